This design comes from an exercise in tuning for small area on the open sky130 flow, not from production work.
Only simulation tests tie the RTL to the original design; equivalence was not proved.
Order is by start time. A run may have started before the one above it ended, and the first run may already hold edits.
Not every run is shown, and edits may drop behaviour that the tests do not exercise.

==> design/flow/design.v <==
module fir_filter #(
    parameter ORDER            = 50,
    parameter DATA_IN_WIDTH   = 16,
    parameter DATA_OUT_WIDTH  = 32,
    parameter TAP_DATA_WIDTH  = 16,
    parameter TAP_ADDR_WIDTH  = 6
)(
    input  wire signed [DATA_IN_WIDTH-1:0]   i_fir_data_in,
    input  wire                              i_fir_en,
    input  wire                              i_tap_wr_en,
    input  wire       [TAP_ADDR_WIDTH-1:0]   i_tap_wr_addr,
    input  wire       [TAP_DATA_WIDTH-1:0]   i_tap_wr_data,
    input  wire                              i_clk,
    input  wire                              i_rst_n,
    output reg  signed [DATA_OUT_WIDTH-1:0]  o_fir_data_out
);
reg signed [TAP_DATA_WIDTH-1:0]  tap[0:ORDER];
reg signed [DATA_IN_WIDTH-1:0]   buffer[0:ORDER];
reg signed [DATA_OUT_WIDTH-1:0]  accumulator[0:ORDER];
integer i;
always @(posedge i_clk or negedge i_rst_n) begin
    if (!i_rst_n) begin
        tap[ 0] <= 16'sb1111111111111101;
        tap[ 1] <= 16'sb1111111111101011;
        tap[ 2] <= 16'sb1111111111011010;
        tap[ 3] <= 16'sb1111111111001011;
        tap[ 4] <= 16'sb1111111111000101;
        tap[ 5] <= 16'sb1111111111010010;
        tap[ 6] <= 16'sb1111111111111010;
        tap[ 7] <= 16'sb0000000000111110;
        tap[ 8] <= 16'sb0000000010010011;
        tap[ 9] <= 16'sb0000000011011111;
        tap[10] <= 16'sb0000000100000010;
        tap[11] <= 16'sb0000000011011010;
        tap[12] <= 16'sb0000000001010001;
        tap[13] <= 16'sb1111111101101110;
        tap[14] <= 16'sb1111111001010110;
        tap[15] <= 16'sb1111110101010001;
        tap[16] <= 16'sb1111110010111110;
        tap[17] <= 16'sb1111110011111101;
        tap[18] <= 16'sb1111111001010110;
        tap[19] <= 16'sb0000000011100011;
        tap[20] <= 16'sb0000010010000000;
        tap[21] <= 16'sb0000100011000111;
        tap[22] <= 16'sb0000110100100100;
        tap[23] <= 16'sb0001000011101001;
        tap[24] <= 16'sb0001001101110111;
        tap[25] <= 16'sb0001010001011111;
        tap[26] <= 16'sb0001001101110111;
        tap[27] <= 16'sb0001000011101001;
        tap[28] <= 16'sb0000110100100100;
        tap[29] <= 16'sb0000100011000111;
        tap[30] <= 16'sb0000010010000000;
        tap[31] <= 16'sb0000000011100011;
        tap[32] <= 16'sb1111111001010110;
        tap[33] <= 16'sb1111110011111101;
        tap[34] <= 16'sb1111110010111110;
        tap[35] <= 16'sb1111110101010001;
        tap[36] <= 16'sb1111111001010110;
        tap[37] <= 16'sb1111111101101110;
        tap[38] <= 16'sb0000000001010001;
        tap[39] <= 16'sb0000000011011010;
        tap[40] <= 16'sb0000000100000010;
        tap[41] <= 16'sb0000000011011111;
        tap[42] <= 16'sb0000000010010011;
        tap[43] <= 16'sb0000000000111110;
        tap[44] <= 16'sb1111111111111010;
        tap[45] <= 16'sb1111111111010010;
        tap[46] <= 16'sb1111111111000101;
        tap[47] <= 16'sb1111111111001011;
        tap[48] <= 16'sb1111111111011010;
        tap[49] <= 16'sb1111111111101011;
        tap[50] <= 16'sb1111111111111101;
    end else if (i_tap_wr_en && !i_fir_en) begin
        tap[i_tap_wr_addr] <= i_tap_wr_data;  
    end
end
always @(posedge i_clk or negedge i_rst_n) begin
    if (!i_rst_n) begin
        for (i = 0; i <= ORDER; i = i + 1)
            buffer[i] <= '0;
    end else if (i_fir_en) begin
        buffer[0] <= i_fir_data_in;
        for (i = 1; i <= ORDER; i = i + 1)
            buffer[i] <= buffer[i - 1];
    end
end
always @(posedge i_clk or negedge i_rst_n) begin
    if (!i_rst_n) begin
        for (i = 0; i <= ORDER; i = i + 1)
            accumulator[i] <= '0;
    end else if (i_fir_en) begin
        for (i = 0; i <= ORDER; i = i + 1)
            accumulator[i] <= buffer[i] * tap[i];
    end
end
reg signed [DATA_OUT_WIDTH-1:0] acc_sum;
integer j;
always @(*) begin
    acc_sum = '0;
    for (j = 0; j <= ORDER; j = j + 1)
        acc_sum = acc_sum + accumulator[j];
end
always @(posedge i_clk or negedge i_rst_n) begin
    if (!i_rst_n)
        o_fir_data_out <= '0;
    else if (i_fir_en)
        o_fir_data_out <= acc_sum;
end
endmodule
==> design/flow/run.sh <==
#!/bin/bash
# synth_recipe.tcl (not shown) runs the flow's synth.tcl, then flattens the netlist and writes it again
# the make line also repeats each setting of config.mk as NAME=value (left out here)
make -C /OpenROAD-flow-scripts/flow DESIGN_CONFIG=/design/flow/config.mk WORK_HOME=/design/flow/orfs CLKGATE_MAP_FILE= SYNTH_SCRIPT=/design/flow/synth_recipe.tcl finish
==> design/flow/config.mk <==
export PLATFORM = sky130hd
export DESIGN_NAME = fir_filter
export DESIGN_NICKNAME = fir_filter
export VERILOG_FILES = /design/flow/design.v
export SDC_FILE = /design/flow/constraint.sdc
export NUM_CORES = 8
export LEC_CHECK = 0
export CAP_MARGIN = 20
export CORE_MARGIN = 2
export CORE_UTILIZATION = 30
export PLACE_DENSITY = 0.4
export SLEW_MARGIN = 20
==> design/flow/constraint.sdc <==
create_clock -name core_clock -period 12.0 [get_ports {i_clk}]
set_input_delay 2.4000 -clock core_clock [delete_from_list [all_inputs] [get_ports {i_clk}]]
set_output_delay 2.4000 -clock core_clock [all_outputs]
set_load 0.01 [all_outputs]
==> summary.md, run 1 <==
| Metric | Value |
|---|---|
| Register area share after synthesis | `12.68%` |
| Mapped Cells | `66500` |
| Vias in the first global route | `486200` |
| Post-DP HPWL | `2001000 µm` |
| Die Area | `2194000 µm²` |
| Clk slew on worst S/H paths | `0.06 ns` |
| Sum Neg Setup Slack | `0 ns` |
| Number of synthesized flops with an enable pin | `0` |
| Max-cap check violation count | `0` |
| CP top delay family | `adder cells` |
| Setup crit start | `accumulator[21][10]` |
| Cell row count | `542` |
| Crit path to | `o_fir_data_out[24]` |
| FF+latch count, synth | `3296` |
| DRT iter0 DRCs | `26830` |
| Initial Utilization | `30.08%` |
| Setup Fix Bufs, Post-CTS | `0` |
| Final setup viols | `0` |
| Die H | `1481 µm` |
| Pins Over Slew Limit | `0` |
| Boundary Pins | `74` |
| Max stage delay on crit path | `0.84 ns` |
| Initial antenna violation count | `315` |
| RR Endpoint | `o_fir_data_out[24]` |
| Antenna viol nets, final | `0` |
| Cell mode on critical path | `fa_1` |
| Min Tclk post-route | `8.972 ns` |
| Synth Area per Inst | `9.846 µm²` |
| Total track usage | `22.48%` |
| Area fraction of the dominant cell type after synthesis | `45.36%` |
| Max Clock Skew | `0.1362 ns` |
| Number of fill cells | `227100` |
| Reg2reg setup slack | `3.03 ns` |
| CTS Sinks | `3296` |
| RSZ-0062 raised after global routing | `false` |
| Drt total wl | `2429000 µm` |
| Via density | `4.634` |
| Distinct cell type count after synthesis | `88` |
| Synth warn | `4` |
| Final Hold Fails | `0` |
| Critical Path Fanout Max | `5` |
| CTS Root Cell | `clkbuf_16` |
| Status | `finished clean` |
| H-tree levels | `5` |
| Largest net degree at the start of global routing | `142` |
| Final Cycle Share | `74.77%` |
| IO Port Bufs | `73` |
| Least-Margin Pin Slew | `1.382 ns` |
| CTS max path bufs | `6` |
| Layout cells sized above 1 | `7.523%` |
| Core ar. | `2177000 µm²` |
| Die X | `1481 µm` |
| CTS tree | `done` |
| Required time worst endpoint | `13.33 ns` |
| Post-Layout Cell Count | `95240` |
| Nets@finish | `84500` |
| Crit path DAT | `10.31 ns` |
| DP Cell Count | `93710` |
| Synth Cell Area | `654800 µm²` |
| Hold_buf cts | `0` |
| CP max-delay cell | `fa_1` |
| Gr ovfl total | `0` |
| Async SR Flop Fraction | `100.0%` |
| Layout area overhead | `8.446%` |
| WL/cell | `25.51 µm` |
| Worst skew pair latency | `1.53 ns` |
| CP Capture Type | `flip-flop` |
| Post-CTS Resized | `0` |
| Via count | `441300` |
| Reg-to-Reg Start | `accumulator[21][10]` |
| Dominant cell type by area after synthesis | `fa_1` |
| Post-route DRC | `0` |
| TritonCTS buffer count | `500` |
| Prevailing post-synth register cell | `dfrtp_1` |
| 1st-pass router iterations | `6` |
| WS Path Type | `flip-flop to flip-flop` |
| Top cells by count, synth | `inv_1, fa_1, nand2_1` |
| Slew headroom | `7.402%` |
| Worst min-delay path class | `flip-flop to flip-flop` |
| FMAX | `0.1115 GHz` |
| Most common cell in the synthesized netlist | `inv_1` |
| Synth area leaders | `fa_1, dfrtp_1, inv_1, ha_1, and2_1` |
| Buf+Inv Stages, Crit Path | `6` |
| Startpoint Class | `flip-flop` |
| Syn Nets | `85620` |
| Levels on crit path | `26` |
| Placer Congestion | `0.9039` |
| Worst R2R Path Depth | `26` |
| First-pass GRT wire length | `3579000 µm` |
layout make-up:
type	instances	area, µm²	area share (%)
multi-input cells	43960	501100	70.57
flip-flops and latches	3296	83050	11.70
inverters	16600	62300	8.774
well taps	28830	36070	5.081
clock buffers	648	14010	1.974
repair buffers	1025	8377	1.180
clock inverters	271	3618	0.5096
diodes	608	1521	0.2143
cell families (layout without fill, tap and decap cells):
family / Yosys count / in the layout / share of synthesized area [%]
buf+inv: 19240 / 18540 / 11.03
mux: 2378 / 2378 / 4.073
compound gates: 4496 / 4496 / 4.369
simple gates: 16210 / 16210 / 11.97
flops: 3296 / 3296 / 12.68
xor+xnor: 1807 / 1807 / 2.417
other cells: 0 / 608 / 0
fa+ha+maj: 19070 / 19070 / 53.46
per-stage QoR:
stage / hold slack [ns] / instance area (µm²) / setup slack (ns) / util [%]
after global routing: 0.4964 / 709600 / 2.735 / 32.60
final: 0.4774 / 710100 / 3.028 / 32.62
after CTS: 0.4795 / 708500 / 3.050 / 32.55
after global placement: 0.4618 / 690600 / 3.007 / 31.73
after floorplan: 0.4432 / 654800 / 4.330 / -
after detailed placement: 0.4660 / 690900 / 3.062 / 31.74
flip-flops by register name (all words and copies together) (netlist names):
signal,flops
tap,816
accumulator,1632
o_fir_data_out,32
buffer,816
per-layer routing:
metal / up-vias / share of wire, % / GRT usage [%]
met5: - / 0.021 / 0
li1: 194100 / - / -
met3: 1887 / 4.4 / 2.743
met2: 8176 / 47 / 37.21
met4: 78 / 3.8 / 7.285
met1: 237100 / 44 / 30.64
placed cells by master (no fill, tap or decap), types with 54 or more instances in the layout:
cell / count
a211o_1: 62
a211oi_1: 161
a21o_1: 669
a21oi_1: 1146
a31oi_1: 128
and2_1: 5109
and3_1: 110
buf_4: 921
bufinv_16: 69
clkbuf_1: 58
clkbuf_16: 504
clkbuf_8: 86
clkdlybuf4s50_1: 54
clkinv_2: 77
dfrtp_1: 2839
dfstp_2: 452
diode_2: 608
fa_1: 14840
ha_1: 4238
inv_1: 16600
mux2_2: 2288
mux2i_1: 90
nand2_1: 8132
nand2b_1: 870
nand3_1: 274
nand4_1: 87
nor2_1: 835
nor2b_1: 122
nor3_1: 291
o211ai_1: 75
o21a_1: 215
o21ai_0: 1197
o21bai_1: 187
o31ai_1: 107
or3_1: 109
xnor2_1: 1409
xnor2_2: 124
xor2_1: 249
worst min path at each step:
| stage | start | to | slack (ns) | depth (start not counted) |
|---|---|---|---|---|
| after CTS | accumulator[13][28] | accumulator[13][28] | 0.48 | 1 |
| after global routing | accumulator[31][11] | accumulator[31][11] | 0.50 | 1 |
| final | accumulator[13][28] | accumulator[13][28] | 0.48 | 1 |
| after detailed placement | accumulator[13][28] | accumulator[13][28] | 0.47 | 1 |
| after global placement | accumulator[38][9] | accumulator[38][9] | 0.46 | 1 |
| after floorplan | accumulator[41][27] | accumulator[41][27] | 0.44 | 2 |
Power of run 1 is left out: the tool's default activity adds up to more than one toggle a clock period on the data nets, which glitch-free logic cannot reach.
==> run 2: too many edits to list; what changed since run 1 <==
design/flow/design.v: 110 -> 9000 lines; modules unchanged: 0
  fir_filter: edited, 110 -> 8992 lines, shown in part
  FA: new, 4 lines
  HAN: new, 4 lines
==> module fir_filter, changes in run 2, first 44 of 9090 lines <==
@@ -1,110 +1,8992 @@
-module fir_filter #(
-    parameter ORDER            = 50,
-    parameter DATA_IN_WIDTH   = 16,
-    parameter DATA_OUT_WIDTH  = 32,
-    parameter TAP_DATA_WIDTH  = 16,
-    parameter TAP_ADDR_WIDTH  = 6
-)(
-    input  wire signed [DATA_IN_WIDTH-1:0]   i_fir_data_in,
-    input  wire                              i_fir_en,
-    input  wire                              i_tap_wr_en,
-    input  wire       [TAP_ADDR_WIDTH-1:0]   i_tap_wr_addr,
-    input  wire       [TAP_DATA_WIDTH-1:0]   i_tap_wr_data,
-    input  wire                              i_clk,
-    input  wire                              i_rst_n,
-    output reg  signed [DATA_OUT_WIDTH-1:0]  o_fir_data_out
+module fir_filter (
+    input  wire signed [15:0] i_fir_data_in,
+    input  wire               i_fir_en,
+    input  wire               i_tap_wr_en,
+    input  wire        [5:0]  i_tap_wr_addr,
+    input  wire        [15:0] i_tap_wr_data,
+    input  wire               i_clk,
+    input  wire               i_rst_n,
+    output reg  signed [31:0] o_fir_data_out
 );
-reg signed [TAP_DATA_WIDTH-1:0]  tap[0:ORDER];
-reg signed [DATA_IN_WIDTH-1:0]   buffer[0:ORDER];
-reg signed [DATA_OUT_WIDTH-1:0]  accumulator[0:ORDER];
+reg [15:0] tap [0:50];
+reg [16:0] buffer [0:50];
+reg [31:0] acc_a, acc_b;    
+reg [21:0] macc_n;
 integer i;
 always @(posedge i_clk or negedge i_rst_n) begin
     if (!i_rst_n) begin
-        tap[ 0] <= 16'sb1111111111111101;
-        tap[ 1] <= 16'sb1111111111101011;
-        tap[ 2] <= 16'sb1111111111011010;
-        tap[ 3] <= 16'sb1111111111001011;
-        tap[ 4] <= 16'sb1111111111000101;
-        tap[ 5] <= 16'sb1111111111010010;
-        tap[ 6] <= 16'sb1111111111111010;
-        tap[ 7] <= 16'sb0000000000111110;
==> module FA as of run 2 <==
module FA (input wire a, input wire b, input wire c, output wire s, output wire co);
    assign s  = a ^ b ^ c;
    assign co = (a & b) | (a & c) | (b & c);
endmodule
==> module HAN as of run 2 <==
module HAN (input wire a, input wire b, output wire s, output wire co);
    assign s  = ~(a ^ b);
    assign co = a | b;
endmodule
--- a/design/flow/config.mk
+++ b/design/flow/config.mk
@@ -5,8 +5,11 @@
 export SDC_FILE = /design/flow/constraint.sdc
 export NUM_CORES = 8
 export LEC_CHECK = 0
+export ABC_AREA = 1
 export CAP_MARGIN = 20
 export CORE_MARGIN = 2
 export CORE_UTILIZATION = 30
 export PLACE_DENSITY = 0.4
 export SLEW_MARGIN = 20
+export SYNTH_HIERARCHICAL = 1
+export SYNTH_MINIMUM_KEEP_SIZE = 0
==> run 2 against run 1 <==
- clock skew shrank 0.019 ns
- critical endpoint is now acc_a[28]
- worst setup slack lost 1.5 ns
- final cell count shrank 51%
- first-iteration DRC count grew 91%
- clock-buffer cell count shrank 261
- die area shrank 52%
- non-clock buffer count shrank 171
- routed wire length grew 7.1%
- area after synthesis shrank 52%
- synthesized cell count shrank 48%
==> summary.md, run 2 <==
| Metric | Value |
|---|---|
| CTS tree | `done` |
| Status | `finished clean` |
| H-tree levels | `5 (unchanged)` |
| Number of synthesized flops with an enable pin | `0 (unchanged)` |
| Reg2reg setup slack | `1.51 ns (-1.52 ns)` |
| Async SR Flop Fraction | `100.0% (unchanged)` |
| Synth area leaders | `fa_1, o22ai_1, dfrtp_1, a21oi_1, dfstp_2` |
| Distinct cell type count after synthesis | `50 (-43%)` |
| Post-route DRC | `0 (unchanged)` |
| CP Capture Type | `flip-flop` |
| Reg-to-Reg Start | `tap[32][15]` |
| Syn Nets | `41570 (-51%)` |
| Most common cell in the synthesized netlist | `fa_1` |
| Worst R2R Path Depth | `18 (-31%)` |
| FMAX | `0.09535 GHz (-14%)` |
| Die Area | `1050000 µm² (-52%)` |
| Initial Utilization | `30.12% (+0.039 points)` |
| Post-CTS Resized | `0 (unchanged)` |
| First-pass GRT wire length | `3251000 µm (-9.2%)` |
| Most frequent cells in the layout | `fa_1, a21oi_1, o22ai_1` |
| Clk slew on worst S/H paths | `0.06 ns (about the same)` |
| Gr ovfl total | `0 (unchanged)` |
| Total track usage | `48.29% (+26 points)` |
| Largest net degree at the start of global routing | `194 (+37%)` |
| IO Port Bufs | `73 (unchanged)` |
| Area fraction of the dominant cell type after synthesis | `43.81% (-1.5 points)` |
| Crit path DAT | `11.51 ns (+1.20 ns)` |
| Cell row count | `374 (-31%)` |
| Pins Over Slew Limit | `0 (unchanged)` |
| Final Cycle Share | `87.40% (+13 points)` |
| Nets@finish | `39370 (-53%)` |
| Hold_buf cts | `0 (unchanged)` |
| Min Tclk post-route | `10.49 ns (+1.516 ns)` |
| Worst hold stages | `2 (+1)` |
| Max-cap check violation count | `0 (unchanged)` |
| RSZ-0062 raised after global routing | `false` |
| RR Endpoint | `acc_a[28]` |
| Prevailing post-synth register cell | `dfrtp_1` |
| Biggest regs | `buffer: 867 flops, tap: 816 flops` |
| Max stage delay on crit path | `1.07 ns (+0.23 ns)` |
| Placer Congestion | `1.137 (+26%)` |
| Reg with most FFs | `buffer` |
| Die X | `1025 µm (-31%)` |
| FF+latch count, synth | `1801 (-45%)` |
| Drt total wl | `2602000 µm (+7.1%)` |
| Max FFs per register | `867 (-47%)` |
| Final setup viols | `0 (unchanged)` |
| Die H | `1025 µm (-31%)` |
| Startpoint Class | `flip-flop` |
| Synth warn | `9 (+5)` |
| Via count | `307300 (-30%)` |
| Most common cell after layout, fill and taps aside | `fa_1` |
| Worst skew pair latency | `1.20 ns (-0.33 ns)` |
| WL/cell | `55.83 µm (+120%)` |
| CP max-delay cell | `fa_1` |
| Dominant cell type by area after synthesis | `fa_1` |
| Via density | `6.595 (+42%)` |
| Layout cells sized above 1 | `6.042% (-1.5 points)` |
| Post-DP HPWL | `2224000 µm (+11%)` |
| Cell mode on critical path | `fa_1` |
| Worst hold start | `tap[47][8]` |
| Setup Fix Bufs, Post-CTS | `0 (unchanged)` |
| Required time worst endpoint | `13.02 ns (-0.31 ns)` |
| Max Clock Skew | `0.1175 ns (-0.01868 ns)` |
| Vias in the first global route | `284300 (-42%)` |
| Synth Area per Inst | `9.038 µm² (-8.2%)` |
| CTS Sinks | `1801 (-45%)` |
| Sum Neg Setup Slack | `0 ns (unchanged)` |
| Register area share after synthesis | `14.64% (+2.0 points)` |
| Layout area overhead | `7.108%` |
| Hold endpoint | `tap[47][8]` |
| Core ar. | `1037000 µm² (-52%)` |
| WS Path Type | `flip-flop to flip-flop` |
| Slew headroom | `5.916% (-1.5 points)` |
| Least-Margin Pin Slew | `1.407 ns (+0.02494 ns)` |
| Top cells by count, synth | `fa_1, a21oi_1, o22ai_1` |
| 1st-pass router iterations | `9 (+3)` |
| Initial antenna violation count | `265 (-16%)` |
| Number of fill cells | `107800 (-53%)` |
| DRT iter0 DRCs | `51230 (+91%)` |
| Boundary Pins | `74 (unchanged)` |
| Mapped Cells | `34570 (-48%)` |
| Critical Path Fanout Max | `29 (+24)` |
| Synth Cell Area | `312400 µm² (-52%)` |
| TritonCTS buffer count | `292 (-42%)` |
| Antenna viol nets, final | `0 (unchanged)` |
| Worst min-delay path class | `flip-flop to flip-flop` |
| CTS max path bufs | `5 (-1)` |
| CP Cell Sequence | `inv_1 > nor3_1 > a21oi_1 > fa_1 > fa_1 > fa_1 > fa_1 > fa_1 > fa_1 > fa_1 > fa_1 > fa_1 > fa_1 > fa_1 > fa_1 > fa_1 > nand2_1 > o21ai_0` |
| Final Hold Fails | `0 (unchanged)` |
| CTS Root Cell | `clkbuf_16` |
==> run 2: cell types whose count changed in the layout (fill, tap and decap cells not counted), moves of 1387 or more <==
cell	change
a21oi_1	+4671
and2_1	-5109
dfrtp_1	-1574
fa_1	-8021
ha_1	-4125
inv_1	-13530
mux2_2	-2288
nand2_1	-5617
o22ai_1	+5711
xnor2_1	-1387
==> run 2: logic make-up after synthesis <==
kind of cell    after synthesis  share of synthesized area (%)
buf+inv                    6525                          7.920
fa+ha+maj                  6953                          44.27
flops                      1801                          14.64
compound gates            13830                          24.88
xor+xnor                    914                          2.562
simple gates               4546                          5.728
==> run 2: modules after synthesis, one instance, submodules excluded <==
module	area [µm²]	cells inside	flops+latches	copies in the design
fir_filter	174400	27500	1801	1
HAN	27.53	5	0	48
FA	20.02	1	0	6829
==> run 2: worst max-delay path by stage <==
stage                                 from  slack [ns]    endpoint
after CTS                   buffer[50][12]        1.98   acc_b[20]
after global routing           tap[32][15]        1.76   acc_a[28]
after global placement    i_fir_data_in[1]        1.21  macc_n[17]
after floorplan           i_fir_data_in[1]        3.85  macc_n[21]
final                          tap[32][15]        1.51   acc_a[28]
after detailed placement  i_fir_data_in[1]        1.64  macc_n[21]
==> run 2: cell type report <==
type                       instances  area, µm²  share of cell area, %
clock inverter                   139       1853                 0.5537
antenna                          270      675.6                 0.2019
inverter                        3180      11980                  3.581
clock buffer                     387       8124                  2.428
timing repair buffer             854       6885                  2.057
multi-input combinational      26240     242200                  72.38
tap                            13720      17170                  5.131
sequential                      1801      45740                  13.67
==> run 2: through the flow <==
stage	area (µm²)	hold slack [ns]	util [%]	std cells	setup WS (ns)
finish	334700	0.4746	32.26	46600	1.512
global route	334200	0.4885	32.21	46400	1.757
CTS	333900	0.4761	32.18	46330	1.977
detailed placement	323900	0.4624	31.22	45800	1.639
global placement	323700	0.4635	31.20	45790	1.212
floorplan	312400	0.4506	-	34570	3.852
==> run 2: worst max-delay path: cells and delay by family (launching register included) <==
family / cells / cell delay, ns
buffers and inverters: 1 / 0.80
flip-flops: 1 / 0.38
AO/OA/AOI/OAI: 2 / 0.84
adder cells (fa/ha/maj): 13 / 7.40
AND/OR/NAND/NOR: 2 / 0.89
==> run 2: per-layer routing <==
metal  vias to the layer above  track usage, %  share of wire [%]
li1                     115400               -                  -
met1                    163100           59.13                 37
met2                     23610           66.52                 40
met3                      5103           17.04                 12
met4                        88           43.40                 11
met5                         -          0.2478              0.048
Power of run 2 is left out for the same reason.
==> run 3: changes to the inputs <==
--- a/design/flow/config.mk
+++ b/design/flow/config.mk
@@ -9,6 +9,8 @@
 export CAP_MARGIN = 20
 export CORE_MARGIN = 2
 export CORE_UTILIZATION = 30
+export CTS_CLUSTER_DIAMETER = 100
+export CTS_CLUSTER_SIZE = 30
 export PLACE_DENSITY = 0.4
 export SLEW_MARGIN = 20
 export SYNTH_HIERARCHICAL = 1
==> run 3 against run 2 <==
- the layout now fails its checks (antenna rules, capacitance limit, slew limit)
- non-clock buffer count rose by 2
- synthesized cell count is the same
- sequential share of layout area up 0.082 points
- critical path type unchanged
- hold slack improved by 0.0027 ns
- fmax grew 1.1%
- register-to-register slack improved by 0.12 ns
- via count fell by 0.12%
- clock-buffer cell count fell by 161
- highest routed layer unchanged
- first-iteration DRC count is 0.84% higher
- routed wire length down 0.22%
- critical path depth is 2 higher
==> summary.md, run 3 <==
| Metric | Value |
|---|---|
| TritonCTS buffer count | `209 (-28%)` |
| Post-DP HPWL | `2224000 µm (unchanged)` |
| Layout area overhead | `6.467%` |
| Area fraction of the dominant cell type after synthesis | `43.81% (unchanged)` |
| Via density | `6.611 (+0.24%)` |
| Initial Utilization | `30.12% (unchanged)` |
| Post-route DRC | `0 (unchanged)` |
| Biggest regs | `buffer: 867 flops, tap: 816 flops` |
| H-tree levels | `4 (-1)` |
| Cell row count | `374 (unchanged)` |
| Die H | `1025 µm (unchanged)` |
| Met2 GRT Util | `66.80% (+0.27 points)` |
| CTS max path bufs | `5 (unchanged)` |
| Most common cell in the synthesized netlist | `fa_1` |
| FF+latch count, synth | `1801 (unchanged)` |
| Distinct cell type count after synthesis | `50 (unchanged)` |
| Final Cycle Share | `86.44% (-0.96 points)` |
| Layer carrying the most global-route usage | `met2` |
| Post-CTS Resized | `0 (unchanged)` |
| WS Path Type | `flip-flop to flip-flop` |
| WL/cell | `55.91 µm (+0.14%)` |
| Most frequent cells in the layout | `fa_1, a21oi_1, o22ai_1` |
| 1st-pass router iterations | `9 (unchanged)` |
| Final setup viols | `0 (unchanged)` |
| CTS Root Cell | `clkbuf_16` |
| Drt total wl | `2596000 µm (-0.22%)` |
| First-pass GRT wire length | `3244000 µm (-0.21%)` |
| Post-Layout Cell Count | `46430 (-0.35%)` |
| Via count | `307000 (-0.12%)` |
| Dominant cell type by area after synthesis | `fa_1` |
| CP Capture Type | `flip-flop` |
| Met3 Use GR | `16.27% (-0.77 points)` |
| Register area share after synthesis | `14.64% (unchanged)` |
| Min Tclk post-route | `10.37 ns (-0.1151 ns)` |
| Status | `finished with violations` |
| Synth Cell Area | `312400 µm² (unchanged)` |
| Prevailing post-synth register cell | `dfrtp_1` |
| Number of synthesized flops with an enable pin | `0 (unchanged)` |
| Max FFs per register | `867 (unchanged)` |
| Slew headroom | `-3.931% (-9.8 points)` |
| Die Area | `1050000 µm² (unchanged)` |
| Startpoint Class | `flip-flop` |
| Max-cap check violation count | `1 (+1)` |
| Die X | `1025 µm (unchanged)` |
| Top cells by count, synth | `fa_1, a21oi_1, o22ai_1` |
| Max Clock Skew | `0.1195 ns (+0.002002 ns)` |
| RSZ-0062 raised after global routing | `false` |
| Critical Path Fanout Max | `14 (-52%)` |
| Nets@finish | `39290 (-0.21%)` |
| Largest net degree at the start of global routing | `194 (unchanged)` |
| Synth Area per Inst | `9.038 µm² (unchanged)` |
| Async SR Flop Fraction | `100.0% (unchanged)` |
| Worst skew pair latency | `1.25 ns (+0.05 ns)` |
| Boundary Pins | `74 (unchanged)` |
| M1 GR Usage | `59.45% (+0.31 points)` |
| CTS tree | `done` |
| DP Cell Count | `45800 (unchanged)` |
| Syn Nets | `41570 (unchanged)` |
| Setup Fix Bufs, Post-CTS | `0 (unchanged)` |
| Synth warn | `9 (unchanged)` |
| Antenna viol nets, final | `1 (+1)` |
| Gr ovfl total | `0 (unchanged)` |
| Layout cells sized above 1 | `5.748% (-0.29 points)` |
| Worst min-delay path class | `flip-flop to flip-flop` |
| Blocking Checks | `antenna rules, capacitance limit, slew limit` |
| Crit path DAT | `11.41 ns (-0.10 ns)` |
| Least-Margin Pin Slew | `1.554 ns (+0.1473 ns)` |
| Synth area leaders | `fa_1, o22ai_1, dfrtp_1, a21oi_1, dfstp_2` |
| Core ar. | `1037000 µm² (unchanged)` |
| Required time worst endpoint | `13.04 ns (+0.02 ns)` |
| Placer Congestion | `1.137 (unchanged)` |
| Total track usage | `48.21% (-0.084 points)` |
| Final Hold Fails | `0 (unchanged)` |
| DRT iter0 DRCs | `51660 (+0.84%)` |
| Vias in the first global route | `283100 (-0.42%)` |
| Mapped Cells | `34570 (unchanged)` |
| Pins Over Slew Limit | `3 (+3)` |
| Final hold slack | `0.4773 ns (+0.002657 ns)` |
| CTS Sinks | `1801 (unchanged)` |
| IO Port Bufs | `73 (unchanged)` |
| Sum Neg Setup Slack | `0 ns (unchanged)` |
| Most common cell after layout, fill and taps aside | `fa_1` |
| Clk slew on worst S/H paths | `0.10 ns (+0.04 ns)` |
| Hold_buf cts | `0 (unchanged)` |
| Reg with most FFs | `buffer` |
| FMAX | `0.09641 GHz (+1.1%)` |
| Initial antenna violation count | `273 (+3.0%)` |
[run 3: per-module statistics from Yosys (local to each module, per instance)]
module / times used / flops+latches
fir_filter: 1 / 1801
FA: 6829 / 0
HAN: 48 / 0
[run 3: cell type report]
class | count | area [µm²]
fill | 108000 | 704800
multi-input combinational | 26240 | 242200
sequential | 1801 | 45740
tap | 13720 | 17170
inverter | 3180 | 11980
timing repair buffer | 856 | 6918
clock buffer | 226 | 5406
clock inverter | 154 | 2587
antenna | 249 | 623.1
[run 3: final timing paths]
| check | start | endpoint | slack (ns) | cells past startpoint |
|---|---|---|---|---|
| max | buffer[50][10] | acc_b[20] | 1.63 | 20 |
| min | tap[47][8] | tap[47][8] | 0.48 | 2 |
| max reg2reg | buffer[50][10] | acc_b[20] | 1.63 | 20 |
| min reg2reg | tap[47][8] | tap[47][8] | 0.48 | 2 |
| max in group asynchronous | i_rst_n | tap[7][13] | 8.12 | 4 |
| min in group asynchronous | i_rst_n | tap[33][8] | 1.12 | 1 |
[run 3: critical path: stages, from the launching register on]
cell and delay, ns:
dfrtp_1 0.38, inv_1 0.06, nor2_1 0.38, inv_1 0.43
o22ai_1 0.28, a21oi_1 0.11, fa_1 0.93, fa_1 0.64
fa_1 1.14, fa_1 0.56, fa_1 0.58, fa_1 0.51
fa_1 0.83, fa_1 0.54, fa_1 0.64, fa_1 0.48
fa_1 0.40, fa_1 0.58, fa_1 0.44, nand2_1 0.11
o21ai_0 0.09
[run 3: through the flow]
step | setup slack (ns) | util, % | cell area, µm²
2_1_floorplan | 3.852 | - | 312400
3_3_place_gp | 1.212 | 31.20 | 323700
3_5_place_dp | 1.639 | 31.22 | 323900
4_1_cts | 1.902 | 31.99 | 331900
5_1_grt | 1.674 | 32.02 | 332200
6_report | 1.627 | 32.06 | 332700
[run 3: cell families after synthesis]
family	count (synthesis)	synth area share [%]
xor gates and xnor gates	914	2.562
AOI/OAI and AO/OA	13830	24.88
DFF	1801	14.64
adders and majority gates	6953	44.27
buffers and inverters	6525	7.920
and+or+nand+nor	4546	5.728
[run 3: per-layer routing]
metal  vias to the layer above  part of all wire (%)
met4                        88                    11
met5                         -                 0.026
met1                    163600                    37
met2                     23410                    40
met3                      4733                    11
li1                     115100                     -
Power of run 3 is left out for the same reason.
==> run 4: changes to the inputs <==
--- a/design/flow/config.mk
+++ b/design/flow/config.mk
@@ -6,12 +6,12 @@
 export NUM_CORES = 8
 export LEC_CHECK = 0
 export ABC_AREA = 1
-export CAP_MARGIN = 20
+export CAP_MARGIN = 30
 export CORE_MARGIN = 2
 export CORE_UTILIZATION = 30
 export CTS_CLUSTER_DIAMETER = 100
 export CTS_CLUSTER_SIZE = 30
 export PLACE_DENSITY = 0.4
-export SLEW_MARGIN = 20
+export SLEW_MARGIN = 30
 export SYNTH_HIERARCHICAL = 1
 export SYNTH_MINIMUM_KEEP_SIZE = 0
==> run 4 against run 3 <==
- now clean on timing, DRC and antenna
- via count about the same
- area after synthesis unchanged
- fmax decreased by 0.12%
- die area unchanged
- final cell count about the same
- routed wire length increased by 0.11%
- clock skew decreased by 0.0067 ns
==> summary.md, run 4 <==
| Metric | Value |
|---|---|
| Most common cell after layout, fill and taps aside | `fa_1` |
| Initial antenna violation count | `268 (-1.8%)` |
| Hold_buf cts | `0 (unchanged)` |
| Die Area | `1050000 µm² (unchanged)` |
| Final hold slack | `0.4781 ns (+0.0008660 ns)` |
| Setup Fix Bufs, Post-CTS | `0 (unchanged)` |
| Startpoint Class | `flip-flop` |
| WS Path Type | `flip-flop to flip-flop` |
| Syn Nets | `41570 (unchanged)` |
| Register area share after synthesis | `14.64% (unchanged)` |
| Largest net degree at the start of global routing | `194 (unchanged)` |
| Mapped Cells | `34570 (unchanged)` |
| Post-route DRC | `0 (unchanged)` |
| Min Tclk post-route | `10.38 ns (+0.01211 ns)` |
| Reg-to-Reg Start | `buffer[50][13]` |
| Reg with most FFs | `buffer` |
| CTS Sinks | `1801 (unchanged)` |
| Clk slew on worst S/H paths | `0.08 ns (-0.02 ns)` |
| Least-Margin Pin Slew | `1.323 ns (-0.2315 ns)` |
| RSZ-0062 raised after global routing | `false` |
| Via count | `306800 (-0.060%)` |
| FF+latch count, synth | `1801 (unchanged)` |
| H-tree levels | `4 (unchanged)` |
| Most frequent cells in the layout | `fa_1, a21oi_1, o22ai_1` |
| Pins Over Slew Limit | `0 (-3)` |
| Area fraction of the dominant cell type after synthesis | `43.81% (unchanged)` |
| Sum Neg Setup Slack | `0 ns (unchanged)` |
| Most common cell in the synthesized netlist | `fa_1` |
| Antenna viol nets, final | `0 (-1)` |
| CTS max path bufs | `5 (unchanged)` |
| Total track usage | `48.23% (about the same)` |
| Distinct cell type count after synthesis | `50 (unchanged)` |
| Area of the multi-input gates | `242400 µm² (about the same)` |
| Synth Cell Area | `312400 µm² (unchanged)` |
| Worst min-delay path class | `flip-flop to flip-flop` |
| Post-CTS Resized | `0 (unchanged)` |
| Max Clock Skew | `0.1128 ns (-0.006690 ns)` |
| Number of fill cells | `108100 (+0.093%)` |
| Prevailing post-synth register cell | `dfrtp_1` |
| First-pass GRT wire length | `3247000 µm (about the same)` |
| Nets@finish | `39310 (+0.061%)` |
| Storage cell area | `45740 µm² (about the same)` |
| Boundary Pins | `74 (unchanged)` |
| Cell row count | `374 (unchanged)` |
| Worst hold start | `tap[47][8]` |
| IO Port Bufs | `73 (unchanged)` |
| Worst skew pair latency | `1.21 ns (-0.04 ns)` |
| Top cells by count, synth | `fa_1, a21oi_1, o22ai_1` |
| Status | `finished clean` |
| Critical Path Fanout Max | `14 (unchanged)` |
| CP Capture Type | `flip-flop` |
| Crit path DAT | `11.47 ns (+0.06 ns)` |
| Final setup viols | `0 (unchanged)` |
| Post-DP HPWL | `2225000 µm (about the same)` |
| Synth warn | `9 (unchanged)` |
| Post-placement worst setup slack | `1.664 ns (+0.02536 ns)` |
| Final Cycle Share | `86.54% (+0.10 points)` |
| Layout cells sized above 1 | `6.054% (+0.31 points)` |
| Synth area leaders | `fa_1, o22ai_1, dfrtp_1, a21oi_1, dfstp_2` |
| Layout area overhead | `6.648%` |
| WL/cell | `55.94 µm (about the same)` |
| Setup crit start | `buffer[50][13]` |
| Die X | `1025 µm (unchanged)` |
| TritonCTS buffer count | `214 (+2.4%)` |
| Initial Utilization | `30.12% (unchanged)` |
| Drt total wl | `2599000 µm (+0.11%)` |
| Async SR Flop Fraction | `100.0% (unchanged)` |
| CTS Root Cell | `clkbuf_16` |
| Max FFs per register | `867 (unchanged)` |
| Fin worst setup slack | `1.615 ns (-0.01211 ns)` |
| Vias in the first global route | `284200 (+0.39%)` |
| DRT iter0 DRCs | `51250 (-0.79%)` |
| Gr ovfl total | `0 (unchanged)` |
| Biggest regs | `buffer: 867 flops, tap: 816 flops` |
| 1st-pass router iterations | `9 (unchanged)` |
| Synth Area per Inst | `9.038 µm² (unchanged)` |
| Slew headroom | `11.81% (+16 points)` |
| Die H | `1025 µm (unchanged)` |
| Max-cap check violation count | `0 (-1)` |
| Via density | `6.603 (-0.11%)` |
| Number of synthesized flops with an enable pin | `0 (unchanged)` |
| Core ar. | `1037000 µm² (unchanged)` |
| Dominant cell type by area after synthesis | `fa_1` |
| Required time worst endpoint | `13.08 ns (+0.04 ns)` |
| Placer Congestion | `1.137 (unchanged)` |
| Final Hold Fails | `0 (unchanged)` |
| FMAX | `0.09630 GHz (-0.12%)` |
| CTS tree | `done` |
-- run 4: cell counts after synthesis --
Identical to the previous run, type by type.
-- run 4: critical path, cell delays in order, from the launching register on --
cell and delay (ns):
dfrtp_1 0.37, nand2_1 0.49, inv_1 0.72, a21oi_1 0.18, fa_1 0.89, fa_1 0.64, fa_1 1.15, fa_1 0.57
fa_1 0.58, fa_1 0.51, fa_1 0.84, fa_1 0.55, fa_1 0.65, fa_1 0.48, fa_1 0.40, fa_1 0.58
fa_1 0.44, nand2_1 0.11, o21ai_0 0.09
-- run 4: area by class of cell --
class	count	share of cell area [%]
inverters	3180	3.596
diodes	243	0.1825
flip-flops and latches	1801	13.73
well taps	13720	5.153
repair buffers	875	2.168
clock inverters	163	0.7716
multi-input cells	26240	72.75
clock buffers	227	1.650
-- run 4: modules after synthesis, one instance, submodules excluded --
module / flops+latches / cell area (µm²) / times used / cells inside
HAN: 0 / 27.53 / 48 / 5
fir_filter: 1801 / 174400 / 1 / 27500
FA: 0 / 20.02 / 6829 / 1
-- run 4: logic make-up (layout without fill, tap and decap cells) --
family                   Yosys count  count (layout)  synth area share [%]
AO/OA/AOI/OAI                  13830           13830                 24.88
buffers and inverters           6525            4445                 7.920
XOR/XNOR                         914             914                 2.562
AND/OR/NAND/NOR                 4546            4546                 5.728
flip-flops                      1801            1801                 14.64
other                              0             243                     0
adder cells (fa/ha/maj)         6953            6953                 44.27
-- run 4: layer usage --
layer | GRT usage [%] | wire length [µm]
met5 | 0.4100 | 927
met4 | 42.97 | 291000
met3 | 16.61 | 295400
met1 | 59.27 | 968500
met2 | 66.65 | 1043000
-- run 4: final timing paths --
path                              endpoint  slack, ns  cells after the start
worst min register to register  tap[47][8]       0.48                      2
worst min-delay path            tap[47][8]       0.48                      2
worst max register to register   acc_b[20]       1.62                     18
max in group asynchronous       tap[17][9]       8.33                      4
min in group asynchronous       tap[33][8]       1.13                      1
worst max-delay path             acc_b[20]       1.62                     18
-- run 4: stage by stage --
step           util, %  area [µm²]  instances
2_1_floorplan        -      312400      34570
3_3_place_gp     31.20      323700      45790
3_5_place_dp     31.25      324200      45810
4_1_cts          32.03      332300      46200
5_1_grt          32.07      332800      46270
6_report         32.12      333200      46460
Power of run 4 is left out for the same reason.
==> run 5: changes to the inputs <==
--- a/design/flow/design.v
+++ b/design/flow/design.v
@@ -109,7 +109,7 @@
         macc_n <= ~macc_next;
         acc_a <= row_a;
         acc_b <= row_b;
-        o_fir_data_out <= ~acc_a + ~acc_b;
+        o_fir_data_out <= ~sum_n;
     end
 end
 wire [16:0] y0 = buffer[0];
@@ -8989,11 +8989,36 @@
 assign t13786 = t13658 ^ t13723 ^ t13722;
 wire [31:0] row_a = {t13786, t13783, t13781, t13780, t13777, t13776, t13773, t13771, t13769, t13767, t13765, t13763, t13761, t13759, t13757, t13755, t13753, t13751, t13749, t13747, t13745, t13743, t13741, t13739, t13737, t13735, t13733, t13731, t13729, t13727, t13725, t13537};
 wire [31:0] row_b = {t13785, t13784, t13782, t13779, t13778, t13775, t13774, t13772, t13770, t13768, t13766, t13764, t13762, t13760, t13758, t13756, t13754, t13752, t13750, t13748, t13746, t13744, t13742, t13740, t13738, t13736, t13734, t13732, t13730, t13728, t13726, t13724};
+wire [31:0] sum_n;                  
+wire [16:1] kl;                     
+wire [31:17] k0, k1;                
+wire [31:16] s0, s1;                
+HAN al0 (acc_a[0], acc_b[0], sum_n[0], kl[1]);
+genvar ai;
+generate for (ai = 1; ai < 16; ai = ai + 1) begin : addl
+    FA a (acc_a[ai], acc_b[ai], kl[ai], sum_n[ai], kl[ai+1]);
+end endgenerate
+HAN ah0 (acc_a[16], acc_b[16], s0[16], k0[17]);
+HA  ah1 (acc_a[16], acc_b[16], s1[16], k1[17]);
+generate for (ai = 17; ai < 32; ai = ai + 1) begin : addh
+    wire u0, u1;
+    FA a0 (acc_a[ai], acc_b[ai], k0[ai], s0[ai], u0);
+    FA a1 (acc_a[ai], acc_b[ai], k1[ai], s1[ai], u1);
+    if (ai < 31) begin : c
+        assign k0[ai+1] = u0;
+        assign k1[ai+1] = u1;
+    end
+end endgenerate
+assign sum_n[31:16] = kl[16] ? s0 : s1;    
 endmodule
 module FA (input wire a, input wire b, input wire c, output wire s, output wire co);
     assign s  = a ^ b ^ c;
     assign co = (a & b) | (a & c) | (b & c);
 endmodule
+module HA (input wire a, input wire b, output wire s, output wire co);
+    assign s  = a ^ b;
+    assign co = a & b;
+endmodule
 module HAN (input wire a, input wire b, output wire s, output wire co);
     assign s  = ~(a ^ b);
     assign co = a | b;
--- a/design/flow/config.mk
+++ b/design/flow/config.mk
@@ -11,7 +11,7 @@
 export CORE_UTILIZATION = 30
 export CTS_CLUSTER_DIAMETER = 100
 export CTS_CLUSTER_SIZE = 30
-export PLACE_DENSITY = 0.4
+export PLACE_DENSITY = 0.5
 export SLEW_MARGIN = 30
 export SYNTH_HIERARCHICAL = 1
 export SYNTH_MINIMUM_KEEP_SIZE = 0
==> run 5 against run 4 <==
- non-clock buffer count up 239
- register-to-register slack worse by 0.04 ns
- clock skew up 0.034 ns
- first-iteration DRC count up 16%
- final cell count down 0.37%
- hold slack worse by 0.0028 ns
- sequential share of layout area about the same
- synthesized cell count down 0.94%
- critical path depth up 2
- via count up 1.0%
- highest routed layer unchanged
==> summary.md, run 5 <==
| Metric | Value |
|---|---|
| Startpoint Class | `flip-flop` |
| CP max-delay cell | `fa_1` |
| Worst skew pair latency | `1.30 ns (+0.09 ns)` |
| Final Cycle Share | `86.89% (+0.35 points)` |
| Core ar. | `1036000 µm² (-0.13%)` |
| Final Hold Fails | `0 (unchanged)` |
| CTS tree | `done` |
| Metal-1 WL | `1035000 µm (+6.8%)` |
| CP Cell Sequence | `inv_1 > nor2_1 > inv_1 > o22ai_1 > a21oi_1 > fa_1 > fa_1 > fa_1 > fa_1 > fa_1 > fa_1 > fa_1 > fa_1 > fa_1 > fa_1 > fa_1 > fa_1 > fa_1 > nand2_1 > nand2_1` |
| Setup Fix Bufs, Post-CTS | `0 (unchanged)` |
| Die Area | `1046000 µm² (-0.33%)` |
| Number of synthesized flops with an enable pin | `0 (unchanged)` |
| Placed cell area | `325100 µm² (+0.26%)` |
| Worst hold start | `acc_b[0]` |
| Final Instance Area | `333700 µm² (+0.16%)` |
| Max stage delay on crit path | `1.21 ns (+0.06 ns)` |
| CP Capture Type | `flip-flop` |
| Synth area leaders | `fa_1, o22ai_1, dfrtp_1, a21oi_1, dfstp_2` |
| Most common cell in the synthesized netlist | `fa_1` |
| Die X | `1023 µm (-0.16%)` |
| Max Clock Skew | `0.1469 ns (+0.03409 ns)` |
| Reg-to-Reg Start | `buffer[0][10]` |
| Worst hold stages | `2 (unchanged)` |
| Required time worst endpoint | `13.12 ns (+0.04 ns)` |
| Synth Area per Inst | `9.094 µm² (+0.62%)` |
| First-pass GRT wire length | `3310000 µm (+1.9%)` |
| Register area share after synthesis | `14.69% (+0.049 points)` |
| Post-route DRC | `0 (unchanged)` |
| Post-DP HPWL | `2300000 µm (+3.4%)` |
| Final setup viols | `0 (unchanged)` |
| Min Tclk post-route | `10.43 ns (+0.04252 ns)` |
| Biggest regs | `buffer: 867 flops, tap: 816 flops` |
| Cell mode on critical path | `fa_1` |
| CTS Root Cell | `clkbuf_16` |
| Reg2reg setup slack | `1.57 ns (-0.04 ns)` |
| Via count | `309800 (+1.0%)` |
| DR top layer | `met5` |
| Initial antenna violation count | `308 (+15%)` |
| FF+latch count, synth | `1801 (unchanged)` |
| Worst R2R Path Depth | `20 (+2)` |
| Dominant cell type by area after synthesis | `fa_1` |
| Post-CTS Resized | `0 (unchanged)` |
| Prevailing post-synth register cell | `dfrtp_1` |
| DRT iter0 DRCs | `59420 (+16%)` |
| Nets@finish | `39210 (-0.26%)` |
| Vias in the first global route | `281100 (-1.1%)` |
| Sum Neg Setup Slack | `0 ns (unchanged)` |
| Die H | `1023 µm (-0.16%)` |
| WS Path Type | `flip-flop to flip-flop` |
| Most frequent cells in the layout | `fa_1, a21oi_1, o22ai_1` |
| Initial Utilization | `30.06% (-0.059 points)` |
| RR Endpoint | `acc_b[21]` |
| Drt total wl | `2673000 µm (+2.9%)` |
| Critical Path Fanout Max | `14 (unchanged)` |
| CTS Sinks | `1801 (unchanged)` |
| CTS max path bufs | `5 (unchanged)` |
| Max-cap check violation count | `0 (unchanged)` |
| Distinct cell type count after synthesis | `44 (-12%)` |
| Synth Cell Area | `311400 µm² (-0.33%)` |
| WL/cell | `57.76 µm (+3.3%)` |
| Crit path DAT | `11.55 ns (+0.08 ns)` |
| Number of fill cells | `107700 (-0.30%)` |
| Reg with most FFs | `buffer` |
| Clk slew on worst S/H paths | `0.11 ns (+0.03 ns)` |
| RSZ-0062 raised after global routing | `false` |
| Max FFs per register | `867 (unchanged)` |
| Layout area overhead | `7.170%` |
| Async SR Flop Fraction | `100.0% (unchanged)` |
| FMAX | `0.09590 GHz (-0.41%)` |
| WL met3 | `419500 µm (+42%)` |
| Layout cells sized above 1 | `6.928% (+0.87 points)` |
| Most common cell after layout, fill and taps aside | `fa_1` |
| Status | `finished clean` |
| Boundary Pins | `74 (unchanged)` |
| Mapped Cells | `34240 (-0.94%)` |
| Hold endpoint | `acc_b[0]` |
| Worst min-delay path class | `flip-flop to flip-flop` |
| Placer Congestion | `1.166 (+2.5%)` |
| Hold_buf cts | `0 (unchanged)` |
| Antenna viol nets, final | `0 (unchanged)` |
| Slew headroom | `12.70% (+0.89 points)` |
| Pins Over Slew Limit | `0 (unchanged)` |
| TritonCTS buffer count | `202 (-5.6%)` |
| 1st-pass router iterations | `10 (+1)` |
| Syn Nets | `41260 (-0.75%)` |
| Synth warn | `9 (unchanged)` |
| Cell row count | `374 (unchanged)` |
| H-tree levels | `4 (unchanged)` |
| Total track usage | `49.65% (+1.4 points)` |
| IO Port Bufs | `73 (unchanged)` |
| Top cells by count, synth | `fa_1, a21oi_1, o22ai_1` |
| Gr ovfl total | `0 (unchanged)` |
| Via density | `6.694 (+1.4%)` |
| Largest net degree at the start of global routing | `199 (+2.6%)` |
| Met2 wire length | `1006000 µm (-3.6%)` |
| Area fraction of the dominant cell type after synthesis | `44.24% (+0.43 points)` |
| Least-Margin Pin Slew | `1.306 ns (-0.01717 ns)` |
run 5: worst max-delay path by stage:
stage	startpoint	to	slack, ns	depth (start not counted)
3_3_place_gp	i_fir_data_in[2]	macc_n[20]	1.22	42
4_1_cts	tap[25][1]	acc_b[20]	1.88	19
2_1_floorplan	i_fir_data_in[1]	macc_n[20]	3.78	39
5_1_grt	buffer[22][0]	acc_b[20]	1.72	21
6_report	buffer[0][10]	acc_b[21]	1.57	20
3_5_place_dp	i_fir_data_in[1]	macc_n[19]	1.68	43
run 5: area by class of cell:
class / count / area (µm²) / share of cell area [%]
multi-input combinational: 26040 / 242100 / 72.55
sequential: 1801 / 45740 / 13.70
tap: 13720 / 17170 / 5.145
inverter: 3038 / 11460 / 3.434
timing repair buffer: 1114 / 9030 / 2.706
clock buffer: 217 / 5245 / 1.572
clock inverter: 149 / 2471 / 0.7404
antenna: 199 / 498.0 / 0.1492
run 5: worst max-delay path: cells and delay by family, from the launching register on:
kind,cells,cell delay [ns]
buf+inv,2,0.51
fa+ha+maj,13,8.43
flops,1,0.41
compound gates,2,0.37
simple gates,3,0.59
run 5: cell families after synthesis:
group,Yosys count,synth area share [%]
AND/OR/NAND/NOR,4455,5.597
XOR/XNOR,920,2.587
buffers and inverters,6402,7.774
adder cells (fa/ha/maj),6969,44.59
flip-flops,1801,14.69
AO/OA/AOI/OAI,13700,24.76
run 5: Yosys stat by module, one instance, submodules excluded:
module	flip-flops and latches	cells inside	cell area, µm²	copies in the design
HAN	0	5	27.53	50
fir_filter	1801	27120	172400	1
HA	0	1	12.51	1
FA	0	1	20.02	6874
run 5: through the flow:
stage | instances | utilization (%) | worst slack [ns] | hold WS (ns)
3_3_place_gp | 45690 | 31.33 | 1.221 | 0.4529
6_report | 46280 | 32.21 | 1.573 | 0.4753
5_1_grt | 46120 | 32.17 | 1.718 | 0.4873
3_5_place_dp | 45700 | 31.38 | 1.684 | 0.4603
2_1_floorplan | 34240 | - | 3.779 | 0.4437
4_1_cts | 46070 | 32.12 | 1.884 | 0.4756
run 5: routing by layer:
layer  vias to the layer above  global-route usage (%)
met4                       158                   30.81
met3                      4208                   25.89
met1                    164700                   64.28
li1                     114300                       -
met5                         -                  0.7704
met2                     26440                   64.29
Power of run 5 is left out for the same reason.
==> run 6: too many edits to list; what changed since run 5 <==
design/flow/design.v: 9025 -> 15451 lines; modules unchanged: 3
  fir_filter: edited, 9013 -> 15439 lines, shown in part
==> module fir_filter, changes in run 6, first 27 of 8059 lines <==
@@ -115,1275 +115,7701 @@
 wire [16:0] y0 = buffer[0];
 wire [15:0] c0 = tap[0];
 wire p1_0_0 = ~y0[1] & y0[0], p2_0_0 = y0[1] & ~y0[0], m1_0_0 = y0[1] & y0[0];
-wire [16:0] r0_0 = ({17{p1_0_0}} & {c0[15], c0}) | ({17{p2_0_0}} & {c0, 1'b0}) | ({17{m1_0_0}} & ~{c0[15], c0});
+wire [16:0] cc0_0 = {c0[15], c0};
+wire [16:0] r0_0;
+assign r0_0[0] = (cc0_0[0] ? p1_0_0 : m1_0_0) | (p2_0_0 & 1'b0);
+assign r0_0[1] = (cc0_0[1] ? p1_0_0 : m1_0_0) | (p2_0_0 & cc0_0[0]);
+assign r0_0[2] = (cc0_0[2] ? p1_0_0 : m1_0_0) | (p2_0_0 & cc0_0[1]);
+assign r0_0[3] = (cc0_0[3] ? p1_0_0 : m1_0_0) | (p2_0_0 & cc0_0[2]);
+assign r0_0[4] = (cc0_0[4] ? p1_0_0 : m1_0_0) | (p2_0_0 & cc0_0[3]);
+assign r0_0[5] = (cc0_0[5] ? p1_0_0 : m1_0_0) | (p2_0_0 & cc0_0[4]);
+assign r0_0[6] = (cc0_0[6] ? p1_0_0 : m1_0_0) | (p2_0_0 & cc0_0[5]);
+assign r0_0[7] = (cc0_0[7] ? p1_0_0 : m1_0_0) | (p2_0_0 & cc0_0[6]);
+assign r0_0[8] = (cc0_0[8] ? p1_0_0 : m1_0_0) | (p2_0_0 & cc0_0[7]);
+assign r0_0[9] = (cc0_0[9] ? p1_0_0 : m1_0_0) | (p2_0_0 & cc0_0[8]);
+assign r0_0[10] = (cc0_0[10] ? p1_0_0 : m1_0_0) | (p2_0_0 & cc0_0[9]);
+assign r0_0[11] = (cc0_0[11] ? p1_0_0 : m1_0_0) | (p2_0_0 & cc0_0[10]);
+assign r0_0[12] = (cc0_0[12] ? p1_0_0 : m1_0_0) | (p2_0_0 & cc0_0[11]);
+assign r0_0[13] = (cc0_0[13] ? p1_0_0 : m1_0_0) | (p2_0_0 & cc0_0[12]);
+assign r0_0[14] = (cc0_0[14] ? p1_0_0 : m1_0_0) | (p2_0_0 & cc0_0[13]);
+assign r0_0[15] = (cc0_0[15] ? p1_0_0 : m1_0_0) | (p2_0_0 & cc0_0[14]);
+assign r0_0[16] = (cc0_0[16] ? p1_0_0 : m1_0_0) | (p2_0_0 & cc0_0[15]);
 wire [16:0] q0_0 = {r0_0[16], ~r0_0[15:0]};
 wire p1_0_1 = ~y0[3] & y0[2], p2_0_1 = y0[3] & ~y0[2], m1_0_1 = y0[3] & y0[2];
-wire [16:0] r0_1 = ({17{p1_0_1}} & {c0[15], c0}) | ({17{p2_0_1}} & {c0, 1'b0}) | ({17{m1_0_1}} & ~{c0[15], c0});
--- a/design/flow/config.mk
+++ b/design/flow/config.mk
@@ -11,7 +11,7 @@
 export CORE_UTILIZATION = 30
 export CTS_CLUSTER_DIAMETER = 100
 export CTS_CLUSTER_SIZE = 30
-export PLACE_DENSITY = 0.5
+export PLACE_DENSITY = 0.4
 export SLEW_MARGIN = 30
 export SYNTH_HIERARCHICAL = 1
 export SYNTH_MINIMUM_KEEP_SIZE = 0
==> run 6 against run 5 <==
- the layout now fails its checks (antenna rules)
- critical path depth unchanged
- largest cell class unchanged
- non-clock buffer count decreased by 54
- synthesized cell count decreased by 1.7%
- highest routed layer unchanged
- via count increased by 0.57%
- fmax decreased by 3.6%
- global-route usage increased by 3.0 points
- flip-flop and latch count unchanged
- design area decreased by 0.51%
- clock-buffer cell count increased by 7
- area after synthesis decreased by 0.89%
- clock skew decreased by 0.032 ns
==> summary.md, run 6 <==
| Metric | Value |
|---|---|
| Status | `finished with violations` |
| Blocking Checks | `antenna rules` |
| Vias in the first global route | `281000 (-0.040%)` |
| FF+latch count, synth | `1801 (unchanged)` |
| Final Hold Fails | `0 (unchanged)` |
| Hold_buf cts | `0 (unchanged)` |
| Gr ovfl total | `0 (unchanged)` |
| Post-Synth XOR/XNOR Area | `2.571% (-0.016 points)` |
| Async SR Flop Fraction | `100.0% (unchanged)` |
| Synth area leaders | `fa_1, o22ai_1, dfrtp_1, a21oi_1, dfstp_2` |
| Initial antenna violation count | `435 (+41%)` |
| Initial Utilization | `30.09% (about the same)` |
| Largest net degree at the start of global routing | `152 (-24%)` |
| Reg2reg setup slack | `1.19 ns (-0.39 ns)` |
| FMAX | `0.09247 GHz (-3.6%)` |
| Min Tclk post-route | `10.81 ns (+0.3871 ns)` |
| WS Path Type | `flip-flop to flip-flop` |
| Startpoint Class | `flip-flop` |
| Main combinational cell family by area after synthesis | `adder cells` |
| Crit path to | `acc_b[24]` |
| Worst hold stages | `2 (unchanged)` |
| Final hold slack | `0.4704 ns (-0.004906 ns)` |
| Sum Neg Setup Slack | `0 ns (unchanged)` |
| First-pass GRT wire length | `3442000 µm (+4.0%)` |
| Worst hold start | `acc_b[0]` |
| Required time worst endpoint | `13.10 ns (-0.02 ns)` |
| Worst skew pair latency | `1.20 ns (-0.10 ns)` |
| Worst min-delay path class | `flip-flop to flip-flop` |
| Final setup viols | `0 (unchanged)` |
| Critical Path Fanout Max | `12 (-2)` |
| Reg-to-Reg Start | `tap[36][13]` |
| Met2 GRT Util | `68.05% (+3.8 points)` |
| Most frequent cells in the layout | `fa_1, o22ai_1, a21oi_1` |
| Reg with most FFs | `buffer` |
| Mapped Cells | `33670 (-1.7%)` |
| Syn Nets | `40680 (-1.4%)` |
| Via density | `6.798 (+1.5%)` |
| DRT iter0 DRCs | `59540 (+0.22%)` |
| Placer Congestion | `1.164 (-0.15%)` |
| WL/cell | `61.23 µm (+6.0%)` |
| CTS Sinks | `1801 (unchanged)` |
| DP Cell Count | `45110 (-1.3%)` |
| Pins Over Slew Limit | `0 (unchanged)` |
| Mux share of post-synthesis cell area | `0% (unchanged)` |
| Layer carrying the most global-route usage | `met2` |
| Least-Margin Pin Slew | `1.445 ns (+0.1392 ns)` |
| Post-Layout Cell Count | `45840 (-0.97%)` |
| Post-layout util | `32.37% (+0.15 points)` |
| Worst R2R Path Depth | `20 (unchanged)` |
| Setup Fix Bufs, Post-CTS | `0 (unchanged)` |
| Distinct cell type count after synthesis | `41 (-6.8%)` |
| Post-Synth Simple-Gate Area | `5.094% (-0.50 points)` |
| Slew headroom | `3.676% (-9.0 points)` |
| Synth Area per Inst | `9.166 µm² (+0.79%)` |
| Biggest regs | `buffer: 867 flops, tap: 816 flops` |
| Die Area | `1037000 µm² (-0.89%)` |
| CP Capture Type | `flip-flop` |
| Fraction of the mapped netlist area in compound gates | `25.41% (+0.65 points)` |
| TritonCTS buffer count | `209 (+3.5%)` |
| Max FFs per register | `867 (unchanged)` |
| Top cells by count, synth | `fa_1, o22ai_1, a21oi_1` |
| CTS max path bufs | `5 (unchanged)` |
| H-tree levels | `4 (unchanged)` |
| Number of synthesized flops with an enable pin | `0 (unchanged)` |
| CTS tree | `done` |
| Drt total wl | `2806000 µm (+5.0%)` |
| Post-DP HPWL | `2388000 µm (+3.8%)` |
| Synth warn | `9 (unchanged)` |
| Core ar. | `1026000 µm² (-0.98%)` |
| Crit path DAT | `11.92 ns (+0.37 ns)` |
| RSZ-0062 raised after global routing | `false` |
| Post-route DRC | `0 (unchanged)` |
| RR Endpoint | `acc_b[24]` |
| Most common cell in the synthesized netlist | `fa_1` |
| Layout cells sized above 1 | `7.124% (+0.20 points)` |
| Synth Cell Area | `308600 µm² (-0.89%)` |
| Dominant cell type by area after synthesis | `fa_1` |
| CTS Root Cell | `clkbuf_16` |
| Register area share after synthesis | `14.82% (+0.13 points)` |
| Most common cell after layout, fill and taps aside | `fa_1` |
| Post-CTS Resized | `0 (unchanged)` |
| M1 GR Usage | `66.55% (+2.3 points)` |
| Final Cycle Share | `90.12% (+3.2 points)` |
| Nets@finish | `38690 (-1.3%)` |
| Max Clock Skew | `0.1149 ns (-0.03207 ns)` |
| 1st-pass router iterations | `9 (-1)` |
| Layout area overhead | `7.580%` |
| Via count | `311600 (+0.57%)` |
| Antenna viol nets, final | `1 (+1)` |
| Max-cap check violation count | `0 (unchanged)` |
| Met3 Use GR | `27.91% (+2.0 points)` |
| Area fraction of the dominant cell type after synthesis | `44.64% (+0.40 points)` |
| Prevailing post-synth register cell | `dfrtp_1` |
| Boundary Pins | `74 (unchanged)` |
| Total track usage | `52.67% (+3.0 points)` |
| Adder-cell share of the synthesized area | `44.99% (+0.40 points)` |
| Die X | `1018 µm (-0.44%)` |
| Die H | `1018 µm (-0.44%)` |
| Clk slew on worst S/H paths | `0.10 ns (about the same)` |
| Cell row count | `372 (-0.53%)` |
| Setup crit start | `tap[36][13]` |
| IO Port Bufs | `73 (unchanged)` |
-- run 6: through the flow --
step	worst slack, ns	cell area (µm²)
4_1_cts	1.600	330700
3_5_place_dp	1.544	322800
2_1_floorplan	3.800	308600
5_1_grt	1.371	331300
3_3_place_gp	1.009	322300
6_report	1.186	332000
-- run 6: worst min-delay path by stage --
stage                          end  slack (ns)
after detailed placement  acc_b[0]        0.46
after floorplan           acc_a[0]        0.44
after CTS                 acc_b[0]        0.47
final                     acc_b[0]        0.47
after global routing      acc_b[0]        0.48
after global placement    acc_a[0]        0.45
-- run 6: logic make-up (layout without fill, tap and decap cells) --
kind of cell               after synthesis  after routing
xor gates and xnor gates               906            906
and+or+nand+nor                       4141           4141
buffers and inverters                 5823           3999
DFF                                   1801           1801
AOI/OAI and AO/OA                    14030          14030
adders and majority gates             6969           6969
other                                    0            337
-- run 6: area by class of cell --
type | instances | area [µm²]
fill | 106900 | 693800
multi-input combinational | 26050 | 241700
sequential | 1801 | 45740
tap | 13650 | 17080
inverter | 2561 | 9703
timing repair buffer | 1060 | 9070
clock buffer | 224 | 5379
clock inverter | 154 | 2490
antenna | 337 | 843.3
-- run 6: critical path: stages (launching register included) --
cell	delay (ns)
dfstp_2	0.54
clkinv_1	0.81
buf_4	0.53
o22ai_1	0.14
a21oi_1	0.11
fa_1	1.03
fa_1	0.54
fa_1	0.78
fa_1	1.04
fa_1	0.61
fa_1	0.54
fa_1	0.44
fa_1	0.53
fa_1	0.58
fa_1	0.47
fa_1	0.44
fa_1	0.57
fa_1	0.59
nand2_1	0.11
buf_12	0.20
nand2_1	0.06
-- run 6: routing by layer --
layer,vias up,share of wire [%]
met5,-,0.075
met1,166000,38
met4,228,8.7
met2,27510,38
met3,4949,16
li1,112900,-
-- run 6: modules after synthesis, one instance, submodules excluded --
module      cells inside  flip-flops and latches
FA                     1                       0
HA                     1                       0
HAN                    5                       0
fir_filter         26550                    1801
Power of run 6 is left out for the same reason.
==> run 7: changes to the inputs <==
--- a/design/flow/config.mk
+++ b/design/flow/config.mk
@@ -9,8 +9,6 @@
 export CAP_MARGIN = 30
 export CORE_MARGIN = 2
 export CORE_UTILIZATION = 30
-export CTS_CLUSTER_DIAMETER = 100
-export CTS_CLUSTER_SIZE = 30
 export PLACE_DENSITY = 0.4
 export SLEW_MARGIN = 30
 export SYNTH_HIERARCHICAL = 1
==> run 7 against run 6 <==
- the layout still fails its checks (antenna rules)
- via count rose by 0.39%
- flip-flop and latch count unchanged
- design area up 0.72%
- synthesized cell count stayed put
- routed wire length up 0.13%
- sequential share of layout area is 0.099 points lower
- area after synthesis unchanged
- critical endpoint unchanged
==> summary.md, run 7 <==
| Metric | Value |
|---|---|
| Status | `finished with violations` |
| Blocking Checks | `antenna rules` |
| CTS Sinks | `1801 (unchanged)` |
| Reg with most FFs | `buffer` |
| RR Endpoint | `acc_b[24]` |
| Crit path DAT | `11.79 ns (-0.13 ns)` |
| Layout cells sized above 1 | `7.413% (+0.29 points)` |
| Adder-cell share of the synthesized area | `44.99% (unchanged)` |
| Area fraction of the dominant cell type after synthesis | `44.64% (unchanged)` |
| WL/cell | `61.08 µm (-0.25%)` |
| Slew headroom | `5.047% (+1.4 points)` |
| Max-cap check violation count | `0 (unchanged)` |
| Fraction of the mapped netlist area in compound gates | `25.41% (unchanged)` |
| Placer Congestion | `1.164 (unchanged)` |
| Most frequent cells in the layout | `fa_1, o22ai_1, a21oi_1` |
| Largest net degree at the start of global routing | `152 (unchanged)` |
| Sum Neg Setup Slack | `0 ns (unchanged)` |
| Main combinational cell family by area after synthesis | `adder cells` |
| 1st-pass router iterations | `10 (+1)` |
| Final Hold Fails | `0 (unchanged)` |
| Hold_buf cts | `0 (unchanged)` |
| Synth Cell Area | `308600 µm² (unchanged)` |
| Post-layout util | `32.60% (+0.23 points)` |
| Drt total wl | `2810000 µm (+0.13%)` |
| Number of fill cells | `106700 (-0.19%)` |
| Post-Layout Cell Count | `46010 (+0.38%)` |
| FF+latch count, synth | `1801 (unchanged)` |
| RSZ-0062 raised after global routing | `false` |
| Post-Synth Simple-Gate Area | `5.094% (unchanged)` |
| Initial Utilization | `30.09% (unchanged)` |
| Post-route DRC | `0 (unchanged)` |
| Min Tclk post-route | `10.75 ns (-0.06089 ns)` |
| Mapped Cells | `33670 (unchanged)` |
| Via density | `6.799 (about the same)` |
| Biggest regs | `buffer: 867 flops, tap: 816 flops` |
| Critical Path Fanout Max | `10 (-2)` |
| Placed cell area | `322800 µm² (unchanged)` |
| Worst hold stages | `2 (unchanged)` |
| Reg-to-Reg Start | `tap[20][7]` |
| Top cells by count, synth | `fa_1, o22ai_1, a21oi_1` |
| CTS tree | `done` |
| H-tree levels | `5 (+1)` |
| Vias in the first global route | `282000 (+0.36%)` |
| Via count | `312800 (+0.39%)` |
| Reg2reg setup slack | `1.25 ns (+0.06 ns)` |
| Die H | `1018 µm (unchanged)` |
| Hold endpoint | `acc_b[0]` |
| Total track usage | `52.72% (about the same)` |
| TritonCTS buffer count | `291 (+39%)` |
| Number of synthesized flops with an enable pin | `0 (unchanged)` |
| CTS Root Cell | `clkbuf_16` |
| Most common cell in the synthesized netlist | `fa_1` |
| Worst min-delay path class | `flip-flop to flip-flop` |
| Clk slew on worst S/H paths | `0.06 ns (-0.04 ns)` |
| DRT iter0 DRCs | `59120 (-0.72%)` |
| Prevailing post-synth register cell | `dfrtp_1` |
| Antenna viol nets, final | `2 (+1)` |
| Syn Nets | `40680 (unchanged)` |
| Core ar. | `1026000 µm² (unchanged)` |
| Worst hold start | `acc_b[0]` |
| Final setup viols | `0 (unchanged)` |
| Die X | `1018 µm (unchanged)` |
| Storage cell area | `45740 µm² (unchanged)` |
| Required time worst endpoint | `13.03 ns (-0.07 ns)` |
| Pins Over Slew Limit | `0 (unchanged)` |
| CTS max path bufs | `5 (unchanged)` |
| Setup Fix Bufs, Post-CTS | `0 (unchanged)` |
| Synth Area per Inst | `9.166 µm² (unchanged)` |
| First-pass GRT wire length | `3445000 µm (about the same)` |
| Cell row count | `372 (unchanged)` |
| Dominant cell type by area after synthesis | `fa_1` |
| Max Clock Skew | `0.1065 ns (-0.008411 ns)` |
| Async SR Flop Fraction | `100.0% (unchanged)` |
| Max FFs per register | `867 (unchanged)` |
| Nets@finish | `38770 (+0.21%)` |
| Post-CTS Resized | `0 (unchanged)` |
| Worst skew pair latency | `1.15 ns (-0.05 ns)` |
| Startpoint Class | `flip-flop` |
| Post-Synth XOR/XNOR Area | `2.571% (unchanged)` |
| Synth warn | `9 (unchanged)` |
| Die Area | `1037000 µm² (unchanged)` |
| Layout area overhead | `8.358%` |
| Initial antenna violation count | `456 (+4.8%)` |
| Final Instance Area | `334400 µm² (+0.72%)` |
| CP Capture Type | `flip-flop` |
| Register area share after synthesis | `14.82% (unchanged)` |
| Boundary Pins | `74 (unchanged)` |
| Area of the multi-input gates | `241700 µm² (about the same)` |
| IO Port Bufs | `73 (unchanged)` |
| DP Cell Count | `45110 (unchanged)` |
| Most common cell after layout, fill and taps aside | `fa_1` |
| Synth area leaders | `fa_1, o22ai_1, dfrtp_1, a21oi_1, dfstp_2` |
| Post-DP HPWL | `2388000 µm (unchanged)` |
| Least-Margin Pin Slew | `1.424 ns (-0.02056 ns)` |
| Worst R2R Path Depth | `21 (+5.0%)` |
| Gr ovfl total | `0 (unchanged)` |
| Mux share of post-synthesis cell area | `0% (unchanged)` |
| WS Path Type | `flip-flop to flip-flop` |
| Distinct cell type count after synthesis | `41 (unchanged)` |
| FMAX | `0.09299 GHz (+0.57%)` |
| Final Cycle Share | `89.61% (-0.51 points)` |
[run 7: layer usage]
| layer | track usage, % | wire, µm | vias to the layer above |
|---|---|---|---|
| met5 | 0.7493 | 2503 | - |
| li1 | - | - | 113200 |
| met1 | 66.44 | 1060000 | 166600 |
| met2 | 67.32 | 1051000 | 27680 |
| met4 | 38.11 | 253400 | 224 |
| met3 | 28.14 | 442500 | 5201 |
[run 7: cells by family (layout without fill, tap and decap cells)]
group / Yosys count / after routing
compound gates: 14030 / 14030
fa+ha+maj: 6969 / 6969
buf+inv: 5823 / 4147
simple gates: 4141 / 4141
flops: 1801 / 1801
xor+xnor: 906 / 906
other cells: 0 / 361
[run 7: area by class of cell]
type / instances / share of cell area [%]
antenna: 361 / 0.2701
clock buffer: 388 / 2.413
clock inverter: 138 / 0.6476
inverter: 2561 / 2.901
multi-input combinational: 26050 / 72.28
sequential: 1801 / 13.68
tap: 13650 / 5.107
timing repair buffer: 1060 / 2.699
[run 7: worst max path at each step]
stage	start	depth (start not counted)	to	slack, ns
after detailed placement	i_fir_data_in[0]	40	macc_n[19]	1.54
after floorplan	i_fir_data_in[1]	38	macc_n[19]	3.80
after global routing	tap[20][7]	21	acc_b[24]	1.45
after CTS	tap[20][7]	21	acc_b[24]	1.57
after global placement	i_fir_data_in[0]	40	macc_n[19]	1.01
final	tap[20][7]	21	acc_b[24]	1.25
[run 7: stage by stage]
stage	hold WS (ns)	worst slack (ns)
2_1_floorplan	0.4436	3.800
3_3_place_gp	0.4539	1.009
3_5_place_dp	0.4608	1.544
4_1_cts	0.4666	1.570
5_1_grt	0.4783	1.450
6_report	0.4638	1.247
[run 7: worst max-delay path: stages, from the launching register on]
cell,delay [ns]
dfstp_2,1.05
inv_1,0.65
buf_4,0.34
o22ai_1,0.16
a21oi_1,0.11
fa_1,0.67
fa_1,0.49
fa_1,0.66
fa_1,0.71
fa_1,0.52
fa_1,0.53
fa_1,0.48
fa_1,0.64
fa_1,0.56
fa_1,0.58
fa_1,0.47
fa_1,0.44
fa_1,0.58
fa_1,0.59
nand2_1,0.11
buf_12,0.20
nand2_1,0.06
[run 7: Yosys stat by module (local to each module, per instance)]
module,times used,flip-flops and latches,cells inside
fir_filter,1,1801,26550
HAN,50,0,5
FA,6874,0,1
HA,1,0,1
Power of run 7 is left out for the same reason.
==> run 8: changes to the inputs <==
--- a/design/flow/config.mk
+++ b/design/flow/config.mk
@@ -8,8 +8,8 @@
 export ABC_AREA = 1
 export CAP_MARGIN = 30
 export CORE_MARGIN = 2
-export CORE_UTILIZATION = 30
-export PLACE_DENSITY = 0.4
+export CORE_UTILIZATION = 40
+export PLACE_DENSITY = 0.5
 export SLEW_MARGIN = 30
 export SYNTH_HIERARCHICAL = 1
 export SYNTH_MINIMUM_KEEP_SIZE = 0
==> run 8 against run 7 <==
- still fails the layout checks on antenna rules
- final cell count decreased by 7.9%
- via count up 3.9%
- critical path depth fell by 2
- worst setup slack got worse by 0.51 ns
- flip-flop and latch count did not move
- fmax is 4.6% lower
- clock skew is 0.026 ns higher
- sequential share of layout area is 0.32 points higher
- global-route usage rose by 11 points
- die area fell by 25%
- critical path type unchanged
- highest routed layer unchanged
==> summary.md, run 8 <==
| Metric | Value |
|---|---|
| CTS tree | `done` |
| Worst min-delay path class | `flip-flop to flip-flop` |
| CTS Sinks | `1801 (unchanged)` |
| Worst skew pair latency | `1.18 ns (+0.03 ns)` |
| 1st-pass router iterations | `20 (+10)` |
| Synth warn | `9 (unchanged)` |
| Cell mode on critical path | `fa_1` |
| CP Cell Sequence | `nor2_1 > inv_1 > o22ai_1 > a21oi_1 > fa_1 > fa_1 > fa_1 > fa_1 > fa_1 > fa_1 > fa_1 > fa_1 > fa_1 > fa_1 > fa_1 > fa_1 > fa_1 > nand2_1 > nand2_1` |
| Placed cell area | `315800 µm² (-2.2%)` |
| Final setup viols | `0 (unchanged)` |
| Hold endpoint | `acc_a[0]` |
| Biggest regs | `buffer: 867 flops, tap: 816 flops` |
| Initial antenna violation count | `425 (-6.8%)` |
| Final Hold Fails | `0 (unchanged)` |
| CP max-delay cell | `fa_1` |
| CTS Root Cell | `clkbuf_16` |
| TritonCTS buffer count | `262 (-10%)` |
| Met3 Use GR | `48.07% (+20 points)` |
| Syn Nets | `40680 (unchanged)` |
| Min Tclk post-route | `11.27 ns (+0.5141 ns)` |
| Max-cap check violation count | `0 (unchanged)` |
| Synth area leaders | `fa_1, o22ai_1, dfrtp_1, a21oi_1, dfstp_2` |
| Max stage delay on crit path | `1.29 ns (+0.24 ns)` |
| Nets@finish | `38470 (-0.80%)` |
| Cell row count | `322 (-13%)` |
| First-pass GRT wire length | `3152000 µm (-8.5%)` |
| Final Cycle Share | `93.90% (+4.3 points)` |
| Register area share after synthesis | `14.82% (unchanged)` |
| Core ar. | `768700 µm² (-25%)` |
| Status | `finished with violations` |
| Hold_buf cts | `0 (unchanged)` |
| Max Clock Skew | `0.1320 ns (+0.02553 ns)` |
| Gr ovfl total | `0 (unchanged)` |
| Post-route DRC | `0 (unchanged)` |
| WS Path Type | `flip-flop to flip-flop` |
| Crit path DAT | `12.27 ns (+0.48 ns)` |
| Most common cell in the synthesized netlist | `fa_1` |
| Reg2reg setup slack | `0.73 ns (-0.51 ns)` |
| Boundary Pins | `74 (unchanged)` |
| Antenna viol nets, final | `1 (-1)` |
| Layout cells sized above 1 | `6.157% (-1.3 points)` |
| Most common cell after layout, fill and taps aside | `fa_1` |
| Number of synthesized flops with an enable pin | `0 (unchanged)` |
| CTS max path bufs | `4 (-1)` |
| DRT iter0 DRCs | `71160 (+20%)` |
| Async SR Flop Fraction | `100.0% (unchanged)` |
| Startpoint Class | `flip-flop` |
| Drt total wl | `2537000 µm (-9.7%)` |
| Pins Over Slew Limit | `0 (unchanged)` |
| Synth Cell Area | `308600 µm² (unchanged)` |
| Total track usage | `63.33% (+11 points)` |
| Die Area | `778600 µm² (-25%)` |
| Sum Neg Setup Slack | `0 ns (unchanged)` |
| RSZ-0062 raised after global routing | `false` |
| Layer carrying the most global-route usage | `met2` |
| Final hold slack | `0.4727 ns (+0.008940 ns)` |
| Die X | `882.4 µm (-13%)` |
| Post-CTS Resized | `0 (unchanged)` |
| Critical Path Fanout Max | `15 (+5)` |
| M1 GR Usage | `70.68% (+4.2 points)` |
| Placer Congestion | `1.270 (+9.2%)` |
| Distinct cell type count after synthesis | `41 (unchanged)` |
| Die H | `882.4 µm (-13%)` |
| Initial Utilization | `40.15% (+10 points)` |
| Slew headroom | `10.46% (+5.4 points)` |
| Dominant cell type by area after synthesis | `fa_1` |
| Via count | `325100 (+3.9%)` |
| Area fraction of the dominant cell type after synthesis | `44.64% (unchanged)` |
| Largest net degree at the start of global routing | `166 (+9.2%)` |
| Max FFs per register | `867 (unchanged)` |
| Top cells by count, synth | `fa_1, o22ai_1, a21oi_1` |
| H-tree levels | `5 (unchanged)` |
| Synth Area per Inst | `9.166 µm² (unchanged)` |
| Met2 GRT Util | `75.26% (+7.9 points)` |
| Reg with most FFs | `buffer` |
| Worst hold start | `acc_a[0]` |
| Vias in the first global route | `287400 (+1.9%)` |
| FF+latch count, synth | `1801 (unchanged)` |
| FMAX | `0.08875 GHz (-4.6%)` |
| Post-DP HPWL | `2131000 µm (-11%)` |
| Mapped Cells | `33670 (unchanged)` |
| CP Capture Type | `flip-flop` |
| Worst hold stages | `2 (unchanged)` |
| Blocking Checks | `antenna rules` |
| Most frequent cells in the layout | `fa_1, o22ai_1, a21oi_1` |
| Layout area overhead | `5.885%` |
| Reg-to-Reg Start | `buffer[40][10]` |
| RR Endpoint | `acc_b[21]` |
| Prevailing post-synth register cell | `dfrtp_1` |
| Least-Margin Pin Slew | `1.339 ns (-0.08523 ns)` |
| IO Port Bufs | `73 (unchanged)` |
| WL/cell | `59.88 µm (-2.0%)` |
| Required time worst endpoint | `13.00 ns (-0.03 ns)` |
| Worst R2R Path Depth | `19 (-9.5%)` |
| Via density | `7.672 (+13%)` |
| Clk slew on worst S/H paths | `0.06 ns (about the same)` |
| Final Instance Area | `326800 µm² (-2.3%)` |
| Setup Fix Bufs, Post-CTS | `0 (unchanged)` |
run 8: cell counts after synthesis:
No cell type changed its count.
run 8: how the worst max path moves through the flow:
stage / from / end / slack (ns) / depth (start not counted)
global placement: i_fir_data_in[0] / macc_n[19] / 0.78 / 42
detailed placement: i_fir_data_in[1] / macc_n[19] / 1.36 / 42
finish: buffer[40][10] / acc_b[21] / 0.73 / 19
global route: tap[40][4] / acc_b[21] / 1.13 / 18
CTS: buffer[50][8] / acc_a[31] / 1.64 / 30
floorplan: i_fir_data_in[1] / macc_n[19] / 3.80 / 38
run 8: per-layer routing:
metal  wire length [µm]  up-vias
met1             836100   165000
met2             881200    37520
met5              10030        -
li1                   -   112700
met3             506600     9528
met4             303300      230
run 8: layout make-up:
class / count / area, µm²
timing repair buffer: 780 / 6467
fill: 74470 / 441900
antenna: 496 / 1241
sequential: 1801 / 45740
inverter: 2561 / 9691
clock buffer: 344 / 7198
multi-input combinational: 26050 / 241500
clock inverter: 135 / 2237
tap: 10210 / 12770
run 8: per-stage QoR:
stage	setup slack (ns)	util, %	std cells
6_report	0.7325	42.51	42370
5_1_grt	1.130	42.41	42040
4_1_cts	1.636	42.30	41860
3_5_place_dp	1.359	41.08	41380
3_3_place_gp	0.7826	41.03	41380
2_1_floorplan	3.800	-	33670
run 8: logic make-up (layout without fill, tap and decap cells):
kind of cell | after synthesis | after routing | share of synthesized area, %
other | 0 | 496 | 0
adders and majority gates | 6969 | 6969 | 44.99
and+or+nand+nor | 4141 | 4141 | 5.094
xor gates and xnor gates | 906 | 906 | 2.571
AOI/OAI and AO/OA | 14030 | 14030 | 25.41
DFF | 1801 | 1801 | 14.82
buffers and inverters | 5823 | 3820 | 7.110
run 8: critical path: cells and delay by family (launching register included):
| kind | cells | cell delay [ns] |
|---|---|---|
| adders and majority gates | 13 | 9.23 |
| and+or+nand+nor | 3 | 0.72 |
| DFF | 1 | 0.48 |
| AOI/OAI and AO/OA | 2 | 0.32 |
| buffers and inverters | 1 | 0.30 |
run 8: per-module statistics from Yosys (local to each module, per instance):
| module | cells | area (µm²) | flip-flops and latches | times used |
|---|---|---|---|---|
| FA | 1 | 20.02 | 0 | 6874 |
| HA | 1 | 12.51 | 0 | 1 |
| HAN | 5 | 27.53 | 0 | 50 |
| fir_filter | 26550 | 169600 | 1801 | 1 |
Power of run 8 is left out for the same reason.
==> run 9: changes to the inputs <==
--- a/design/flow/config.mk
+++ b/design/flow/config.mk
@@ -8,8 +8,8 @@
 export ABC_AREA = 1
 export CAP_MARGIN = 30
 export CORE_MARGIN = 2
-export CORE_UTILIZATION = 40
-export PLACE_DENSITY = 0.5
+export CORE_UTILIZATION = 45
+export PLACE_DENSITY = 0.55
 export SLEW_MARGIN = 30
 export SYNTH_HIERARCHICAL = 1
 export SYNTH_MINIMUM_KEEP_SIZE = 0
==> run 9 against run 8 <==
- the layout fails its checks (slew limit)
- register-to-register slack improved by 0.17 ns
- via count rose by 2.7%
- clock-buffer cell count rose by 19
- flip-flop and latch count did not move
- final cell count fell by 2.4%
- fmax rose by 1.5%
- design area fell by 0.56%
- critical path type unchanged
==> summary.md, run 9 <==
| Metric | Value |
|---|---|
| Top cells by count, synth | `fa_1, o22ai_1, a21oi_1` |
| Status | `finished with violations` |
| Least-Margin Pin Slew | `1.644 ns (+0.3054 ns)` |
| Register area share after synthesis | `14.82% (unchanged)` |
| Placed cell area | `313900 µm² (-0.58%)` |
| Gr ovfl total | `0 (unchanged)` |
| FF+latch count, synth | `1801 (unchanged)` |
| Sum Neg Setup Slack | `0 ns (unchanged)` |
| CTS Root Cell | `clkbuf_16` |
| Placer Congestion | `1.306 (+2.8%)` |
| Via density | `8.076 (+5.3%)` |
| Cell row count | `304 (-5.6%)` |
| Die Area | `692500 µm² (-11%)` |
| Post-DP HPWL | `2023000 µm (-5.1%)` |
| Core ar. | `684300 µm² (-11%)` |
| Synth area leaders | `fa_1, o22ai_1, dfrtp_1, a21oi_1, dfstp_2` |
| Vias in the first global route | `292100 (+1.6%)` |
| Layout cells sized above 1 | `5.883% (-0.27 points)` |
| Initial Utilization | `45.10% (+5.0 points)` |
| Prevailing post-synth register cell | `dfrtp_1` |
| Post-CTS Resized | `0 (unchanged)` |
| IO Port Bufs | `73 (unchanged)` |
| Worst skew pair latency | `1.16 ns (-0.02 ns)` |
| Antenna viol nets, final | `0 (-1)` |
| Max FFs per register | `867 (unchanged)` |
| Setup crit start | `tap[21][14]` |
| Initial antenna violation count | `371 (-13%)` |
| Setup Fix Bufs, Post-CTS | `0 (unchanged)` |
| Worst min-delay path class | `flip-flop to flip-flop` |
| Async SR Flop Fraction | `100.0% (unchanged)` |
| Dominant cell type by area after synthesis | `fa_1` |
| Total track usage | `68.42% (+5.1 points)` |
| Number of synthesized flops with an enable pin | `0 (unchanged)` |
| First-pass GRT wire length | `3058000 µm (-3.0%)` |
| Syn Nets | `40680 (unchanged)` |
| WS Path Type | `flip-flop to flip-flop` |
| Slew headroom | `-9.630% (-20 points)` |
| Startpoint Class | `flip-flop` |
| Biggest regs | `buffer: 867 flops, tap: 816 flops` |
| Synth warn | `9 (unchanged)` |
| WL/cell | `59.15 µm (-1.2%)` |
| Synth Cell Area | `308600 µm² (unchanged)` |
| DRT iter0 DRCs | `80620 (+13%)` |
| Synth Area per Inst | `9.166 µm² (unchanged)` |
| Reg-to-Reg Start | `tap[21][14]` |
| Hold_buf cts | `0 (unchanged)` |
| Most common cell in the synthesized netlist | `fa_1` |
| Blocking Checks | `slew limit` |
| Hold endpoint | `acc_a[0]` |
| FMAX | `0.09008 GHz (+1.5%)` |
| Max-cap check violation count | `0 (unchanged)` |
| Reg2reg setup slack | `0.90 ns (+0.17 ns)` |
| RR Endpoint | `acc_a[31]` |
| Boundary Pins | `74 (unchanged)` |
| Post-layout util | `47.49% (+5.0 points)` |
| TritonCTS buffer count | `262 (unchanged)` |
| Worst R2R Path Depth | `27 (+8)` |
| Crit path DAT | `12.12 ns (-0.15 ns)` |
| Required time worst endpoint | `13.02 ns (+0.02 ns)` |
| Final setup viols | `0 (unchanged)` |
| Drt total wl | `2445000 µm (-3.6%)` |
| RSZ-0062 raised after global routing | `false` |
| Worst hold stages | `2 (unchanged)` |
| 1st-pass router iterations | `23 (+15%)` |
| Most frequent cells in the layout | `fa_1, o22ai_1, a21oi_1` |
| Clk slew on worst S/H paths | `0.07 ns (about the same)` |
| Critical Path Fanout Max | `16 (+1)` |
| Min Tclk post-route | `11.10 ns (-0.1659 ns)` |
| Largest net degree at the start of global routing | `174 (+4.8%)` |
| Via count | `333900 (+2.7%)` |
| CTS tree | `done` |
| Final Instance Area | `325000 µm² (-0.56%)` |
| Die X | `832.2 µm (-5.7%)` |
| Post-route DRC | `0 (unchanged)` |
| Mapped Cells | `33670 (unchanged)` |
| Nets@finish | `38400 (-0.17%)` |
| Max Clock Skew | `0.1043 ns (-0.02763 ns)` |
| CP Capture Type | `flip-flop` |
| Distinct cell type count after synthesis | `41 (unchanged)` |
| Pins Over Slew Limit | `15 (+15)` |
| Final Hold Fails | `0 (unchanged)` |
| Reg with most FFs | `buffer` |
| Area fraction of the dominant cell type after synthesis | `44.64% (unchanged)` |
| CTS Sinks | `1801 (unchanged)` |
| Die H | `832.2 µm (-5.7%)` |
| Worst hold start | `acc_a[0]` |
| Most common cell after layout, fill and taps aside | `fa_1` |
| Layout area overhead | `5.293%` |
| CTS max path bufs | `4 (unchanged)` |
| H-tree levels | `5 (unchanged)` |
| Final Cycle Share | `92.51% (-1.4 points)` |
==> run 9: cell counts after synthesis <==
No cell type changed its count.
==> run 9: kinds of logic after synthesis <==
group,Yosys count,synth area share [%]
fa+ha+maj,6969,44.99
flops,1801,14.82
xor+xnor,906,2.571
compound gates,14030,25.41
buf+inv,5823,7.110
simple gates,4141,5.094
==> run 9: modules after synthesis, one instance, submodules excluded <==
| module | area, µm² | copies in the design |
|---|---|---|
| fir_filter | 169600 | 1 |
| HAN | 27.53 | 50 |
| FA | 20.02 | 6874 |
| HA | 12.51 | 1 |
==> run 9: through the flow <==
step / cells / worst slack, ns / hold slack [ns]
after detailed placement: 40150 / 1.797 / 0.4586
final: 41340 / 0.8983 / 0.4672
after floorplan: 33670 / 3.800 / 0.4436
after global placement: 40140 / 1.362 / 0.4510
after CTS: 40630 / 1.926 / 0.4678
after global routing: 40910 / 1.500 / 0.4895
==> run 9: area by class of cell <==
| cell class | count | area [µm²] |
|---|---|---|
| clock buffer | 363 | 7423 |
| antenna | 713 | 1784 |
| timing repair buffer | 713 | 6028 |
| inverter | 2561 | 9671 |
| clock inverter | 115 | 1622 |
| tap | 9027 | 11290 |
| sequential | 1801 | 45740 |
| fill | 63970 | 359300 |
| multi-input combinational | 26050 | 241400 |
==> run 9: worst max path at each step <==
stage | endpoint | slack [ns]
5_1_grt | acc_b[25] | 1.50
3_3_place_gp | macc_n[19] | 1.36
4_1_cts | acc_b[20] | 1.93
3_5_place_dp | macc_n[19] | 1.80
6_report | acc_a[31] | 0.90
2_1_floorplan | macc_n[19] | 3.80
==> run 9: worst max-delay path, cell delays in order (launching register included) <==
cell and delay (ns):
dfrtp_1 0.82, inv_1 0.60, o22ai_1 0.35, xor2_1 0.13
fa_1 1.32, fa_1 0.61, fa_1 1.15, fa_1 0.58
fa_1 0.56, fa_1 0.45, fa_1 0.40, fa_1 0.41
fa_1 0.55, xnor2_1 0.18, buf_4 0.19, nand3b_1 0.17
nand2_1 0.48, nand2_1 0.16, inv_1 0.09, nor2_1 0.04
nand2_1 0.08, nand3_1 0.07, nand2_1 0.23, inv_1 0.07
nand2_1 0.07, nand3_1 0.55, buf_4 0.48, nand2_1 0.09
==> run 9: per-layer routing <==
metal,vias to the layer above,global-route usage [%],wire (µm)
li1,112800,-,-
met1,166100,72.94,760200
met2,42110,80.06,832300
met3,12510,55.59,513500
met4,310,63.70,320900
met5,-,21.47,18570
Power of run 9 is left out for the same reason.
==> run 10: changes to the inputs <==
--- a/design/flow/config.mk
+++ b/design/flow/config.mk
@@ -8,8 +8,10 @@
 export ABC_AREA = 1
 export CAP_MARGIN = 30
 export CORE_MARGIN = 2
-export CORE_UTILIZATION = 45
-export PLACE_DENSITY = 0.55
+export CORE_UTILIZATION = 30
+export CTS_CLUSTER_DIAMETER = 100
+export CTS_CLUSTER_SIZE = 30
+export PLACE_DENSITY = 0.45
 export SLEW_MARGIN = 30
 export SYNTH_HIERARCHICAL = 1
 export SYNTH_MINIMUM_KEEP_SIZE = 0
==> run 10 against run 9 <==
- critical endpoint is now acc_a[26]
- via count is 7.6% lower
- critical path depth fell by 8
- final cell count grew 11%
- hold slack improved by 0.0013 ns
- core utilization fell by 15 points
- fmax is 2.8% higher
- first-iteration DRC count down 28%
- the layout fails its checks (antenna rules)
- clock skew rose by 0.020 ns
- worst setup slack better by 0.30 ns
- clock-buffer cell count fell by 157
- design area is 1.7% higher
==> summary.md, run 10 <==
| Metric | Value |
|---|---|
| Most frequent cells in the layout | `fa_1, o22ai_1, a21oi_1` |
| Die H | `1018 µm (+22%)` |
| Blocking Checks | `antenna rules` |
| Sum Neg Setup Slack | `0 ns (unchanged)` |
| IO Port Bufs | `73 (unchanged)` |
| Mapped Cells | `33670 (unchanged)` |
| Reg with most FFs | `buffer` |
| CTS Sinks | `1801 (unchanged)` |
| 1st-pass router iterations | `9 (-61%)` |
| Initial Utilization | `30.09% (-15 points)` |
| Total track usage | `50.15% (-18 points)` |
| Pins Over Slew Limit | `0 (-15)` |
| CTS max path bufs | `5 (+1)` |
| CP top delay family | `adder cells` |
| Slew headroom | `12.36% (+22 points)` |
| Vias in the first global route | `280300 (-4.0%)` |
| WL/cell | `58.45 µm (-1.2%)` |
| Placer Congestion | `1.209 (-7.4%)` |
| Buf+Inv Stages, Crit Path | `2 (-3)` |
| Post-layout util | `32.20% (-15 points)` |
| Synth area leaders | `fa_1, o22ai_1, dfrtp_1, a21oi_1, dfstp_2` |
| Synth Cell Area | `308600 µm² (unchanged)` |
| Largest net degree at the start of global routing | `154 (-11%)` |
| Number of synthesized flops with an enable pin | `0 (unchanged)` |
| Setup Fix Bufs, Post-CTS | `0 (unchanged)` |
| Biggest regs | `buffer: 867 flops, tap: 816 flops` |
| Drt total wl | `2675000 µm (+9.4%)` |
| Critical Path Fanout Max | `3 (-13)` |
| Most common cell after layout, fill and taps aside | `fa_1` |
| Final setup viols | `0 (unchanged)` |
| Register area share after synthesis | `14.82% (unchanged)` |
| Max stage delay on crit path | `0.99 ns (-0.33 ns)` |
| DRT iter0 DRCs | `57700 (-28%)` |
| CP Capture Type | `flip-flop` |
| Post-DP HPWL | `2276000 µm (+13%)` |
| Antenna viol nets, final | `1 (+1)` |
| Synth warn | `9 (unchanged)` |
| Worst skew pair latency | `1.21 ns (+0.05 ns)` |
| CTS tree | `done` |
| Prevailing post-synth register cell | `dfrtp_1` |
| H-tree levels | `4 (-1)` |
| Final hold slack | `0.4685 ns (+0.001261 ns)` |
| Cell row count | `372 (+22%)` |
| Via count | `308700 (-7.6%)` |
| Final Cycle Share | `89.99% (-2.5 points)` |
| Dominant cell type by area after synthesis | `fa_1` |
| Status | `finished with violations` |
| Synth Area per Inst | `9.166 µm² (unchanged)` |
| Via density | `6.744 (-16%)` |
| Gr ovfl total | `0 (unchanged)` |
| Die X | `1018 µm (+22%)` |
| TritonCTS buffer count | `192 (-27%)` |
| Storage cell area | `45740 µm² (unchanged)` |
| Boundary Pins | `74 (unchanged)` |
| FF+latch count, synth | `1801 (unchanged)` |
| Max FFs per register | `867 (unchanged)` |
| Area fraction of the dominant cell type after synthesis | `44.64% (unchanged)` |
| Post-route DRC | `0 (unchanged)` |
| Cell mode on critical path | `fa_1` |
| First-pass GRT wire length | `3310000 µm (+8.3%)` |
| CTS Root Cell | `clkbuf_16` |
| Worst min-delay path class | `flip-flop to flip-flop` |
| Async SR Flop Fraction | `100.0% (unchanged)` |
| Core ar. | `1026000 µm² (+50%)` |
| Max Clock Skew | `0.1243 ns (+0.01994 ns)` |
| Max-cap check violation count | `0 (unchanged)` |
| CP max-delay cell | `fa_1` |
| Most common cell in the synthesized netlist | `fa_1` |
| WS Path Type | `flip-flop to flip-flop` |
| Layout cells sized above 1 | `6.760% (+0.88 points)` |
| Initial antenna violation count | `388 (+4.6%)` |
| Clk slew on worst S/H paths | `0.09 ns (+0.02 ns)` |
| Hold_buf cts | `0 (unchanged)` |
| Crit path DAT | `11.84 ns (-0.28 ns)` |
| CP Cell Sequence | `clkinv_1 > o22ai_1 > xor2_1 > buf_4 > fa_1 > fa_1 > fa_1 > fa_1 > fa_1 > fa_1 > fa_1 > fa_1 > fa_1 > fa_1 > fa_1 > fa_1 > fa_1 > nand2_1 > nand2_1` |
| Startpoint Class | `flip-flop` |
| Syn Nets | `40680 (unchanged)` |
| Distinct cell type count after synthesis | `41 (unchanged)` |
| FMAX | `0.09260 GHz (+2.8%)` |
| Post-CTS Resized | `0 (unchanged)` |
| Final Hold Fails | `0 (unchanged)` |
| Die Area | `1037000 µm² (+50%)` |
| RSZ-0062 raised after global routing | `false` |
| Number of fill cells | `106800 (+67%)` |
| Layout area overhead | `7.033%` |
| Required time worst endpoint | `13.04 ns (+0.02 ns)` |
| Min Tclk post-route | `10.80 ns (-0.3029 ns)` |
| Area of the multi-input gates | `241500 µm² (about the same)` |
| Top cells by count, synth | `fa_1, o22ai_1, a21oi_1` |
| Least-Margin Pin Slew | `1.311 ns (-0.3337 ns)` |
| Nets@finish | `38640 (+0.62%)` |
[run 10: cell counts after synthesis]
Identical to the previous run, type by type.
[run 10: Yosys stat by module, one instance, submodules excluded]
module      times used  cells  flip-flops and latches  cell area [µm²]
FA                6874      1                       0            20.02
HA                   1      1                       0            12.51
HAN                 50      5                       0            27.53
fir_filter           1  26550                    1801           169600
[run 10: layout make-up]
class,count,share of cell area [%]
multi-input combinational,26050,73.11
sequential,1801,13.85
tap,13650,5.170
inverter,2561,2.935
timing repair buffer,1021,2.512
clock buffer,206,1.495
clock inverter,139,0.6753
antenna,340,0.2576
[run 10: through the flow]
step	instances	worst slack (ns)	cell area (µm²)
CTS	45420	1.741	329200
global route	45550	1.441	329800
global placement	45070	1.080	321600
finish	45770	1.201	330300
detailed placement	45080	1.635	322000
floorplan	33670	3.800	308600
[run 10: worst paths after layout]
path | from | to | slack (ns) | cells past startpoint
max | tap[35][7] | acc_a[26] | 1.20 | 19
min | acc_b[0] | acc_b[0] | 0.47 | 2
max reg2reg | tap[35][7] | acc_a[26] | 1.20 | 19
min reg2reg | acc_b[0] | acc_b[0] | 0.47 | 2
max in group asynchronous | i_rst_n | buffer[1][1] | 7.83 | 4
min in group asynchronous | i_rst_n | tap[40][13] | 1.12 | 1
[run 10: worst register-to-register path, stage by stage (launching register included)]
cell and delay, ns:
dfrtp_1 0.36, clkinv_1 0.38, o22ai_1 0.65, xor2_1 0.48, buf_4 0.28, fa_1 0.48
fa_1 0.94, fa_1 0.92, fa_1 0.99, fa_1 0.58, fa_1 0.43, fa_1 0.47
fa_1 0.50, fa_1 0.60, fa_1 0.48, fa_1 0.43, fa_1 0.51, fa_1 0.91
nand2_1 0.15, nand2_1 0.09
[run 10: kinds of logic (layout without fill, tap and decap cells)]
family,after synthesis,count (layout),synth area share (%)
buffers and inverters,5823,3927,7.110
other,0,340,0
AOI/OAI and AO/OA,14030,14030,25.41
xor gates and xnor gates,906,906,2.571
adders and majority gates,6969,6969,44.99
DFF,1801,1801,14.82
and+or+nand+nor,4141,4141,5.094
[run 10: metal layers]
| metal | wire length, µm | track usage, % | part of all wire (%) |
|---|---|---|---|
| met4 | 229300 | 33.31 | 8.6 |
| met3 | 437800 | 28.11 | 16 |
| met2 | 994100 | 64.15 | 37 |
| met5 | 1284 | 0 | 0.048 |
| met1 | 1013000 | 63.48 | 38 |
Power of run 10 is left out for the same reason.
==> run 11: changes to the inputs <==
==> design/flow/design.v: back to that of run 5 <==
--- a/design/flow/config.mk
+++ b/design/flow/config.mk
@@ -8,10 +8,8 @@
 export ABC_AREA = 1
 export CAP_MARGIN = 30
 export CORE_MARGIN = 2
-export CORE_UTILIZATION = 30
-export CTS_CLUSTER_DIAMETER = 100
-export CTS_CLUSTER_SIZE = 30
-export PLACE_DENSITY = 0.45
+export CORE_UTILIZATION = 40
+export PLACE_DENSITY = 0.5
 export SLEW_MARGIN = 30
 export SYNTH_HIERARCHICAL = 1
 export SYNTH_MINIMUM_KEEP_SIZE = 0
==> run 11 against run 10 <==
- now clean on timing, DRC and antenna
- critical path depth unchanged
- core utilization increased by 10 points
- routed wire length decreased by 7.7%
- hold slack got worse by 0.0017 ns
- final cell count decreased by 6.8%
- flip-flop and latch count unchanged
- design area decreased by 0.79%
- fmax increased by 1.3%
- via count increased by 4.2%
- clock skew decreased by 0.027 ns
- clock-buffer cell count increased by 144
- first-iteration DRC count increased by 19%
==> summary.md, run 11 <==
| Metric | Value |
|---|---|
| Syn Nets | `41260 (+1.4%)` |
| Initial antenna violation count | `364 (-6.2%)` |
| Required time worst endpoint | `13.02 ns (-0.02 ns)` |
| Crit path DAT | `11.69 ns (-0.15 ns)` |
| CP top delay family | `adder cells` |
| Post-placement worst setup slack | `1.776 ns (+0.1409 ns)` |
| Worst hold start | `acc_b[0]` |
| Vias in the first global route | `286400 (+2.1%)` |
| H-tree levels | `5 (+1)` |
| CTS Root Cell | `clkbuf_16` |
| TritonCTS buffer count | `266 (+39%)` |
| Final setup viols | `0 (unchanged)` |
| Buf+Inv Stages, Crit Path | `1 (-1)` |
| Hold endpoint | `acc_b[0]` |
| Most frequent cells in the layout | `fa_1, a21oi_1, o22ai_1` |
| CTS tree | `done` |
| Storage cell area | `45740 µm² (about the same)` |
| IO Port Bufs | `73 (unchanged)` |
| Distinct cell type count after synthesis | `44 (+7.3%)` |
| Layout cells sized above 1 | `5.656% (-1.1 points)` |
| Largest net degree at the start of global routing | `186 (+21%)` |
| Final Cycle Share | `88.85% (-1.1 points)` |
| Status | `finished clean` |
| Via density | `7.540 (+12%)` |
| CP Capture Type | `flip-flop` |
| CTS Sinks | `1801 (unchanged)` |
| Reg with most FFs | `buffer` |
| Worst R2R Path Depth | `19 (unchanged)` |
| RSZ-0062 raised after global routing | `false` |
| Gr ovfl total | `0 (unchanged)` |
| Max Clock Skew | `0.09737 ns (-0.02692 ns)` |
| Final Hold Fails | `0 (unchanged)` |
| CP max-delay cell | `dfstp_2` |
| Initial Utilization | `40.07% (+10 points)` |
| WL/cell | `57.85 µm (-1.0%)` |
| Sum Neg Setup Slack | `0 ns (unchanged)` |
| Worst min-delay path class | `flip-flop to flip-flop` |
| Cell mode on critical path | `fa_1` |
| Boundary Pins | `74 (unchanged)` |
| Number of fill cells | `75980 (-29%)` |
| Synth warn | `9 (unchanged)` |
| Slew headroom | `10.13% (-2.2 points)` |
| Post-CTS Resized | `0 (unchanged)` |
| Dominant cell type by area after synthesis | `fa_1` |
| CP Cell Sequence | `clkinv_1 > o21ai_0 > xor2_1 > fa_1 > fa_1 > fa_1 > fa_1 > fa_1 > fa_1 > fa_1 > fa_1 > fa_1 > fa_1 > fa_1 > fa_1 > fa_1 > fa_1 > nand2_1 > nand2_1` |
| Synth Cell Area | `311400 µm² (+0.90%)` |
| Biggest regs | `buffer: 867 flops, tap: 816 flops` |
| Mapped Cells | `34240 (+1.7%)` |
| Nets@finish | `38810 (+0.46%)` |
| Die H | `886.3 µm (-13%)` |
| Fin worst setup slack | `1.338 ns (+0.1364 ns)` |
| Most common cell in the synthesized netlist | `fa_1` |
| FMAX | `0.09379 GHz (+1.3%)` |
| Die X | `886.3 µm (-13%)` |
| Most common cell after layout, fill and taps aside | `fa_1` |
| Max stage delay on crit path | `0.87 ns (-0.12 ns)` |
| Clk slew on worst S/H paths | `0.07 ns (-0.02 ns)` |
| Post-DP HPWL | `2073000 µm (-8.9%)` |
| 1st-pass router iterations | `13 (+4)` |
| Drt total wl | `2468000 µm (-7.7%)` |
| Number of synthesized flops with an enable pin | `0 (unchanged)` |
| Top cells by count, synth | `fa_1, a21oi_1, o22ai_1` |
| Worst hold stages | `2 (unchanged)` |
| Setup Fix Bufs, Post-CTS | `0 (unchanged)` |
| Max FFs per register | `867 (unchanged)` |
| CTS max path bufs | `4 (-1)` |
| Total track usage | `60.92% (+11 points)` |
| Least-Margin Pin Slew | `1.348 ns (+0.03742 ns)` |
| Prevailing post-synth register cell | `dfrtp_1` |
| Startpoint Class | `flip-flop` |
| Post-layout util | `42.17% (+10 points)` |
| Hold_buf cts | `0 (unchanged)` |
| Post-route DRC | `0 (unchanged)` |
| Layout area overhead | `5.237%` |
| FF+latch count, synth | `1801 (unchanged)` |
| Max-cap check violation count | `0 (unchanged)` |
| WS Path Type | `flip-flop to flip-flop` |
| Synth area leaders | `fa_1, o22ai_1, dfrtp_1, a21oi_1, dfstp_2` |
| Worst skew pair latency | `1.16 ns (-0.05 ns)` |
| First-pass GRT wire length | `3082000 µm (-6.9%)` |
| Levels on crit path | `19 (unchanged)` |
| Reg2reg setup slack | `1.34 ns (+0.14 ns)` |
| Antenna viol nets, final | `0 (-1)` |
| Critical Path Fanout Max | `16 (+13)` |
| Area fraction of the dominant cell type after synthesis | `44.24% (-0.40 points)` |
| Via count | `321700 (+4.2%)` |
| Core ar. | `777100 µm² (-24%)` |
| Reg-to-Reg Start | `tap[16][1]` |
| Cell row count | `324 (-13%)` |
| RR Endpoint | `acc_b[21]` |
| Post-Layout Cell Count | `42670 (-6.8%)` |
| Placer Congestion | `1.234 (+2.1%)` |
| Async SR Flop Fraction | `100.0% (unchanged)` |
| Pins Over Slew Limit | `0 (unchanged)` |
| DRT iter0 DRCs | `68780 (+19%)` |
| Synth Area per Inst | `9.094 µm² (-0.79%)` |
| Register area share after synthesis | `14.69% (-0.13 points)` |
| Area of the multi-input gates | `241900 µm² (+0.17%)` |
| DP Cell Count | `41790 (-7.3%)` |
| Die Area | `785600 µm² (-24%)` |
| Min Tclk post-route | `10.66 ns (-0.1364 ns)` |
run 11: how the worst max path moves through the flow:
stage                          start    endpoint  slack [ns]
floorplan           i_fir_data_in[1]  macc_n[20]        3.78
global placement    i_fir_data_in[0]  macc_n[20]        1.55
detailed placement        tap[16][1]   acc_b[21]        1.78
CTS                       tap[16][1]   acc_b[21]        1.68
global route              tap[16][1]   acc_b[21]        1.53
finish                    tap[16][1]   acc_b[21]        1.34
run 11: routing by layer:
metal  part of all wire [%]  global-route usage [%]  vias up
met5                   0.35                   7.268        -
met4                     12                   53.20      230
met3                     19                   41.92     8603
met2                     35                   73.71    35150
met1                     34                   70.22   163800
li1                       -                       -   113900
run 11: final cells by class:
cell class / instances / share of cell area (%)
well taps: 10270 / 3.921
clock buffers: 350 / 2.266
repair buffers: 654 / 1.713
diodes: 383 / 0.2924
clock inverters: 135 / 0.5318
multi-input cells: 26040 / 73.82
inverters: 3038 / 3.497
flip-flops and latches: 1801 / 13.96
run 11: cells by family (layout without fill, tap and decap cells):
| kind of cell | count (synthesis) | count (layout) | synth area share, % |
|---|---|---|---|
| compound gates | 13700 | 13700 | 24.76 |
| xor+xnor | 920 | 920 | 2.587 |
| fa+ha+maj | 6969 | 6969 | 44.59 |
| buf+inv | 6402 | 4177 | 7.774 |
| flops | 1801 | 1801 | 14.69 |
| other cells | 0 | 383 | 0 |
| simple gates | 4455 | 4455 | 5.597 |
run 11: Yosys stat by module, one instance, submodules excluded:
module / copies in the design / flip-flops and latches / cells / cell area, µm²
HA: 1 / 0 / 1 / 12.51
HAN: 50 / 0 / 5 / 27.53
fir_filter: 1 / 1801 / 27120 / 172400
FA: 6874 / 0 / 1 / 20.02
run 11: stage by stage:
stage | instance area, µm² | hold slack (ns)
finish | 327700 | 0.4667
global route | 327000 | 0.4811
CTS | 326300 | 0.4687
detailed placement | 317100 | 0.4604
global placement | 316800 | 0.4561
floorplan | 311400 | 0.4437
run 11: worst reg2reg max path, cell delays in order, from the launching register on:
cell and delay (ns):
dfstp_2 0.87, clkinv_1 0.54, o21ai_0 0.50, xor2_1 0.25, fa_1 0.47, fa_1 0.85, fa_1 0.76, fa_1 0.76
fa_1 0.55, fa_1 0.53, fa_1 0.48, fa_1 0.48, fa_1 0.86, fa_1 0.62, fa_1 0.53, fa_1 0.40
fa_1 0.44, fa_1 0.52, nand2_1 0.05, nand2_1 0.11
Power of run 11 is left out for the same reason.

## what the ideal ports hide
No port has a modelled driver above. Below, the same layouts with a new extraction and two added sets of constraints.
Step 1 (the two cells are an assumption about what drives the block):
set clk [get_ports {i_clk}]
set_driving_cell -lib_cell sky130_fd_sc_hd__clkbuf_16 $clk
set_driving_cell -lib_cell sky130_fd_sc_hd__buf_2 [delete_from_list [all_inputs] $clk]
Step 2 adds t to the input delays and takes it off the output delays; t is the mean of the earliest and latest rising clock arrival at the registers after step 1. Input paths then give back, and output paths get back, about the clock's delay inside the block.
Three values: ideal, step 1, step 2; two values: the first two.
run	shift t [ns]	setup slack, ns	worst setup path after step 2	pins driven straight from the clock port
run 1	1.644	3.028 / 3.028 / 3.028	register to register	1
run 2	1.285	1.512 / 1.512 / 1.492	input to register	1
run 3	1.356	1.627 / 1.627 / 1.466	input to register	1
run 4	1.360	1.615 / 1.615 / 1.440	input to register	1
run 5	1.344	1.573 / 1.573 / 1.492	input to register	1
run 6	1.337	1.186 / 1.186 / 1.186	register to register	1
run 7	1.286	1.247 / 1.247 / 1.247	register to register	1
run 8	1.277	0.732 / 0.732 / 0.732	register to register	1
run 9	1.272	0.898 / 0.898 / 0.898	register to register	1
run 10	1.315	1.201 / 1.201 / 1.201	register to register	1
run 11	1.292	1.338 / 1.338 / 1.338	register to register	1
For run 4, which loses most, drivers alone change the setup slack by 0.000 ns; drivers and shift together by -0.175 ns.
